What follows belongs to an exercise in optimizing a design on an open flow for small area; a production flow would make more cautious choices.
Function was checked by simulation only, so behaviour that the tests miss may differ from the original.
The runs stand in the order in which they began. Some may have run side by side, so a run need not build on the results above it, and the first need not be the original design.
Some runs may be left out. An edit can pass the tests and still lose a function that they never use.
Power figures rest on the tool's default switching activity, not on a simulated workload.

**flow/run.sh**
```bash
#!/bin/bash
# synth_recipe.tcl (not shown) runs the flow's synth.tcl, then flattens the netlist and writes it again
# the make line also repeats each setting of config.mk as NAME=value (left out here)
make -C /OpenROAD-flow-scripts/flow DESIGN_CONFIG=/design/flow/config.mk WORK_HOME=/design/flow/orfs CLKGATE_MAP_FILE= SYNTH_SCRIPT=/design/flow/synth_recipe.tcl finish
```
**flow/config.mk**
```make
export PLATFORM = sky130hd
export DESIGN_NAME = processor
export DESIGN_NICKNAME = processor
export VERILOG_FILES = /design/flow/design.v
export SDC_FILE = /design/flow/constraint.sdc
export NUM_CORES = 4
export LEC_CHECK = 0
export CAP_MARGIN = 20
export CORE_MARGIN = 2
export CORE_UTILIZATION = 40
export SLEW_MARGIN = 20
```
**flow/constraint.sdc**
```tcl
create_clock -name core_clock -period 12.0 [get_ports {clk}]
set_input_delay 2.4000 -clock core_clock [delete_from_list [all_inputs] [get_ports {clk}]]
set_output_delay 2.4000 -clock core_clock [all_outputs]
set_load 0.01 [all_outputs]
```
**flow/design.v**
```verilog
module add4(
    input wire [31:0] pc_in,
    output wire [31:0] pc_out
);
        assign pc_out = pc_in + 4;
endmodule
module mux(
    input wire [31:0] i0,
    input wire [31:0] i1,
    input wire sel,
    output wire [31:0] y
);
    assign y = (sel == 1'b1) ? i1 : i0;
endmodule
module alu(
    input wire [31:0] operandA,
    input wire [31:0] operandB,
    input wire [3:0] aluControl,
    output reg [31:0] result
);
    always@(*)
        begin
            case(aluControl)
                4'b0000 : result = $signed(operandA) + $signed(operandB);  
                4'b0001 : result = $signed(operandA) - $signed(operandB);  
                4'b0010 : result = $signed(operandA) & $signed(operandB);  
                4'b0011 : result = $signed(operandA) | $signed(operandB);  
                4'b0100 : result = $signed(operandA) ^ $signed(operandB);  
                4'b0101 : result = operandA << operandB[4:0];  
                4'b0110 : result = operandA >> operandB[4:0];  
                4'b0111 : result = $signed(operandA) >>> operandB[4:0];  
                4'b1000 : result = operandA < operandB ? 1 : 0;  
                4'b1001 : result = $signed(operandA) < $signed(operandB) ? 1 : 0;  
                default : result = 0;
            endcase
        end
endmodule
module program_counter(
    input wire clk,
    input wire reset,
    input wire [31:0] pc_in,
    output wire [31:0] pc_out
);
    reg [31:0] pc_reg;
    assign pc_out = pc_reg;
    always @(posedge clk or posedge reset) begin
        if (reset == 1'b1) begin
            pc_reg <= 32'h0;
        end else begin
            pc_reg <= pc_in;
        end
    end
endmodule
module register_file(
    input wire clk,
    input wire reset,
    input wire read_enable,
    input wire [4:0] read_addr1,
    input wire [4:0] read_addr2,
    input wire write_enable,
    input wire [4:0] write_addr,
    input wire [31:0] write_data,
    output reg [31:0] data_out1,
    output reg [31:0] data_out2,
    output wire [31:0] x1,
    output wire [31:0] x2,
    output wire [31:0] x3,
    output wire [31:0] x4
);
    reg [31:0] data [0:31];
    assign x1 = data[1];
    assign x2 = data[2];
    assign x3 = data[3];
    assign x4 = data[4];
    integer i;
    always@(posedge clk or posedge reset) begin
        if(reset == 1'b1) begin
            for (i = 0; i < 32; i = i + 1) begin
                data[i] <= 32'b0;
            end
        end else begin
                if(write_enable == 1'b1 && write_addr != 5'd0) begin
                    data[write_addr] <= write_data;
                end
        end
    end
    always@(*) begin
        data_out1 = data[read_addr1];
        data_out2 = data[read_addr2];
    end
endmodule
module control(
    input wire [31:0] instruction,  
    input wire [31:0] address_from_pc,  
    output reg [31:0] address_to_pc_from_control,  
    output reg addr_sel_for_pc,  
    output reg write_enable_data_mem,  
    output reg read_enable_data_mem,  
    output reg [31:0] data_to_mem,  
    output reg [3:0] strobe_to_mem,  
    input wire [31:0] data_from_mem,  
    output reg [31:0] address_for_data_mem,  
    input wire [31:0] data_from_rs1,  
    input wire [31:0] data_from_rs2,  
    output reg write_enable_register_file,  
    output reg read_enable_register_file,  
    output reg [4:0] write_addr_register_file,  
    output reg [4:0] read_addr_rs1,  
    output reg [4:0] read_addr_rs2,  
    output reg [31:0] write_data_rd,  
    output reg [3:0] alu_op,
    output reg [31:0] data_for_alu,  
    output reg sel_for_alu,  
    input wire [31:0] data_from_alu  
);
    wire [6:0] opcode;  
    assign opcode = instruction[6:0];
    wire [2:0] funct3;
    assign funct3 = instruction[14:12];
    wire [6:0] funct7;
    assign funct7 = instruction[31:25];
    wire [4:0] rs1;
    assign rs1 = instruction[19:15];
    wire [4:0] rs2;
    assign rs2 = instruction[24:20];
    wire [4:0] rd;
    assign rd = instruction[11:7];
    reg [31:0] immediate;
    wire [31:0] mem_addr;
    assign mem_addr = data_from_rs1 + immediate;
    wire [7:0] load_byte;
    assign load_byte = data_from_mem >> {mem_addr[1:0], 3'b000};
    wire [15:0] load_half;
    assign load_half = mem_addr[1] ? data_from_mem[31:16] : data_from_mem[15:0];
    always@(*)
        begin
            case(opcode)
                7'b0010011: immediate <= {{20{instruction[31]}},instruction[31:20]};  
                7'b0010111: immediate <= {instruction[31:12],12'b0};  
                7'b1100011: immediate <= {{20{instruction[31]}},instruction[7],instruction[30:25],instruction[11:8],1'b0};  
                7'b1101111: immediate <= {{12{instruction[31]}}, instruction[19:12], instruction[20], instruction[30:21], 1'b0};  
                7'b1100111: immediate <= { {20{instruction[31]}},instruction[31:20]};  
                7'b0000011: immediate <= { {20{instruction[31]}},instruction[31:20]};  
                7'b0100011: immediate <= { {20{instruction[31]}}, instruction[31:25], instruction[11:7]};  
                7'b0110111: immediate <= {instruction[31:12], 12'b0};  
                default: immediate <= 32'b0;
            endcase
    end
     always@(*)
         begin
                      data_for_alu <= 32'b0;
                      read_addr_rs2 <= rs2;
                      read_addr_rs1 <= rs1;
                      write_addr_register_file <= rd;
                      write_enable_register_file <= 1'b0;
                      read_enable_register_file <= 1'b0;
                      write_data_rd <= 1'b0;
                      sel_for_alu <= 1'b0;  
                      alu_op <= 5'b0;  
                      address_to_pc_from_control <= 32'b0;
                      addr_sel_for_pc <= 1'b0;
                      write_enable_data_mem <= 1'b0;
                      read_enable_data_mem <= 1'b0;
                      address_for_data_mem <= 32'b0;
                      data_to_mem <= 32'b0;
                      strobe_to_mem <= 4'b0;
             case(opcode)
                 7'b0110011:  
                      begin
                      write_enable_register_file <= 1'b1;
                      read_enable_register_file <= 1'b1;
                      write_data_rd <= data_from_alu;
                      case(funct3)
                          3'b000: begin if(funct7 == 7'b0100000) alu_op <= 4'b0001; else alu_op <= 4'b0000; end  
                          3'b001: alu_op <= 4'b0101;  
                          3'b010: alu_op <= 4'b1001;  
                          3'b011: alu_op <= 4'b1000;  
                          3'b100: alu_op <= 4'b0100;  
                          3'b101: begin if(funct7 == 7'b0100000) alu_op <= 4'b0111; else alu_op <= 4'b0110; end  
                          3'b110: alu_op <= 4'b0011;  
                          3'b111: alu_op <= 4'b0010;  
                          default: alu_op <= 4'b0000;
                      endcase
                      end
                7'b0010011: begin  
                      write_enable_register_file <= 1'b1;
                      read_enable_register_file <= 1'b1;
                      write_data_rd <= data_from_alu;
                      addr_sel_for_pc <= 1'b0;
                      data_for_alu <= immediate;
                      sel_for_alu <= 1'b1;  
                    case(funct3)
                        3'b000: alu_op <= 4'b0000;  
                        3'b100: alu_op <= 4'b0100;  
                        3'b011: alu_op <= 4'b1000;  
                        3'b010: alu_op <= 4'b1001;  
                        3'b110: alu_op <= 4'b0011;  
                        3'b111: alu_op <= 4'b0010;  
                        3'b001: alu_op <= 4'b0101;  
                        3'b101: begin if(funct7 == 7'b0100000) alu_op <= 4'b0111; else alu_op <= 4'b0110; end  
                        default: alu_op <= 4'b0000;
                    endcase    
                end
                7'b0010111: begin  
                      write_enable_register_file <= 1'b1;
                      read_enable_register_file <= 1'b0;
                      write_data_rd <= immediate + address_from_pc;
                end
                7'b1100011: begin  
                      read_enable_register_file <= 1'b1;
                    case(funct3)
                        3'b000: begin 
                        if(data_from_rs1 == data_from_rs2) begin 
                        address_to_pc_from_control <= $signed(address_from_pc) + $signed(immediate);
                        addr_sel_for_pc <= 1'b1; 
                        end 
                        else begin 
                        address_to_pc_from_control <= 32'b0; 
                        addr_sel_for_pc <= 1'b0; 
                        end 
                        end  
                        3'b101: begin 
                        if($signed(data_from_rs1) >= $signed(data_from_rs2)) begin 
                        address_to_pc_from_control <= $signed(address_from_pc) + $signed(immediate);
                        addr_sel_for_pc <= 1'b1; 
                        end 
                        else begin 
                        address_to_pc_from_control <= 32'b0; 
                        addr_sel_for_pc <= 1'b0; 
                        end 
                        end  
                        3'b111: begin 
                        if(data_from_rs1 >= data_from_rs2) begin 
                        address_to_pc_from_control <= $signed(address_from_pc) + $signed(immediate);
                        addr_sel_for_pc <= 1'b1; 
                        end 
                        else begin 
                        address_to_pc_from_control <= 32'b0; 
                        addr_sel_for_pc <= 1'b0; 
                        end 
                        end  
                        3'b100: begin if($signed(data_from_rs1) < $signed(data_from_rs2)) begin 
                        address_to_pc_from_control <= $signed(address_from_pc) + $signed(immediate);
                        addr_sel_for_pc <= 1'b1; 
                        end 
                        else begin 
                        address_to_pc_from_control <= 32'b0; 
                        addr_sel_for_pc <= 1'b0; 
                        end 
                        end  
                        3'b110: begin if(data_from_rs1 < data_from_rs2) begin 
                        address_to_pc_from_control <= $signed(address_from_pc) + $signed(immediate);
                        addr_sel_for_pc <= 1'b1; 
                        end 
                        else begin 
                        address_to_pc_from_control <= 32'b0; 
                        addr_sel_for_pc <= 1'b0; 
                        end 
                        end  
                        3'b001: begin if(data_from_rs1 != data_from_rs2) begin 
                        address_to_pc_from_control <= $signed(address_from_pc) + $signed(immediate);
                        addr_sel_for_pc <= 1'b1; 
                        end 
                        else begin 
                        address_to_pc_from_control <= 32'b0; 
                        addr_sel_for_pc <= 1'b0; 
                        end 
                        end  
                        default: address_to_pc_from_control <= address_from_pc;
                    endcase
                end
                7'b1101111: begin  
                      write_enable_register_file <= 1'b1;
                      write_data_rd <= address_from_pc + 4;
                      address_to_pc_from_control <= $signed(address_from_pc) + $signed(immediate);
                      addr_sel_for_pc <= 1'b1;
                end
                7'b1100111: begin  
                      write_enable_register_file <= 1'b1;
                      read_enable_register_file <= 1'b1;
                      write_data_rd <= address_from_pc + 4;
                     address_to_pc_from_control <= (data_from_rs1 + immediate) & 32'hFFFFFFFE;
                      addr_sel_for_pc <= 1'b1;
                end
                7'b0000011: begin  
                      write_enable_register_file <= 1'b1;
                      read_enable_register_file <= 1'b1;
                      read_enable_data_mem <= 1'b1;
                      address_for_data_mem <= mem_addr;
                    case(funct3)
                    3'b000: begin
                    write_data_rd <= {{24{load_byte[7]}},load_byte};
                    end  
                    3'b100: begin
                        write_data_rd <= {24'b0,load_byte};  
                    end  
                    3'b001: begin
                        write_data_rd <= {{16{load_half[15]}},
                        load_half};  
                    end
                    3'b101: begin
                        write_data_rd <= {16'b0,load_half};  
                    end
                    3'b010: begin
                        write_data_rd <= data_from_mem;  
                    end
                    default:
                        write_data_rd <= 32'b0;
                    endcase
                end
                7'b0100011: begin  
                      read_enable_register_file <= 1'b1;
                      write_enable_data_mem <= 1'b1;
                      address_for_data_mem <= mem_addr;
                    case(funct3)
                        3'b000: begin
                            data_to_mem <= {4{data_from_rs2[7:0]}};  
                            strobe_to_mem <= 4'b0001 << mem_addr[1:0];
                        end
                        3'b001: begin
                            data_to_mem <= {2{data_from_rs2[15:0]}};  
                            strobe_to_mem <= mem_addr[1] ? 4'b1100 : 4'b0011;
                        end
                        3'b010: begin
                            data_to_mem <= data_from_rs2;  
                            strobe_to_mem <= 4'b1111;
                        end
                        default: begin
                            data_to_mem <= 32'b0;
                            write_enable_data_mem <= 1'b0;
                        end
                    endcase
                end
                7'b0110111: begin  
                      write_enable_register_file <= 1'b1;
                      write_data_rd <= immediate;
                end
                 default: begin
                      write_enable_register_file <= 1'b0;
                      read_enable_register_file <= 1'b0;
                      write_data_rd <= immediate + address_from_pc;
                      sel_for_alu <= 1'b0;  
                      alu_op <= 5'b0;  
                      address_to_pc_from_control <= 32'b0;
                      addr_sel_for_pc <= 1'b0;
                      write_enable_data_mem <= 1'b0;
                      read_enable_data_mem <= 1'b0;
                      address_for_data_mem <= 32'b0;
                      data_to_mem <= 32'b0;
                      strobe_to_mem <= 4'b0;
                 end
             endcase
        end
endmodule 
module processor(
    input wire clk,
    input wire reset,
    output [31:0] imem_addr,
    input wire [31:0] imem_data,
    output [31:0] dmem_addr,
    output [31:0] dmem_wdata,
    output [3:0] dmem_wstrb,
    output dmem_we,
    output dmem_re,
    input wire [31:0] dmem_rdata,
    output [31:0] x1,
    output [31:0] x2,
    output [31:0] x3,
    output [31:0] x4
);
    wire [31:0] address_to_pc_from_control;
    wire addr_sel_for_pc;
    wire [31:0] address_for_data_mem;
    wire [31:0] data_to_mem;
    wire [3:0] strobe_to_mem;
    wire [31:0] data_from_mem;
    wire read_enable_data_mem;
    wire write_enable_data_mem;
    wire [31:0] data_from_rs1;
    wire [31:0] data_from_rs2;
    wire [4:0] read_addr1;
    wire [4:0] read_addr2;
    wire [4:0] write_addr;
    wire read_enable_register_file;
    wire write_enable_register_file;
    wire [31:0] write_data;
    wire [31:0] pc_in;
    wire [31:0] pc_out_add;
    wire [31:0] operandB;
    wire [31:0] result;
    wire [3:0] alu_op;
    wire sel_for_alu;
    wire [31:0] data_for_alu;
    wire [31:0] address;
    wire [31:0] instruction;
    assign imem_addr = address;
    assign instruction = imem_data;
    assign dmem_addr = address_for_data_mem;
    assign dmem_wdata = data_to_mem;
    assign dmem_wstrb = strobe_to_mem;
    assign dmem_we = write_enable_data_mem;
    assign dmem_re = read_enable_data_mem;
    assign data_from_mem = dmem_rdata;
    add4 add4_0(
        .pc_in(address),
        .pc_out(pc_out_add)
    );
    mux mux0(
        .i0(pc_out_add),
        .i1(address_to_pc_from_control),
        .sel(addr_sel_for_pc),
        .y(pc_in)
    );
    mux mux1(
        .i0(data_from_rs2),
        .i1(data_for_alu),
        .sel(sel_for_alu),
        .y(operandB)
    );
    register_file register_file0(
        .clk(clk),
        .reset(reset),
        .read_enable(read_enable_register_file),
        .write_enable(write_enable_register_file),
        .read_addr1(read_addr1),
        .read_addr2(read_addr2),
        .write_addr(write_addr),
        .write_data(write_data),
        .data_out1(data_from_rs1),
        .data_out2(data_from_rs2),
        .x1(x1),
        .x2(x2),
        .x3(x3),
        .x4(x4)
    );
    program_counter program_counter0(
        .pc_in(pc_in),
        .pc_out(address),
        .clk(clk),
        .reset(reset)
    );
    alu alu0(
        .operandA(data_from_rs1),
        .operandB(operandB),
        .aluControl(alu_op),
        .result(result)
    );
    control control(
        .instruction(instruction),
        .address_from_pc(address),
        .address_to_pc_from_control(address_to_pc_from_control),
        .addr_sel_for_pc(addr_sel_for_pc),
        .write_enable_data_mem(write_enable_data_mem),
        .read_enable_data_mem(read_enable_data_mem),
        .data_to_mem(data_to_mem),
        .strobe_to_mem(strobe_to_mem),
        .data_from_mem(data_from_mem),
        .address_for_data_mem(address_for_data_mem),
        .data_from_rs1(data_from_rs1),
        .data_from_rs2(data_from_rs2),
        .write_enable_register_file(write_enable_register_file),
        .read_enable_register_file(read_enable_register_file),
        .write_addr_register_file(write_addr),
        .read_addr_rs1(read_addr1),
        .read_addr_rs2(read_addr2),
        .write_data_rd(write_data),
        .alu_op(alu_op),
        .data_for_alu(data_for_alu),
        .sel_for_alu(sel_for_alu),
        .data_from_alu(result)
    );
endmodule
```
==> metrics.csv, run 1 <==
metric,value,unit
leading cell types by count after synthesis,"1162 x nand2_1, 1056 x dfrtp_1, 721 x nand3_1",
global-route wire length before repair,613000,um
CP max-delay cell,a2111oi_0,
Critical Path End Type,output pin,
worst hold start,register_file0.data[0][4],
gr busiest metal,met2,
Post-layout nets,8576,
post-synth cell types,113,
sequential area share after synthesis,0.381,
most frequently used flop master after synthesis,dfrtp_1,
Mapped Area,69300,um^2
"Max FO, Critical Path",19,
Leakage,35.0,nW
Worst Setup SP,imem_data[15],
PD cells,141,nW/um^2
Wirelength per Cell,42.2,um
Mapped Cells,8225,
DR vias,77200,
Final ANT Viol Nets,0,
fin cells,10700,
yosys warns,5,
Worst EP required,9.60,ns
critical path type,in2out,
Clock Latency Late Sink,0.83,ns
1st-iter DRT viols,13100,
placed insts,10500,
Final TNS setup,0,ns
CTS tree,yes,
Pre-Repair DR Iteration Count,7,
Seq cells post-synth,1056,
final setup margin,0.256,ns
post-synth top area cell,dfrtp_1,
CP max stage delay,0.68,ns
Worst Path Arrival,9.34,ns
count of final setup violators,0,
"CTS clk-pin slew, worst paths",0.07,ns
most numerous cell in the Yosys netlist,nand2_1,
fill count,16900,
Post-synth ARST share,1.00,
area of the die,177000,um^2
pre-CTS setup slack,0.347,ns
"Remaining Overflow, GRT",0,
Max Buffers Root-to-Sink,3,
post-route clock skew,0.0727,ns
number of max-cap violations,0,
hpwl dp,320000,um
routed wire length,454000,um
Synth top area share,0.381,
port buffer count,295,
largest net degree at the start of global routing,158,
Avg Vias per Cell,7.18,
"Avg Cell Area, Syn",8.43,um^2
Synth-to-Final Area Change,16.7,%
met2 Use GR,0.710,
buffers plus inverters on the worst setup path,5,
Die Ht,420,um
met1 usage,0.618,
peak supply drop,132,uV
Pins Over Slew Limit,0,
routability cong.,1.06,
chip width,420,um
largest cells by area after synthesis,"dfrtp_1 38%, nand2_1 6.3%, a22oi_1 5.5%, nand3_1 5.2%, mux2_2 4.7%",
Tcrit/Tclk final,0.979,
maximum clock rate,85.2,MHz
Worst-Margin Slew,1.27,ns
min Tclk post-route,11.74,ns
worst hold path type,reg2reg,
row count,152,
worst r2r src,register_file0.data[1][0],
Post-synth EDFFs,0,
gr usage total,0.501,
cts hold-fix bufs,0,
Largest register FFs,1024,
design area,80900,um^2
DP Area,76500,um^2
Num CTS Buffers,120,
CP Launch Type,input pin,
I/O pin count,296,
vias in the first global route,70900,
CTS H-tree depth,3,
Core ar.,172000,um^2
top cell family by delay on the critical path,compound AO/OA/AOI/OAI gates,
Residual DRC,0,
RSZ-0062 raised after global routing,no,
worst relative slew slack,0.150,
Final Hold Fails,0,
final design utilization,0.471,
met3 Use GR,0.163,
share of layout cells above drive strength 1,0.144,
Starting Density,0.403,
outcome,"complete, no violations",
initial antenna violation count,28,
clock sink count,1056,
Clk Tree Root Cell,clkbuf_16,
-- worst paths after layout --
check                           cells after the start  slack, ns                     endpoint
worst min register to register                      0       0.41    register_file0.data[0][4]
worst max-delay path                               25       0.26                dmem_addr[30]
worst min-delay path                                0       0.41    register_file0.data[0][4]
worst max register to register                     16       4.22  register_file0.data[31][13]
min in group asynchronous                           2       2.14   register_file0.data[8][16]
max in group asynchronous                           4       7.57   register_file0.data[6][30]
-- cell type report --
class,instances,area [um^2],area share
well taps,2310,2890,0.0357
clock inverters,58,892,0.0110
flip-flops and latches,1056,26400,0.327
clock buffers,166,3410,0.0421
diodes,20,50.0,0.000619
repair buffers,729,6560,0.0811
inverters,153,581,0.00717
multi-input cells,6253,40100,0.496
-- through the flow --
| step | hold slack [ns] | total power, mW |
|---|---|---|
| floorplan | 0.444 | 5.62 |
| global placement | 0.390 | 7.19 |
| detailed placement | 0.390 | 7.20 |
| CTS | 0.405 | 11.2 |
| global route | 0.415 | 11.6 |
| finish | 0.407 | 11.4 |
-- power by group --
group          internal, mW  total, mW  switching [mW]
Sequential             3.82       4.24           0.417
Combinational         0.934       3.08            2.14
Clock                  2.39       4.09            1.70
-- per-layer routing --
| metal | vias to the layer above | part of all wire |
|---|---|---|
| met1 | 37900 | 0.36 |
| met4 | 10 | 0.11 |
| met3 | 1972 | 0.13 |
| li1 | 30500 | - |
| met2 | 6777 | 0.40 |
| met5 | - | 0.00017 |
-- worst register-to-register path, delay by kind of cell (launching register included) --
| family | cells | cell delay, ns |
|---|---|---|
| muxes | 2 | 0.93 |
| buffers and inverters | 1 | 0.32 |
| adders and majority gates | 2 | 1.10 |
| and+or+nand+nor | 4 | 1.31 |
| AOI/OAI and AO/OA | 7 | 3.46 |
| DFF | 1 | 0.58 |
-- placed cells by master, fill, tap and decap left out, types with 40 or more instances in the layout --
cell type	instances
and3_1	129
o211ai_1	127
mux2_2	292
a21o_1	78
clkdlybuf4s50_1	285
buf_4	402
xnor2_1	61
o31ai_1	47
o22ai_1	43
a221oi_1	64
a22o_1	49
o21ai_1	85
nand2b_1	47
inv_1	145
nor2_4	46
a21oi_1	355
ha_1	193
a22oi_1	505
clkbuf_16	121
nor4_1	72
nand3_1	708
nand4_1	187
dfrtp_1	1056
nand2_1	1144
o21ai_0	625
nor2_1	422
mux2i_1	128
nor3_1	84
xor2_1	40
-- cells by family (layout without fill, tap and decap cells) --
group / count (synthesis) / after routing / synth area share
XOR/XNOR: 101 / 101 / 0.0128
AO/OA/AOI/OAI: 2395 / 2395 / 0.229
multiplexers: 444 / 444 / 0.0732
adder cells (fa/ha/maj): 197 / 197 / 0.0360
flip-flops: 1056 / 1056 / 0.381
buffers and inverters: 916 / 1106 / 0.0570
AND/OR/NAND/NOR: 3116 / 3116 / 0.211
other: 0 / 20 / 0
-- timing repair --
item / 4_1_cts / 5_1_grt
resized for setup: 0 / 2
endpoints found under the setup margin: 0 / 1
setup buffers: 0 / 0
==> run 2: changes to the inputs <==
==> flow/design.v (replaced) <==
module add4(
    input wire [31:0] pc_in,
    output wire [31:0] pc_out
);
        assign pc_out = pc_in + 4;
endmodule
module mux(
    input wire [31:0] i0,
    input wire [31:0] i1,
    input wire sel,
    output wire [31:0] y
);
    assign y = (sel == 1'b1) ? i1 : i0;
endmodule
module alu(
    input wire [31:0] operandA,
    input wire [31:0] operandB,
    input wire sub,
    input wire arith,
    input wire [2:0] f3,
    output wire [31:0] sum,
    output wire eq,
    output wire ltu,
    output wire lt,
    output reg [31:0] result
);
    wire [32:0] s = {1'b0, operandA} + {1'b0, operandB ^ {32{sub}}} + {32'b0, sub};
    assign sum = s[31:0];
    assign eq = (s[31:0] == 32'b0);
    assign ltu = ~s[32];
    assign lt = (operandA[31] ^ operandB[31]) ? operandA[31] : ltu;
    wire left = (f3 == 3'b001);
    reg [31:0] ra, rr;
    integer i;
    always @(*) for (i = 0; i < 32; i = i + 1) ra[i] = operandA[31 - i];
    wire [31:0] shin = left ? ra : operandA;
    wire [31:0] shr = $signed({arith & ~left & operandA[31], shin}) >>> operandB[4:0];
    always @(*) for (i = 0; i < 32; i = i + 1) rr[i] = shr[31 - i];
    always @(*) begin
        case (f3)
            3'b000: result = sum;
            3'b001: result = rr;
            3'b010: result = {31'b0, lt};
            3'b011: result = {31'b0, ltu};
            3'b100: result = operandA ^ operandB;
            3'b101: result = shr;
            3'b110: result = operandA | operandB;
            default: result = operandA & operandB;
        endcase
    end
endmodule
module program_counter(
    input wire clk,
    input wire reset,
    input wire [31:1] pc_in,
    output wire [31:0] pc_out
);
    reg [31:1] pc_reg;
    assign pc_out = {pc_reg, 1'b0};
    always @(posedge clk or posedge reset) begin
        if (reset) pc_reg <= 31'h0;
        else pc_reg <= pc_in;
    end
endmodule
module register_file(
    input wire clk,
    input wire reset,
    input wire [4:0] read_addr1,
    input wire [4:0] read_addr2,
    input wire write_enable,
    input wire [4:0] write_addr,
    input wire [31:0] write_data,
    output wire [31:0] data_out1,
    output wire [31:0] data_out2,
    output wire [31:0] x1,
    output wire [31:0] x2,
    output wire [31:0] x3,
    output wire [31:0] x4
);
    reg [31:0] rlo [1:4];
    reg [31:0] rhi [5:31];
    reg [31:5] valid;
    assign x1 = rlo[1];
    assign x2 = rlo[2];
    assign x3 = rlo[3];
    assign x4 = rlo[4];
    integer i;
    always @(posedge clk or posedge reset) begin
        if (reset) begin
            for (i = 1; i <= 4; i = i + 1) rlo[i] <= 32'b0;
            valid <= 27'b0;
        end else if (write_enable) begin
            for (i = 1; i <= 4; i = i + 1)
                if (write_addr == i) rlo[i] <= write_data;
            for (i = 5; i <= 31; i = i + 1)
                if (write_addr == i) valid[i] <= 1'b1;
        end
    end
    always @(posedge clk) begin
        if (write_enable)
            for (i = 5; i <= 31; i = i + 1)
                if (write_addr == i) rhi[i] <= write_data;
    end
    reg [31:0] r1, r2;
    always @(*) begin
        r1 = 32'b0;
        r2 = 32'b0;
        for (i = 1; i <= 4; i = i + 1) begin
            r1 = r1 | (rlo[i] & {32{read_addr1 == i}});
            r2 = r2 | (rlo[i] & {32{read_addr2 == i}});
        end
        for (i = 5; i <= 31; i = i + 1) begin
            r1 = r1 | (rhi[i] & {32{read_addr1 == i && valid[i]}});
            r2 = r2 | (rhi[i] & {32{read_addr2 == i && valid[i]}});
        end
    end
    assign data_out1 = r1;
    assign data_out2 = r2;
endmodule
module control(
    input wire [31:0] instruction,
    input wire [31:0] address_from_pc,
    input wire [31:0] data_from_rs2,
    input wire [31:0] data_from_mem,
    input wire [1:0] mem_addr_lo,      
    input wire eq,
    input wire lt,
    input wire ltu,
    output wire [4:0] read_addr_rs1,   
    output wire [4:0] read_addr_rs2,
    output wire [4:0] write_addr_register_file,
    output wire write_enable_register_file,
    output wire sel_pc_a,              
    output wire [31:0] operand_b,      
    output wire alu_sub,
    output wire alu_arith,
    output wire [2:0] alu_f3,
    output wire jump,                  
    output wire branch_taken,
    output wire [31:0] branch_imm,
    output wire wb_link,               
    output wire wb_load,               
    output wire [31:0] load_data,
    output wire write_enable_data_mem,
    output wire read_enable_data_mem,
    output wire [31:0] data_to_mem,
    output wire [3:0] strobe_to_mem
);
    wire [31:0] ins = instruction;
    wire [2:0] f3 = ins[14:12];
    wire alt = (ins[31:25] == 7'b0100000);
    wire ok = (ins[1:0] == 2'b11);
    wire [4:0] op = ins[6:2];
    wire is_op    = ok && op == 5'b01100;
    wire is_opimm = ok && op == 5'b00100;
    wire is_lui   = ok && op == 5'b01101;
    wire is_auipc = ok && op == 5'b00101;
    wire is_jal   = ok && op == 5'b11011;
    wire is_jalr  = ok && op == 5'b11001;
    wire is_br    = ok && op == 5'b11000;
    wire is_load  = ok && op == 5'b00000;
    wire is_store = ok && op == 5'b01000;
    wire [31:0] immI = {{20{ins[31]}}, ins[31:20]};
    wire [31:0] immS = {{20{ins[31]}}, ins[31:25], ins[11:7]};
    wire [31:0] immB = {{20{ins[31]}}, ins[7], ins[30:25], ins[11:8], 1'b0};
    wire [31:0] immU = {ins[31:12], 12'b0};
    wire [31:0] immJ = {{12{ins[31]}}, ins[19:12], ins[20], ins[30:21], 1'b0};
    assign read_addr_rs1 = (is_lui | is_auipc | is_jal) ? 5'd0 : ins[19:15];
    assign read_addr_rs2 = ins[24:20];
    assign write_addr_register_file = ins[11:7];
    assign write_enable_register_file = is_op | is_opimm | is_lui | is_auipc | is_jal | is_jalr | is_load;
    assign sel_pc_a = is_auipc | is_jal;
    assign operand_b = (is_op | is_br) ? data_from_rs2 :
                       is_store ? immS :
                       (is_lui | is_auipc) ? immU :
                       is_jal ? immJ : immI;
    assign alu_sub = is_br | ((is_op | is_opimm) & (f3[2:1] == 2'b01)) | (is_op & f3 == 3'b000 & alt);
    assign alu_arith = alt;
    assign alu_f3 = (is_op | is_opimm) ? f3 : 3'b000;
    assign jump = is_jal | is_jalr;
    assign branch_taken = is_br & (f3[2] ? ((f3[1] ? ltu : lt) ^ f3[0]) : (~f3[1] & (eq ^ f3[0])));
    assign branch_imm = immB;
    assign wb_link = is_jal | is_jalr;
    assign wb_load = is_load;
    wire [7:0] lbyte = mem_addr_lo[1] ? (mem_addr_lo[0] ? data_from_mem[31:24] : data_from_mem[23:16])
                                      : (mem_addr_lo[0] ? data_from_mem[15:8] : data_from_mem[7:0]);
    wire [15:0] lhalf = mem_addr_lo[1] ? data_from_mem[31:16] : data_from_mem[15:0];
    reg [31:0] ld;
    always @(*) begin
        case (f3)
            3'b000: ld = {{24{lbyte[7]}}, lbyte};
            3'b100: ld = {24'b0, lbyte};
            3'b001: ld = {{16{lhalf[15]}}, lhalf};
            3'b101: ld = {16'b0, lhalf};
            3'b010: ld = data_from_mem;
            default: ld = 32'b0;
        endcase
    end
    assign load_data = ld;
    assign read_enable_data_mem = is_load;
    assign write_enable_data_mem = is_store & ~f3[2] & ~(f3[1] & f3[0]);
    assign strobe_to_mem = f3[1] ? 4'b1111 :
                           f3[0] ? (mem_addr_lo[1] ? 4'b1100 : 4'b0011) :
                           (4'b0001 << mem_addr_lo);
    assign data_to_mem[7:0]   = data_from_rs2[7:0];
    assign data_to_mem[15:8]  = (f3[1] | f3[0]) ? data_from_rs2[15:8] : data_from_rs2[7:0];
    assign data_to_mem[23:16] = f3[1] ? data_from_rs2[23:16] : data_from_rs2[7:0];
    assign data_to_mem[31:24] = f3[1] ? data_from_rs2[31:24] : f3[0] ? data_from_rs2[15:8] : data_from_rs2[7:0];
endmodule
module processor(
    input wire clk,
    input wire reset,
    output [31:0] imem_addr,
    input wire [31:0] imem_data,
    output [31:0] dmem_addr,
    output [31:0] dmem_wdata,
    output [3:0] dmem_wstrb,
    output dmem_we,
    output dmem_re,
    input wire [31:0] dmem_rdata,
    output [31:0] x1,
    output [31:0] x2,
    output [31:0] x3,
    output [31:0] x4
);
    wire [31:0] pc;
    wire [31:0] rs1_data, rs2_data;
    wire [4:0] ra1, ra2, wa;
    wire rf_we;
    wire [31:0] wb;
    wire sel_pc_a, alu_sub, alu_arith, jump, branch_taken, wb_link, wb_load;
    wire [2:0] alu_f3;
    wire [31:0] operand_a, operand_b, sum, result, branch_imm, load_data;
    wire eq, lt, ltu;
    assign imem_addr = pc;
    assign dmem_addr = sum;
    register_file register_file0(
        .clk(clk), .reset(reset),
        .read_addr1(ra1), .read_addr2(ra2),
        .write_enable(rf_we), .write_addr(wa), .write_data(wb),
        .data_out1(rs1_data), .data_out2(rs2_data),
        .x1(x1), .x2(x2), .x3(x3), .x4(x4)
    );
    control control0(
        .instruction(imem_data),
        .address_from_pc(pc),
        .data_from_rs2(rs2_data),
        .data_from_mem(dmem_rdata),
        .mem_addr_lo(sum[1:0]),
        .eq(eq), .lt(lt), .ltu(ltu),
        .read_addr_rs1(ra1), .read_addr_rs2(ra2),
        .write_addr_register_file(wa),
        .write_enable_register_file(rf_we),
        .sel_pc_a(sel_pc_a),
        .operand_b(operand_b),
        .alu_sub(alu_sub), .alu_arith(alu_arith), .alu_f3(alu_f3),
        .jump(jump), .branch_taken(branch_taken), .branch_imm(branch_imm),
        .wb_link(wb_link), .wb_load(wb_load), .load_data(load_data),
        .write_enable_data_mem(dmem_we),
        .read_enable_data_mem(dmem_re),
        .data_to_mem(dmem_wdata),
        .strobe_to_mem(dmem_wstrb)
    );
    assign operand_a = rs1_data | (pc & {32{sel_pc_a}});
    alu alu0(
        .operandA(operand_a), .operandB(operand_b),
        .sub(alu_sub), .arith(alu_arith), .f3(alu_f3),
        .sum(sum), .eq(eq), .ltu(ltu), .lt(lt),
        .result(result)
    );
    wire [31:1] pc_next_seq = pc[31:1] + (branch_taken ? branch_imm[31:1] : 31'd2);
    wire [31:1] pc_in = jump ? sum[31:1] : pc_next_seq;
    assign wb = wb_link ? {pc_next_seq, 1'b0} : wb_load ? load_data : result;
    program_counter program_counter0(
        .clk(clk), .reset(reset),
        .pc_in(pc_in), .pc_out(pc)
    );
endmodule
==> metrics.csv, run 2 <==
metric,value,unit,change
Max Buffers Root-to-Sink,3,,unchanged
Seq pwr share,0.414,,+0.043
initial antenna violation count,42,,+50%
Clock Latency Late Sink,0.80,ns,-0.03 ns
worst relative slew slack,0.0925,,-0.0573
Pre-Repair DR Iteration Count,12,,+5
Multi-input gate area,25500,um^2,-36%
CP max stage delay,0.53,ns,-0.15 ns
Post-synth EDFFs,864,,+864
Final Hold Slack,0.594,ns,+0.187 ns
"most common cell after layout, fill and taps aside",buf_4,,
port buffer count,294,,-0.34%
"Max FO, Critical Path",27,,+8
critical path type,in2reg,,
Die Ht,377,um,-10%
"Remaining Overflow, GRT",0,,unchanged
Final Hold Fails,0,,unchanged
Combinational Power Share,0.220,,-0.050
RSZ-0062 raised after global routing,yes,,
Avg Vias per Cell,7.61,,+5.9%
Seq cells post-synth,1050,,-0.57%
"Avg Cell Area, Syn",11.4,um^2,+35%
global-route wire length before repair,524000,um,-15%
fill count,11800,,-31%
Synth top area share,0.465,,+0.0842
Critical Path End Type,flip-flop,,
Post-layout nets,6363,,-26%
post-synth top area cell,edfxtp_1,,
Worst-Margin Slew,1.35,ns,+0.0809 ns
area of the die,142000,um^2,-19%
Int Pwr,7.32,mW,+2.3%
I/O pin count,296,,unchanged
"commonest cells after routing, fill and taps aside","1086 x buf_4, 864 x edfxtp_1, 450 x a22oi_1",,
Worst Path Arrival,13.39,ns,+4.05 ns
worst hold path type,reg2reg,,
Clk pwr share,0.366,,+0.007
Pins Over Slew Limit,0,,unchanged
Clk Tree Root Cell,clkbuf_16,,
peak supply drop,136,uV,+3.1%
largest net degree at the start of global routing,54,,-66%
post-route clock skew,0.0899,ns,+0.0172 ns
"CTS clk-pin slew, worst paths",0.06,ns,about the same
Mapped Cells,4884,,-41%
fin cells,8113,,-24%
number of max-cap violations,0,,unchanged
Starting Density,0.405,,+0.00125
DR vias,61700,,-20%
row count,136,,-11%
Leakage,29.8,nW,-15%
Wirelength per Cell,50.1,um,+18%
Num CTS Buffers,115,,-4.2%
maximum clock rate,77.8,MHz,-8.7%
most frequently used flop master after synthesis,edfxtp_1,,
share of layout cells above drive strength 1,0.308,,+0.164
Mapped Area,55800,um^2,-20%
hpwl dp,291000,um,-8.9%
min Tclk post-route,12.86,ns,+1.12 ns
Core ar.,138000,um^2,-20%
gr usage total,0.554,,+0.0528
Largest register FFs,864,,-16%
buffers plus inverters on the worst setup path,9,,+4
most numerous cell in the Yosys netlist,edfxtp_1,,
routed wire length,406000,um,-11%
chip width,377,um,-10%
placed insts,7742,,-26%
vias in the first global route,56300,,-21%
yosys warns,6,,+1
SO Faults,setup timing,,
outcome,"complete, but fails checks",,
Post-synth ARST share,0.177,,-0.823
pre-CTS setup slack,-3.12,ns,-3.47 ns
Residual DRC,0,,unchanged
leading cell types by count after synthesis,"864 x edfxtp_1, 457 x a22oi_1, 330 x nand2_1",,
top cell family by delay on the critical path,compound AO/OA/AOI/OAI gates,,
Switching Share,0.312,,-0.0611
count of final setup violators,529,,+529
post-synth cell types,93,,-18%
largest cells by area after synthesis,"edfxtp_1 47%, dfrtp_1 8.3%, a22oi_1 6.2%, ha_1 2.8%, a22o_1 2.6%",,
cts hold-fix bufs,0,,unchanged
sequential area share after synthesis,0.549,,+0.168
clock sink count,1050,,-0.57%
register area,30600,um^2,+16%
Worst EP required,12.53,ns,+2.93 ns
CP max-delay cell,a222oi_1,,
CP Launch Type,input pin,,
routability cong.,1.16,,+10%
final setup margin,-0.862,ns,-1.12 ns
NetSw,3.32,mW,-22%
CTS H-tree depth,3,,unchanged
total power,10.6,mW,-6.8%
Synth-to-Final Area Change,38.7,%,
Tcrit/Tclk final,1.07,,+0.0932
PD cells,138,nW/um^2,-2.4%
1st-iter DRT viols,14000,,+7.1%
Final ANT Viol Nets,0,,unchanged
CTS tree,yes,,
==> run 2: final timing paths <==
path,startpoint,to,slack (ns),cells past startpoint
min,register_file0.rlo[4][20],register_file0.rlo[4][20],0.59,2
max in group asynchronous,reset,register_file0.rlo[4][19],8.13,4
min reg2reg,register_file0.rlo[4][20],register_file0.rlo[4][20],0.59,2
max reg2reg,register_file0.valid[15],register_file0.rhi[16][31],0.65,49
max,imem_data[16],register_file0.rhi[16][31],-0.86,47
min in group asynchronous,reset,register_file0.rlo[3][0],2.10,2
==> run 2: power by group through the flow <==
stage                     sequential, mW  clock [mW]  combinational (mW)
final                               4.41        3.89                2.34
after global routing                4.39        4.00                2.39
after CTS                           4.37        3.87                2.13
after detailed placement            4.44           0                2.07
after global placement              4.45           0                2.06
after floorplan                     4.32           0               0.717
==> run 2: final cells by class <==
cell class,count,area share
timing repair inverter,2,0.000291
multi-input combinational,3329,0.329
timing repair buffer,1557,0.184
inverter,115,0.00647
clock buffer,152,0.0416
antenna,47,0.00152
sequential,1050,0.396
tap,1794,0.0290
clock inverter,67,0.0115
==> run 2: repair_timing <==
action | CTS | global route
resized for setup | 189 | 260
pin swaps | 72 | 128
cloned | 3 | 9
setup endpoints to repair | 828 | 745
setup buffers | 34 | 70
==> run 2: logic make-up after synthesis <==
group	synth area share
other	0.0000673
muxes	0.0381
buffers and inverters	0.0344
AOI/OAI and AO/OA	0.223
DFF	0.549
adders and majority gates	0.0288
xor gates and xnor gates	0.0127
and+or+nand+nor	0.114
==> run 2: stage by stage <==
step	TNS [ns]	area (um^2)	utilization
floorplan	-13.72	56200	-
global placement	-1800.71	70200	0.509
detailed placement	-1690.11	70200	0.509
CTS	-191.04	75400	0.547
global route	-213.90	77200	0.560
finish	-181.92	77300	0.561
==> run 2: routing by layer <==
metal | global-route usage | part of all wire | vias up
li1 | - | - | 22400
met1 | 0.629 | 0.33 | 30100
met2 | 0.758 | 0.39 | 6883
met3 | 0.306 | 0.17 | 2285
met4 | 0.452 | 0.11 | 40
met5 | 0.0106 | 0.0015 | -
==> run 2: worst min-delay path: cells and delay by family, from the launching register on <==
kind / cells / cell delay [ns]
flip-flops: 1 / 0.42
AND/OR/NAND/NOR: 1 / 0.07
AO/OA/AOI/OAI: 1 / 0.07
==> run 3: changes to the inputs <==
==> flow/design.v (replaced) <==
module add4(
    input wire [31:0] pc_in,
    output wire [31:0] pc_out
);
        assign pc_out = pc_in + 4;
endmodule
module mux(
    input wire [31:0] i0,
    input wire [31:0] i1,
    input wire sel,
    output wire [31:0] y
);
    assign y = (sel == 1'b1) ? i1 : i0;
endmodule
module alu_adder(
    input wire [31:0] a,
    input wire [31:0] b,
    input wire sub,
    output wire [31:0] s,
    output wire cout,
    output wire eq,
    output wire [31:0] p0,
    output wire [31:0] g0
);
    wire [31:0] bb = b ^ {32{sub}};
    assign p0 = a ^ bb;
    assign g0 = a & bb;
    reg [31:0] g, p;
    integer i, l;
    always @(*) begin
        g = g0; p = p0;
        g[0] = g0[0] | (p0[0] & sub);
        for (l = 1; l < 32; l = l * 2)
            for (i = 2*l-1; i < 32; i = i + 2*l) begin
                g[i] = g[i] | (p[i] & g[i-l]);
                p[i] = p[i] & p[i-l];
            end
        for (l = 8; l >= 1; l = l / 2)
            for (i = 3*l-1; i < 32; i = i + 2*l) begin
                g[i] = g[i] | (p[i] & g[i-l]);
                p[i] = p[i] & p[i-l];
            end
    end
    assign s = p0 ^ {g[30:0], sub};
    assign cout = g[31];
    assign eq = &p0;
endmodule
module alu(
    input wire [31:0] operandA,
    input wire [31:0] operandB,
    input wire sub,
    input wire s_sum,       
    input wire s_sll,
    input wire s_sr,        
    input wire s_sra,
    input wire s_and,       
    input wire s_xor,       
    input wire s_lt,
    input wire s_ltu,
    output wire [31:0] sum,
    output wire eq,
    output wire ltu,
    output wire lt,
    output wire [31:0] result
);
    wire cout;
    wire [31:0] p0, g0;
    alu_adder adder(.a(operandA), .b(operandB), .sub(sub), .s(sum), .cout(cout), .eq(eq), .p0(p0), .g0(g0));
    assign ltu = ~cout;
    assign lt = (operandA[31] ^ operandB[31]) ? operandA[31] : ltu;
    reg [31:0] ra, rr;
    integer i;
    always @(*) for (i = 0; i < 32; i = i + 1) ra[i] = operandA[31 - i];
    wire [31:0] shin = (operandA & {32{s_sr}}) | (ra & {32{s_sll}});
    wire [31:0] shr = $signed({s_sra & operandA[31], shin}) >>> operandB[4:0];
    always @(*) for (i = 0; i < 32; i = i + 1) rr[i] = shr[31 - i];
    assign result = (sum & {32{s_sum}}) | (rr & {32{s_sll}}) | (shr & {32{s_sr}}) |
                    (g0 & {32{s_and}}) | (p0 & {32{s_xor}}) |
                    {31'b0, (lt & s_lt) | (ltu & s_ltu)};
endmodule
module program_counter(
    input wire [31:1] pc,
    input wire [12:1] branch_imm,      
    input wire branch_taken,
    input wire jump,
    input wire [31:1] jump_target,
    output wire [31:1] pc_plus4,
    output wire [31:1] pc_next
);
    genvar i;
    wire [13:2] ci;
    wire [13:1] c;
    wire [12:1] bt_lo;
    assign ci[2] = 1'b1;
    assign c[1] = 1'b0;
    assign pc_plus4[1] = pc[1];
    generate
        for (i = 2; i <= 12; i = i + 1) begin : inc
            assign pc_plus4[i] = pc[i] ^ ci[i];
            assign ci[i+1] = ci[i] & pc[i];
        end
        for (i = 1; i <= 12; i = i + 1) begin : lo
            assign bt_lo[i] = pc[i] ^ branch_imm[i] ^ c[i];
            assign c[i+1] = (pc[i] & branch_imm[i]) | (c[i] & (pc[i] ^ branch_imm[i]));
        end
    endgenerate
    wire s = branch_imm[12];
    wire [32:13] all1, any1;
    wire [31:13] bt_hi;
    assign all1[13] = 1'b1;
    assign any1[13] = 1'b0;
    generate
        for (i = 13; i <= 31; i = i + 1) begin : hi
            assign all1[i+1] = all1[i] & pc[i];
            assign any1[i+1] = any1[i] | pc[i];
            assign pc_plus4[i] = pc[i] ^ (ci[13] & all1[i]);
            assign bt_hi[i] = pc[i] ^ (s ? (~c[13] & ~any1[i]) : (c[13] & all1[i]));
        end
    endgenerate
    assign pc_next = jump ? jump_target : branch_taken ? {bt_hi, bt_lo} : pc_plus4;
endmodule
module rf_aoi222(
    input wire a1, a2, b1, b2, c1, c2,
    output wire y
);
    assign y = ~((a1 & a2) | (b1 & b2) | (c1 & c2));
endmodule
module rf_read_bit #(parameter N = 31) (
    input wire [N-1:0] d,
    input wire [N-1:0] sel,
    output wire y
);
    localparam G = N / 3;
    wire [G:0] t;
    genvar k;
    generate
        for (k = 0; k < G; k = k + 1) begin : grp
            rf_aoi222 u(.a1(d[3*k]), .a2(sel[3*k]), .b1(d[3*k+1]), .b2(sel[3*k+1]),
                        .c1(d[3*k+2]), .c2(sel[3*k+2]), .y(t[k]));
        end
        if (N % 3 == 2) begin : rest2
            assign t[G] = ~((d[N-2] & sel[N-2]) | (d[N-1] & sel[N-1]));
        end else if (N % 3 == 1) begin : rest1
            assign t[G] = ~(d[N-1] & sel[N-1]);
        end else begin : rest0
            assign t[G] = 1'b1;
        end
    endgenerate
    assign y = ~&t;
endmodule
module rf_read #(parameter N = 32) (
    input wire [N*32-1:0] data,
    input wire [N-1:0] sel,
    output wire [31:0] y
);
    genvar b, e;
    generate
        for (b = 0; b < 32; b = b + 1) begin : bit_
            wire [N-1:0] col;
            for (e = 0; e < N; e = e + 1) begin : ent
                assign col[e] = data[32*e + b];
            end
            rf_read_bit #(.N(N)) u(.d(col), .sel(sel), .y(y[b]));
        end
    endgenerate
endmodule
module rf_wmux(
    input wire [31:0] q,
    input wire [31:0] wd,
    input wire we,
    input wire we_n,
    output wire [31:0] d
);
    assign d = (wd & {32{we}}) | (q & {32{we_n}});
endmodule
module rf_decode(
    input wire [4:0] wa,
    input wire wen,
    input wire [4:0] ra1,
    input wire kill1,                  
    input wire [4:0] ra2,
    input wire [31:5] valid,
    output reg [31:1] we,
    output reg [31:1] we_n,
    output reg [31:1] sel1,
    output reg [31:1] sel2
);
    integer i;
    always @(*) begin
        for (i = 1; i < 32; i = i + 1) begin
            we[i] = wen && wa == i;
            we_n[i] = !(wen && wa == i);
            sel1[i] = ra1 == i && !kill1;
            sel2[i] = ra2 == i;
            if (i >= 5) begin
                sel1[i] = sel1[i] && valid[i];
                sel2[i] = sel2[i] && valid[i];
            end
        end
    end
endmodule
module control(
    input wire [31:0] instruction,
    input wire [31:0] address_from_pc,
    input wire [31:0] data_from_rs2,
    input wire [31:0] data_from_mem,
    input wire [1:0] mem_addr_lo,      
    input wire eq,
    input wire lt,
    input wire ltu,
    output wire [4:0] read_addr_rs1,
    output wire kill_rs1,              
    output wire [4:0] read_addr_rs2,
    output wire [4:0] write_addr_register_file,
    output wire write_enable_register_file,
    output wire sel_pc_a,              
    output wire [31:0] operand_b,      
    output wire alu_sub,
    output wire s_sum,
    output wire s_sll,
    output wire s_sr,
    output wire s_sra,
    output wire s_and,
    output wire s_xor,
    output wire s_lt,
    output wire s_ltu,
    output wire jump,                  
    output wire branch_taken,
    output wire [31:0] branch_imm,
    output wire wb_link,               
    output wire wb_load,               
    output wire [31:0] load_data,
    output wire write_enable_data_mem,
    output wire read_enable_data_mem,
    output wire [31:0] data_to_mem,
    output wire [3:0] strobe_to_mem
);
    wire [31:0] ins = instruction;
    wire [2:0] f3 = ins[14:12];
    wire alt = (ins[31:25] == 7'b0100000);
    wire ok = (ins[1:0] == 2'b11);
    wire [4:0] op = ins[6:2];
    wire is_op    = ok && op == 5'b01100;
    wire is_opimm = ok && op == 5'b00100;
    wire is_lui   = ok && op == 5'b01101;
    wire is_auipc = ok && op == 5'b00101;
    wire is_jal   = ok && op == 5'b11011;
    wire is_jalr  = ok && op == 5'b11001;
    wire is_br    = ok && op == 5'b11000;
    wire is_load  = ok && op == 5'b00000;
    wire is_store = ok && op == 5'b01000;
    wire [31:0] immI = {{20{ins[31]}}, ins[31:20]};
    wire [31:0] immS = {{20{ins[31]}}, ins[31:25], ins[11:7]};
    wire [31:0] immB = {{20{ins[31]}}, ins[7], ins[30:25], ins[11:8], 1'b0};
    wire [31:0] immU = {ins[31:12], 12'b0};
    wire [31:0] immJ = {{12{ins[31]}}, ins[19:12], ins[20], ins[30:21], 1'b0};
    assign read_addr_rs1 = ins[19:15];
    assign kill_rs1 = is_lui | is_auipc | is_jal;
    assign read_addr_rs2 = ins[24:20];
    assign write_addr_register_file = ins[11:7];
    assign write_enable_register_file = is_op | is_opimm | is_lui | is_auipc | is_jal | is_jalr | is_load;
    assign sel_pc_a = is_auipc | is_jal;
    assign operand_b = (is_op | is_br) ? data_from_rs2 :
                       is_store ? immS :
                       (is_lui | is_auipc) ? immU :
                       is_jal ? immJ : immI;
    assign alu_sub = is_br | ((is_op | is_opimm) & (f3[2:1] == 2'b01)) | (is_op & f3 == 3'b000 & alt);
    wire is_alu = is_op | is_opimm;
    assign s_sum = ~is_alu | (f3 == 3'b000);
    assign s_sll = is_alu & (f3 == 3'b001);
    assign s_sr  = is_alu & (f3 == 3'b101);
    assign s_sra = is_alu & (f3 == 3'b101) & alt;
    assign s_and = is_alu & (f3[2:1] == 2'b11);
    assign s_xor = is_alu & (f3 == 3'b100 || f3 == 3'b110);
    assign s_lt  = is_alu & (f3 == 3'b010);
    assign s_ltu = is_alu & (f3 == 3'b011);
    assign jump = is_jal | is_jalr;
    assign branch_taken = is_br & (f3[2] ? ((f3[1] ? ltu : lt) ^ f3[0]) : (~f3[1] & (eq ^ f3[0])));
    assign branch_imm = immB;
    assign wb_link = is_jal | is_jalr;
    assign wb_load = is_load;
    wire [7:0] lbyte = mem_addr_lo[1] ? (mem_addr_lo[0] ? data_from_mem[31:24] : data_from_mem[23:16])
                                      : (mem_addr_lo[0] ? data_from_mem[15:8] : data_from_mem[7:0]);
    wire [15:0] lhalf = mem_addr_lo[1] ? data_from_mem[31:16] : data_from_mem[15:0];
    reg [31:0] ld;
    always @(*) begin
        case (f3)
            3'b000: ld = {{24{lbyte[7]}}, lbyte};
            3'b100: ld = {24'b0, lbyte};
            3'b001: ld = {{16{lhalf[15]}}, lhalf};
            3'b101: ld = {16'b0, lhalf};
            3'b010: ld = data_from_mem;
            default: ld = 32'b0;
        endcase
    end
    assign load_data = ld;
    assign read_enable_data_mem = is_load;
    assign write_enable_data_mem = is_store & ~f3[2] & ~(f3[1] & f3[0]);
    assign strobe_to_mem = f3[1] ? 4'b1111 :
                           f3[0] ? (mem_addr_lo[1] ? 4'b1100 : 4'b0011) :
                           (4'b0001 << mem_addr_lo);
    assign data_to_mem[7:0]   = data_from_rs2[7:0];
    assign data_to_mem[15:8]  = (f3[1] | f3[0]) ? data_from_rs2[15:8] : data_from_rs2[7:0];
    assign data_to_mem[23:16] = f3[1] ? data_from_rs2[23:16] : data_from_rs2[7:0];
    assign data_to_mem[31:24] = f3[1] ? data_from_rs2[31:24] : f3[0] ? data_from_rs2[15:8] : data_from_rs2[7:0];
endmodule
module processor(
    input wire clk,
    input wire reset,
    output [31:0] imem_addr,
    input wire [31:0] imem_data,
    output [31:0] dmem_addr,
    output [31:0] dmem_wdata,
    output [3:0] dmem_wstrb,
    output dmem_we,
    output dmem_re,
    input wire [31:0] dmem_rdata,
    output [31:0] x1,
    output [31:0] x2,
    output [31:0] x3,
    output [31:0] x4
);
    reg [31:1] pc;
    reg [31:0] regs [1:31];
    reg [31:5] valid;
    wire [31:1] pc_next;
    wire [31:1] we, we_n, sel1, sel2;
    wire [32*31-1:0] d_next;
    wire [32*31-1:0] q_all;
    wire [31:0] wb;
    wire rf_we;
    wire kill1;
    integer i;
    always @(posedge clk or posedge reset) begin
        if (reset) begin
            pc <= 31'b0;
            for (i = 1; i <= 4; i = i + 1) regs[i] <= 32'b0;
            valid <= 27'b0;
        end else begin
            pc <= pc_next;
            for (i = 1; i <= 4; i = i + 1) regs[i] <= d_next[32*(i-1) +: 32];
            valid <= valid | we[31:5];
        end
    end
    always @(posedge clk) begin
        for (i = 5; i <= 31; i = i + 1) regs[i] <= d_next[32*(i-1) +: 32];
    end
    genvar k;
    generate
        for (k = 1; k <= 31; k = k + 1) begin : rf
            assign q_all[32*(k-1) +: 32] = regs[k];
            rf_wmux wmux(.q(regs[k]), .wd(wb), .we(we[k]), .we_n(we_n[k]), .d(d_next[32*(k-1) +: 32]));
        end
    endgenerate
    assign x1 = regs[1];
    assign x2 = regs[2];
    assign x3 = regs[3];
    assign x4 = regs[4];
    wire [31:0] pc32 = {pc, 1'b0};
    wire [31:0] rs1_data, rs2_data;
    wire [4:0] ra1, ra2, wa;
    wire sel_pc_a, alu_sub, s_sum, s_sll, s_sr, s_sra, s_and, s_xor, s_lt, s_ltu, jump, branch_taken, wb_link, wb_load;
    wire [31:0] operand_b, sum, result, branch_imm, load_data;
    wire [31:1] pc_plus4;
    wire eq, lt, ltu;
    assign imem_addr = pc32;
    assign dmem_addr = sum;
    rf_decode dec(
        .wa(wa), .wen(rf_we), .ra1(ra1), .kill1(kill1), .ra2(ra2), .valid(valid),
        .we(we), .we_n(we_n), .sel1(sel1), .sel2(sel2)
    );
    rf_read #(.N(32)) read1(.data({pc32, q_all}), .sel({sel_pc_a, sel1}), .y(rs1_data));
    rf_read #(.N(31)) read2(.data(q_all), .sel(sel2), .y(rs2_data));
    control control0(
        .instruction(imem_data),
        .address_from_pc(pc32),
        .data_from_rs2(rs2_data),
        .data_from_mem(dmem_rdata),
        .mem_addr_lo(sum[1:0]),
        .eq(eq), .lt(lt), .ltu(ltu),
        .read_addr_rs1(ra1), .kill_rs1(kill1), .read_addr_rs2(ra2),
        .write_addr_register_file(wa),
        .write_enable_register_file(rf_we),
        .sel_pc_a(sel_pc_a),
        .operand_b(operand_b),
        .alu_sub(alu_sub), .s_sum(s_sum), .s_sll(s_sll), .s_sr(s_sr), .s_sra(s_sra),
        .s_and(s_and), .s_xor(s_xor), .s_lt(s_lt), .s_ltu(s_ltu),
        .jump(jump), .branch_taken(branch_taken), .branch_imm(branch_imm),
        .wb_link(wb_link), .wb_load(wb_load), .load_data(load_data),
        .write_enable_data_mem(dmem_we),
        .read_enable_data_mem(dmem_re),
        .data_to_mem(dmem_wdata),
        .strobe_to_mem(dmem_wstrb)
    );
    alu alu0(
        .operandA(rs1_data), .operandB(operand_b),
        .sub(alu_sub), .s_sum(s_sum), .s_sll(s_sll), .s_sr(s_sr), .s_sra(s_sra),
        .s_and(s_and), .s_xor(s_xor), .s_lt(s_lt), .s_ltu(s_ltu),
        .sum(sum), .eq(eq), .ltu(ltu), .lt(lt),
        .result(result)
    );
    program_counter pcu(
        .pc(pc), .branch_imm(branch_imm[12:1]), .branch_taken(branch_taken),
        .jump(jump), .jump_target(sum[31:1]),
        .pc_plus4(pc_plus4), .pc_next(pc_next)
    );
    assign wb = wb_link ? {pc_plus4, 1'b0} : wb_load ? load_data : result;
endmodule
--- a/flow/config.mk
+++ b/flow/config.mk
@@ -9,3 +9,4 @@
 export CORE_MARGIN = 2
 export CORE_UTILIZATION = 40
 export SLEW_MARGIN = 20
+export SYNTH_HIERARCHICAL = 1
==> metrics.csv, run 3 <==
metric,value,unit,change
CP max stage delay,1.17,ns,+0.64 ns
Worst Path Arrival,9.79,ns,-3.60 ns
routability cong.,1.07,,-7.7%
Die Ht,370,um,-2.0%
CP Launch Type,input pin,,
SO Faults,setup timing,,
total power,9.10,mW,-14%
1st-iter DRT viols,15400,,+9.9%
Pins Over Slew Limit,0,,unchanged
"CTS clk-pin slew, worst paths",0.07,ns,about the same
initial antenna violation count,23,,-45%
worst r2r src,valid[9],,
share of layout cells above drive strength 1,0.179,,-0.129
worst hold path type,reg2reg,,
Mapped Area,53500,um^2,-4.0%
DR vias,55300,,-10%
Final ANT Viol Nets,0,,unchanged
CTS H-tree depth,3,,unchanged
RSZ-0062 raised after global routing,no,,
Final TNS setup,-0.797,ns,+181.12 ns
number of max-cap violations,0,,unchanged
Starting Density,0.402,,-0.00234
Core ar.,133000,um^2,-3.4%
hpwl dp,208000,um,-28%
maximum clock rate,82.0,MHz,+5.5%
vias in the first global route,49300,,-13%
largest net degree at the start of global routing,67,,+24%
Worst EP required,9.60,ns,-2.93 ns
CP max-delay cell,a222oi_1,,
Pre-Repair DR Iteration Count,17,,+5
post-route clock skew,0.117,ns,+0.0266 ns
row count,134,,-1.5%
PD cells,144,nW/um^2,+4.3%
min Tclk post-route,12.19,ns,-0.668 ns
clock sink count,1050,,unchanged
I/O pin count,296,,unchanged
Residual DRC,0,,unchanged
Largest register FFs,992,,+15%
Max Buffers Root-to-Sink,3,,unchanged
"Remaining Overflow, GRT",0,,unchanged
chip width,370,um,-2.0%
outcome,"complete, but fails checks",,
Leakage,25.1,nW,-16%
critical path type,in2out,,
Critical Path End Type,output pin,,
Worst Setup SP,imem_data[19],,
"Max FO, Critical Path",32,,+19%
port buffer count,294,,unchanged
global-route wire length before repair,402000,um,-23%
Biggest register,regs,,
Final Hold Fails,0,,unchanged
"Avg Cell Area, Syn",10.9,um^2,-4.7%
CTS tree,yes,,
Clock Latency Late Sink,0.77,ns,-0.03 ns
peak supply drop,124,uV,-8.9%
Mapped Cells,4919,,+0.72%
gr usage total,0.408,,-0.146
Clk Tree Root Cell,clkbuf_16,,
worst reg-to-reg path cell count,26,,-47%
Wirelength per Cell,40.8,um,-18%
worst-path cell chain,"clkdlybuf4s50_1, and4bb_1, and3_1, buf_6, a222oi_1, nand4_1, or4_4, ha_2, nand2_1, o21ai_0, buf_4, a21oi_1, o21ai_1, a21oi_2, buf_4, fa_1, xnor2_2, clkdlybuf4s50_1",,
yosys warns,13,,+7
Num CTS Buffers,110,,-4.3%
"most common cell after layout, fill and taps aside",a22o_1,,
Post-layout nets,5457,,-14%
worst relative slew slack,0.107,,+0.0146
count of final setup violators,12,,-98%
Hold Path Depth,1,,-1
Avg Vias per Cell,7.69,,+1.1%
area of the die,137000,um^2,-3.9%
Worst-Margin Slew,1.34,ns,-0.0137 ns
final setup margin,-0.194,ns,+0.668 ns
routed wire length,293000,um,-28%
worst hold start,valid[9],,
Synth-to-Final Area Change,18.4,%,
final design utilization,0.476,,-0.0848
"commonest cells after routing, fill and taps aside","993 x a22o_1, 864 x dfxtp_1, 673 x a222oi_1",,
Tcrit/Tclk final,1.02,,-0.0557
-- run 3: cell count changes in the layout (fill, tap and decap cells not counted), sizes merged, moves of 80 or more --
cell	before	now
a22o	165	1055
dfxtp	0	864
edfxtp	864	0
buf	1257	477
a222oi	102	673
a22oi	457	31
a21oi	223	66
a221oi	151	13
nand3	155	36
nor2	236	130
ha	125	45
-- run 3: critical path, delay by kind of cell --
kind	cells	cell delay, ns
AO/OA/AOI/OAI	5	1.68
XOR/XNOR	1	0.22
buffers and inverters	5	2.24
AND/OR/NAND/NOR	5	2.37
adder cells (fa/ha/maj)	2	0.84
-- run 3: routing by layer --
layer | vias up | track usage | wire, um
met5 | - | 0.0210 | 730
li1 | 21700 | - | -
met4 | 36 | 0.213 | 19900
met2 | 5382 | 0.554 | 114000
met1 | 27300 | 0.540 | 109000
met3 | 930 | 0.177 | 49400
-- run 3: layout make-up --
| cell class | count | area [um^2] |
|---|---|---|
| clock buffer | 156 | 3240 |
| antenna | 6 | 15.0 |
| clock inverter | 52 | 788 |
| fill | 12200 | 69700 |
| timing repair buffer | 770 | 6930 |
| multi-input combinational | 3323 | 28000 |
| sequential | 1050 | 22000 |
| tap | 1768 | 2210 |
| inverter | 64 | 248 |
-- run 3: metrics by stage --
step / area, um^2 / hold slack (ns) / setup WS [ns] / instances
finish: 63400 / 0.480 / -0.194 / 7189
global route: 63400 / 0.500 / 0.0186 / 7183
CTS: 63200 / 0.480 / 0.00734 / 7177
detailed placement: 59200 / 0.460 / -0.239 / 6969
global placement: 59100 / 0.467 / -0.192 / 6964
floorplan: 53500 / 0.443 / 2.11 / 4920
-- run 3: worst paths after layout --
check                      slack, ns            end
setup / recovery               -0.19  dmem_addr[29]
hold / removal                  0.48       valid[9]
setup reg to reg                3.76   regs[29][31]
hold reg to reg                 0.48       valid[9]
max in group asynchronous       8.52          pc[7]
min in group asynchronous       2.10    regs[1][20]
-- run 3: what timing repair did --
item / CTS / global route
resized for setup: 4 / 11
setup buffers: 0 / 3
endpoints found under the setup margin: 2 / 14
pin swaps: 2 / 5
hold buffers: 0 / 0
-- run 3: power by group --
group          internal, mW  total, mW  leakage (nW)  switching [mW]
clock network          2.22       3.80          1.97            1.58
registers              3.71       4.06          9.52           0.354
logic                 0.502       1.23          13.6           0.731
==> run 4: changes to the inputs <==
==> flow/flow/run.sh (new file) <==
#!/bin/bash
set -e
cp standard.sh standard_sh_copy.log
export BUFFER_PORTS_ARGS="-buffer_cell sky130_fd_sc_hd__buf_1"
export CTS_ARGS="-sink_clustering_enable -repair_clock_nets -dont_use_dummy_load"
bash standard.sh > standard.log 2>&1
==> flow/standard.sh (new file) <==
#!/bin/bash
# synth_recipe.tcl (not shown) runs the flow's synth.tcl, then flattens the netlist and writes it again
# the make line also repeats each setting of config.mk as NAME=value (left out here)
make -C /OpenROAD-flow-scripts/flow DESIGN_CONFIG=/design/flow/config.mk WORK_HOME=/design/flow/orfs CLKGATE_MAP_FILE= SYNTH_SCRIPT=/design/flow/synth_recipe.tcl "${@:-finish}"
--- a/flow/config.mk
+++ b/flow/config.mk
@@ -8,5 +8,6 @@
 export CAP_MARGIN = 20
 export CORE_MARGIN = 2
 export CORE_UTILIZATION = 40
+export SETUP_SLACK_MARGIN = 0.2
 export SLEW_MARGIN = 20
 export SYNTH_HIERARCHICAL = 1
removed: flow/run.sh
==> metrics.csv, run 4 <==
metric,value,unit,change
outcome,"complete, no violations",,
CTS H-tree depth,3,,unchanged
"CTS clk-pin slew, worst paths",0.06,ns,about the same
1st-iter DRT viols,14900,,-3.4%
RSZ-0062 raised after global routing,no,,
Final Hold Fails,0,,unchanged
worst hold path type,reg2reg,,
Hold Path Depth,1,,unchanged
PD cells,138,nW/um^2,-3.7%
Mapped Cells,4919,,unchanged
Mapped Area,53500,um^2,unchanged
cts hold-fix bufs,0,,unchanged
worst-path cell chain,"buf_1, nor2b_1, nand4_1, nand2_2, nor4b_2, and3_1, buf_4, a222oi_1, nand4_1, or4_4, ha_1, a21oi_1, o21ai_1, a21o_1, a31oi_4, o21bai_2, buf_4, o41ai_2, fa_1, inv_1, buf_1",,
number of max-cap violations,0,,unchanged
routability cong.,1.06,,-1.4%
Num CTS Buffers,108,,-1.8%
"most common cell after layout, fill and taps aside",a22o_1,,
Core ar.,133000,um^2,unchanged
Int Pwr,5.66,mW,-12%
fill count,12600,,+4.0%
Residual DRC,0,,unchanged
Wirelength per Cell,41.9,um,+2.7%
Switching Share,0.302,,+0.00854
area of the die,137000,um^2,unchanged
register area,22000,um^2,unchanged
I/O pin count,296,,unchanged
Biggest register,regs,,
Post-CTS Resized,0,,-4
"Avg Cell Area, Syn",10.9,um^2,unchanged
flop-to-flop setup slack,3.75,ns,about the same
Critical Path End Type,output pin,,
Final TNS setup,0,ns,+0.797 ns
post-CTS setup buffers,0,,unchanged
Tcrit/Tclk final,0.973,,-0.0431
share of layout cells above drive strength 1,0.133,,-0.0459
Synth-to-Final Area Change,9.44,%,
Worst Path Arrival,9.28,ns,-0.51 ns
DR vias,54500,,-1.4%
Clk pwr share,0.364,,-0.054
Reg-to-Reg End,regs[11][31],,
Leakage,22.6,nW,-9.7%
chip width,370,um,unchanged
worst hold start,valid[5],,
global-route wire length before repair,393000,um,-2.2%
maximum clock rate,85.6,MHz,+4.4%
largest net degree at the start of global routing,89,,+33%
row count,134,,unchanged
Clk Tree Root Cell,clkbuf_16,,
Starting Density,0.402,,unchanged
Pins Over Slew Limit,0,,unchanged
Worst-Margin Slew,1.31,ns,-0.0282 ns
min Tclk post-route,11.68,ns,-0.518 ns
total power,8.10,mW,-11%
Post-layout nets,5250,,-3.8%
Seq pwr share,0.499,,+0.052
Multi-input gate area,28000,um^2,about the same
Largest register FFs,992,,unchanged
final design utilization,0.440,,-0.0360
gr usage total,0.400,,-0.00849
Final ANT Viol Nets,0,,unchanged
Pre-Repair DR Iteration Count,17,,unchanged
worst reg-to-reg path cell count,24,,-7.7%
worst relative slew slack,0.126,,+0.0188
count of final setup violators,0,,-12
"Max FO, Critical Path",20,,-38%
CP max stage delay,0.67,ns,-0.50 ns
CP max-delay cell,a222oi_1,,
clock sink count,1050,,unchanged
"commonest cells after routing, fill and taps aside","993 x a22o_1, 864 x dfxtp_1, 673 x a222oi_1",,
vias in the first global route,47900,,-2.7%
CP Launch Type,input pin,,
yosys warns,13,,unchanged
peak supply drop,127,uV,+2.3%
Worst EP required,9.60,ns,about the same
worst r2r src,valid[21],,
post-route clock skew,0.139,ns,+0.0227 ns
Worst Setup SP,imem_data[5],,
Avg Vias per Cell,7.92,,+3.0%
initial antenna violation count,25,,+8.7%
Max Buffers Root-to-Sink,3,,unchanged
Combinational Power Share,0.137,,about the same
"Remaining Overflow, GRT",0,,unchanged
routed wire length,288000,um,-1.7%
worst hold endpoint,valid[5],,
hpwl dp,205000,um,-1.7%
Die Ht,370,um,unchanged
CTS tree,yes,,
critical path type,in2out,,
Clock Latency Late Sink,0.78,ns,about the same
port buffer count,294,,unchanged
NetSw,2.44,mW,-8.4%
## run 4: metrics by stage
| step | instances | area (um^2) | worst slack [ns] | hold WS, ns |
|---|---|---|---|---|
| 3_5_place_dp | 6768 | 55800 | 0.545 | 0.470 |
| 5_1_grt | 6878 | 58600 | 0.247 | 0.498 |
| 3_3_place_gp | 6761 | 55600 | 0.607 | 0.474 |
| 6_report | 6883 | 58600 | 0.324 | 0.488 |
| 4_1_cts | 6876 | 58500 | 0.528 | 0.485 |
| 2_1_floorplan | 4920 | 53500 | 2.11 | 0.443 |
## run 4: final cells by class
type                       instances  share of cell area
tap                             1768              0.0378
clock buffer                     108              0.0461
antenna                            5            0.000214
timing repair buffer             565              0.0586
inverter                          64             0.00423
multi-input combinational       3323               0.478
sequential                      1050               0.375
## run 4: worst max-delay path: cells and delay by family
kind	cells	cell delay, ns
adders and majority gates	2	0.84
buffers and inverters	5	1.14
AOI/OAI and AO/OA	7	1.85
and+or+nand+nor	7	3.01
## run 4: power groups by stage
stage               clock, mW  combinational (mW)  sequential [mW]
floorplan                   0               0.645             3.95
CTS                      2.93                1.07             4.02
finish                   2.95                1.11             4.04
global placement            0                1.06             4.09
global route             3.07                1.16             4.05
detailed placement          0                1.07             4.09
## run 4: worst max path at each step
stage / end / slack (ns) / cells after the start
5_1_grt: dmem_addr[31] / 0.25 / 20
4_1_cts: dmem_addr[31] / 0.53 / 20
3_3_place_gp: dmem_addr[31] / 0.61 / 20
2_1_floorplan: regs[1][31] / 2.11 / 23
6_report: dmem_addr[26] / 0.32 / 21
3_5_place_dp: dmem_addr[31] / 0.55 / 20
## run 4: layer usage
| layer | wire, um | up-vias | global-route usage |
|---|---|---|---|
| met5 | 648 | - | 0.0140 |
| met4 | 21600 | 44 | 0.239 |
| met3 | 46200 | 961 | 0.145 |
| met2 | 113000 | 5391 | 0.548 |
| met1 | 107000 | 27000 | 0.531 |
| li1 | - | 21200 | - |
==> run 5: changes to the inputs <==
--- a/flow/design.v
+++ b/flow/design.v
@@ -254,31 +254,37 @@
     wire [31:0] immB = {{20{ins[31]}}, ins[7], ins[30:25], ins[11:8], 1'b0};
     wire [31:0] immU = {ins[31:12], 12'b0};
     wire [31:0] immJ = {{12{ins[31]}}, ins[19:12], ins[20], ins[30:21], 1'b0};
+    wire f_alu   = ~ins[2] & ins[4] & ~ins[6];           
+    wire f_op    = f_alu & ins[5];                       
+    wire f_br    = ~ins[2] & ~ins[4] & ins[6];           
+    wire f_rs2   = ~ins[2] & ins[5] & (ins[4] | ins[6]);  
+    wire f_immS  = ~ins[2] & ins[5];                     
+    wire f_immU  = ins[2] & ins[4];                      
+    wire f_immJ  = ins[2] & ins[3];                      
+    assign kill_rs1 = ins[2] & (ins[3] | ins[4]);        
+    assign sel_pc_a = ins[2] & (ins[3] | (ins[4] & ~ins[5]));  
     assign read_addr_rs1 = ins[19:15];
-    assign kill_rs1 = is_lui | is_auipc | is_jal;
     assign read_addr_rs2 = ins[24:20];
     assign write_addr_register_file = ins[11:7];
     assign write_enable_register_file = is_op | is_opimm | is_lui | is_auipc | is_jal | is_jalr | is_load;
-    assign sel_pc_a = is_auipc | is_jal;
-    assign operand_b = (is_op | is_br) ? data_from_rs2 :
-                       is_store ? immS :
-                       (is_lui | is_auipc) ? immU :
-                       is_jal ? immJ : immI;
-    assign alu_sub = is_br | ((is_op | is_opimm) & (f3[2:1] == 2'b01)) | (is_op & f3 == 3'b000 & alt);
-    wire is_alu = is_op | is_opimm;
-    assign s_sum = ~is_alu | (f3 == 3'b000);
-    assign s_sll = is_alu & (f3 == 3'b001);
-    assign s_sr  = is_alu & (f3 == 3'b101);
-    assign s_sra = is_alu & (f3 == 3'b101) & alt;
-    assign s_and = is_alu & (f3[2:1] == 2'b11);
-    assign s_xor = is_alu & (f3 == 3'b100 || f3 == 3'b110);
-    assign s_lt  = is_alu & (f3 == 3'b010);
-    assign s_ltu = is_alu & (f3 == 3'b011);
+    assign operand_b = f_rs2 ? data_from_rs2 :
+                       f_immS ? immS :
+                       f_immU ? immU :
+                       f_immJ ? immJ : immI;
+    assign alu_sub = f_br | (f_alu & (f3[2:1] == 2'b01)) | (f_op & f3 == 3'b000 & alt);
+    assign s_sum = ~f_alu | (f3 == 3'b000);
+    assign s_sll = f_alu & (f3 == 3'b001);
+    assign s_sr  = f_alu & (f3 == 3'b101);
+    assign s_sra = f_alu & (f3 == 3'b101) & alt;
+    assign s_and = f_alu & (f3[2:1] == 2'b11);
+    assign s_xor = f_alu & (f3 == 3'b100 || f3 == 3'b110);
+    assign s_lt  = f_alu & (f3 == 3'b010);
+    assign s_ltu = f_alu & (f3 == 3'b011);
     assign jump = is_jal | is_jalr;
     assign branch_taken = is_br & (f3[2] ? ((f3[1] ? ltu : lt) ^ f3[0]) : (~f3[1] & (eq ^ f3[0])));
     assign branch_imm = immB;
-    assign wb_link = is_jal | is_jalr;
-    assign wb_load = is_load;
+    assign wb_link = ins[2] & ins[6];                    
+    assign wb_load = ~ins[2] & ~ins[4] & ~ins[5];        
     wire [7:0] lbyte = mem_addr_lo[1] ? (mem_addr_lo[0] ? data_from_mem[31:24] : data_from_mem[23:16])
                                       : (mem_addr_lo[0] ? data_from_mem[15:8] : data_from_mem[7:0]);
     wire [15:0] lhalf = mem_addr_lo[1] ? data_from_mem[31:16] : data_from_mem[15:0];
==> flow/flow/run.sh (replaced) <==
#!/bin/bash
set -e
cp standard.sh standard_sh_copy.log
export BUFFER_PORTS_ARGS="-buffer_cell sky130_fd_sc_hd__buf_1"
export CTS_ARGS="-sink_clustering_enable -repair_clock_nets -dont_use_dummy_load -sink_clustering_size 30 -sink_clustering_max_diameter 60"
bash standard.sh > standard.log 2>&1
--- a/flow/config.mk
+++ b/flow/config.mk
@@ -9,5 +9,5 @@
 export CORE_MARGIN = 2
 export CORE_UTILIZATION = 40
 export SETUP_SLACK_MARGIN = 0.2
-export SLEW_MARGIN = 20
+export SLEW_MARGIN = 40
 export SYNTH_HIERARCHICAL = 1
==> metrics.csv, run 5 <==
metric,value,unit,change
outcome,"complete, no violations",,
routed wire length,286000,um,-0.98%
worst reg-to-reg path cell count,23,,-4.2%
post-CTS setup buffers,0,,unchanged
Leakage,22.5,nW,-0.64%
clock sink count,1050,,unchanged
1st-iter DRT viols,14300,,-3.8%
critical path type,in2out,,
DP Area,56100,um^2,+0.56%
"Remaining Overflow, GRT",0,,unchanged
Die Ht,370,um,+0.12%
port buffer count,294,,unchanged
"CTS clk-pin slew, worst paths",0.08,ns,+0.02 ns
placed insts,6792,,+0.35%
"commonest cells after routing, fill and taps aside","993 x a22o_1, 864 x dfxtp_1, 672 x a222oi_1",,
hpwl dp,202000,um,-1.5%
"Max FO, Critical Path",18,,-10%
share of layout cells above drive strength 1,0.136,,+0.00259
final design utilization,0.439,,-0.00129
Reg-to-Reg End,regs[19][25],,
RSZ-0062 raised after global routing,no,,
Largest register FFs,992,,unchanged
maximum clock rate,88.8,MHz,+3.6%
Clk pwr share,0.302,,-0.062
fill count,12600,,-0.20%
Mapped Cells,4943,,+0.49%
Final TNS setup,0,ns,unchanged
Critical Path End Type,output pin,,
largest net degree at the start of global routing,71,,-20%
Pins Over Slew Limit,0,,unchanged
DR vias,54500,,+0.037%
Wirelength per Cell,41.4,um,-1.2%
peak supply drop,89.8,uV,-29%
flop-to-flop setup slack,3.75,ns,about the same
Biggest register,regs,,
PD cells,150,nW/um^2,+8.3%
I/O pin count,296,,unchanged
Combinational Power Share,0.237,,+0.100
vias in the first global route,48000,,+0.033%
Int Pwr,5.65,mW,-0.17%
crit path to,dmem_addr[25],,
register area,22000,um^2,unchanged
Worst-Margin Slew,1.07,ns,-0.245 ns
Worst Setup SP,imem_data[3],,
Switching Share,0.355,,+0.0537
Clock Latency Late Sink,0.72,ns,-0.06 ns
Final ANT Viol Nets,0,,unchanged
worst hold path type,reg2reg,,
Final Hold Fails,0,,unchanged
initial antenna violation count,19,,-24%
count of final setup violators,0,,unchanged
Synth-to-Final Area Change,9.00,%,
area of the die,137000,um^2,+0.24%
worst relative slew slack,0.289,,+0.163
Max Buffers Root-to-Sink,3,,unchanged
post-route clock skew,0.0997,ns,-0.0395 ns
Core ar.,133000,um^2,+0.13%
design area,58500,um^2,-0.17%
Seq pwr share,0.461,,-0.038
Post-layout nets,5263,,+0.25%
chip width,370,um,+0.12%
Post-CTS Resized,0,,unchanged
Starting Density,0.403,,+0.000442
Pre-Repair DR Iteration Count,17,,unchanged
Worst EP required,9.60,ns,about the same
CTS tree,yes,,
"Avg Cell Area, Syn",10.9,um^2,-0.25%
"most common cell after layout, fill and taps aside",a22o_1,,
NetSw,3.11,mW,+27%
Num CTS Buffers,91,,-16%
Residual DRC,0,,unchanged
routability cong.,1.06,,+0.36%
Tcrit/Tclk final,0.939,,-0.0340
Clk Tree Root Cell,clkbuf_16,,
row count,134,,unchanged
global-route wire length before repair,390000,um,-0.79%
Avg Vias per Cell,7.91,,-0.17%
yosys warns,13,,unchanged
gr usage total,0.395,,-0.00499
Mapped Area,53700,um^2,+0.24%
worst r2r src,valid[21],,
Multi-input gate area,28200,um^2,+0.74%
number of max-cap violations,0,,unchanged
CP Launch Type,input pin,,
min Tclk post-route,11.27,ns,-0.409 ns
CTS H-tree depth,3,,unchanged
cts hold-fix bufs,0,,unchanged
fin cells,6897,,+0.20%
Worst Path Arrival,8.87,ns,-0.41 ns
run 5: how the worst min path moves through the flow:
| stage | start | slack, ns | cells after the start | endpoint |
|---|---|---|---|---|
| floorplan | valid[10] | 0.44 | 1 | valid[10] |
| global placement | valid[16] | 0.46 | 1 | valid[16] |
| detailed placement | valid[23] | 0.46 | 1 | valid[23] |
| CTS | valid[29] | 0.48 | 1 | valid[29] |
| global route | valid[19] | 0.50 | 1 | valid[19] |
| finish | valid[19] | 0.48 | 1 | valid[19] |
run 5: layout make-up:
class | instances | area share
multi-input combinational | 3351 | 0.483
sequential | 1050 | 0.375
timing repair buffer | 573 | 0.0611
clock buffer | 91 | 0.0389
tap | 1768 | 0.0378
inverter | 58 | 0.00385
antenna | 6 | 0.000257
run 5: per-stage QoR:
step	hold slack [ns]	setup slack, ns	power (mW)
after floorplan	0.443	2.92	5.03
after global placement	0.458	0.981	6.03
after detailed placement	0.459	1.05	6.08
after CTS	0.482	1.02	8.65
after global routing	0.501	0.831	8.94
final	0.483	0.733	8.76
run 5: routing by layer:
layer | global-route usage | wire [um]
met5 | 0.0234 | 529
met4 | 0.228 | 21300
met3 | 0.153 | 46000
met2 | 0.538 | 112000
met1 | 0.523 | 106000
run 5: critical path, cell delays in order:
cell      delay (ns)
buf_1           0.06
buf_4           0.12
o21a_1          0.52
buf_4           0.36
and4bb_1        0.29
and3_1          0.53
buf_4           0.39
a222oi_1        0.32
nand4_1         0.51
or4_4           0.71
ha_1            0.43
and4_1          0.33
nand4_1         0.21
o21bai_4        0.26
nand3_1         0.16
inv_1           0.09
fa_1            0.41
xnor2_1         0.50
buf_1           0.22
run 5: power by group through the flow:
stage | logic (mW) | clock network [mW] | registers, mW
2_1_floorplan | 1.08 | 0 | 3.95
3_3_place_gp | 1.94 | 0 | 4.09
3_5_place_dp | 1.98 | 0 | 4.10
4_1_cts | 1.99 | 2.63 | 4.02
5_1_grt | 2.12 | 2.76 | 4.05
6_report | 2.08 | 2.65 | 4.04
==> run 6: changes to the inputs <==
==> flow/flow/run.sh (replaced) <==
#!/bin/bash
set -e
cp standard.sh standard_sh_copy.log
export BUFFER_PORTS_ARGS="-buffer_cell sky130_fd_sc_hd__buf_1"
export CTS_ARGS="-sink_clustering_enable -repair_clock_nets -dont_use_dummy_load -buf_list sky130_fd_sc_hd__clkbuf_8 -sink_clustering_size 12 -sink_clustering_max_diameter 50"
bash standard.sh > standard.log 2>&1
==> metrics.csv, run 6 <==
metric,value,unit,change
CP max stage delay,0.77,ns,+0.06 ns
"Remaining Overflow, GRT",0,,unchanged
Core ar.,133000,um^2,unchanged
hpwl dp,202000,um,unchanged
count of final setup violators,0,,unchanged
Critical Path End Type,output pin,,
Pre-Repair DR Iteration Count,15,,-2
"CTS clk-pin slew, worst paths",0.07,ns,about the same
Final Hold Fails,0,,unchanged
Biggest register,regs,,
Clock Latency Late Sink,0.93,ns,+0.21 ns
Multi-input gate area,28200,um^2,about the same
fill count,12700,,+0.52%
Clk Tree Root Cell,clkbuf_8,,
routability cong.,1.06,,unchanged
Final TNS setup,0,ns,unchanged
1st-iter DRT viols,14400,,+0.62%
worst hold start,valid[17],,
vias in the first global route,48100,,+0.33%
DR vias,54600,,+0.022%
DRT met1 WL,107000,um,+0.89%
Pins Over Slew Limit,0,,unchanged
Starting Density,0.403,,unchanged
flop-to-flop setup slack,3.66,ns,-0.09 ns
Final ANT Viol Nets,0,,unchanged
initial antenna violation count,24,,+5
port buffer count,294,,unchanged
worst-path cell chain,"buf_1, and3b_1, and3_1, buf_4, a222oi_1, nand4_1, a2111o_1, a221o_1, xor2_1, ha_1, and4_4, nand4_1, o21bai_4, nand3_1, inv_1, fa_1, xnor2_1, buf_1",,
"Avg Cell Area, Syn",10.9,um^2,unchanged
Post-CTS Resized,0,,unchanged
RSZ-0062 raised after global routing,no,,
global-route wire length before repair,391000,um,+0.13%
top cell family by delay on the critical path,compound AO/OA/AOI/OAI gates,,
Reg-to-Reg End,regs[30][25],,
CP max-delay cell,a222oi_1,,
critical path type,in2out,,
PD cells,142,nW/um^2,-4.9%
Worst EP required,9.60,ns,about the same
pre-CTS setup slack,1.05,ns,unchanged
Worst-Margin Slew,1.02,ns,-0.0434 ns
worst hold path type,reg2reg,,
worst r2r src,valid[19],,
Hold Path Depth,1,,unchanged
met3 routed WL,46200,um,+0.37%
share of layout cells above drive strength 1,0.140,,+0.00397
row count,134,,unchanged
yosys warns,13,,unchanged
Met2 Wirelength,112000,um,+0.31%
Max Buffers Root-to-Sink,3,,unchanged
register area,22000,um^2,unchanged
Residual DRC,0,,unchanged
I/O pin count,296,,unchanged
Tcrit/Tclk final,0.945,,+0.00562
Worst Path Arrival,8.93,ns,+0.06 ns
chip width,370,um,unchanged
CP Launch Type,input pin,,
worst reg-to-reg path cell count,23,,unchanged
Largest register FFs,992,,unchanged
gr usage total,0.396,,+0.00115
"most common cell after layout, fill and taps aside",a22o_1,,
Post-layout nets,5289,,+0.49%
area of the die,137000,um^2,unchanged
worst relative slew slack,0.318,,+0.0289
min Tclk post-route,11.33,ns,+0.0675 ns
DP Area,56100,um^2,unchanged
post-CTS setup buffers,0,,unchanged
"Max FO, Critical Path",19,,+1
design area,57800,um^2,-1.1%
peak supply drop,88.5,uV,-1.4%
Mapped Cells,4943,,unchanged
"commonest cells after routing, fill and taps aside","993 x a22o_1, 864 x dfxtp_1, 672 x a222oi_1",,
number of stages on the worst setup path,18,,-1
Mapped Area,53700,um^2,unchanged
largest net degree at the start of global routing,71,,unchanged
Die Ht,370,um,unchanged
buffers plus inverters on the worst setup path,4,,-2
outcome,"complete, no violations",,
Wirelength per Cell,41.3,um,-0.31%
Num CTS Buffers,115,,+26%
routed wire length,286000,um,+0.16%
CTS H-tree depth,3,,unchanged
post-route clock skew,0.153,ns,+0.0534 ns
CTS tree,yes,,
number of max-cap violations,0,,unchanged
Leakage,22.2,nW,-1.3%
worst hold endpoint,valid[17],,
highest metal used,met5,,
cts hold-fix bufs,0,,unchanged
maximum clock rate,88.2,MHz,-0.60%
clock sink count,1050,,unchanged
Synth-to-Final Area Change,7.75,%,
total power,8.23,mW,-6.0%
Avg Vias per Cell,7.87,,-0.44%
final setup margin,0.665,ns,-0.0675 ns
-- run 6: worst max-delay path by stage --
stage,startpoint,end
after CTS,imem_data[24],dmem_addr[25]
after detailed placement,imem_data[24],dmem_addr[25]
after global routing,imem_data[24],dmem_addr[25]
after global placement,imem_data[20],dmem_addr[21]
after floorplan,imem_data[4],regs[1][31]
final,imem_data[24],dmem_addr[25]
-- run 6: worst reg2reg max path, stage by stage, from the launching register on --
cell and delay [ns]:
dfrtp_1 0.38, and3_1 0.44, buf_4 0.34, a222oi_1 0.78, nand4_1 0.50, a2111o_1 0.64
a221o_1 0.41, xor2_1 0.19, ha_1 0.35, and4_4 0.26, nand4_1 0.19, o21bai_4 0.27
nand3_1 0.17, inv_1 0.09, fa_1 0.41, xnor2_1 0.25, a222oi_1 0.41, inv_1 0.24
a211oi_1 0.31, nand3_1 0.40, mux2i_1 0.45, o21ai_4 0.06, buf_4 0.32, a22o_1 0.35
-- run 6: final cells by class --
class,count,share of cell area
sequential,1050,0.380
timing repair buffer,575,0.0620
antenna,12,0.000519
multi-input combinational,3351,0.488
clock buffer,115,0.0274
tap,1768,0.0383
inverter,58,0.00390
-- run 6: where the power goes --
| group | switching [mW] | total [mW] | internal, mW |
|---|---|---|---|
| Sequential | 0.335 | 4.04 | 3.70 |
| Clock | 1.27 | 2.12 | 0.843 |
| Combinational | 1.46 | 2.08 | 0.612 |
| Total | 3.07 | 8.23 | 5.16 |
-- run 6: stage by stage --
| stage | utilization | hold WS, ns | std cells |
|---|---|---|---|
| global route | 0.434 | 0.501 | 6921 |
| floorplan | - | 0.443 | 4944 |
| detailed placement | 0.421 | 0.459 | 6792 |
| CTS | 0.433 | 0.483 | 6907 |
| finish | 0.434 | 0.483 | 6929 |
| global placement | 0.416 | 0.458 | 6753 |
-- run 6: metal layers --
metal	global-route usage	vias to the layer above
li1	-	21300
met1	0.524	27100
met5	0	-
met2	0.541	5280
met3	0.156	873
met4	0.226	18
==> run 7: changes to the inputs <==
==> flow/flow/run.sh (replaced) <==
#!/bin/bash
set -e
cp standard.sh standard_sh_copy.log
export BUFFER_PORTS_ARGS="-buffer_cell sky130_fd_sc_hd__buf_1"
export CTS_ARGS="-sink_clustering_enable -repair_clock_nets -dont_use_dummy_load -buf_list sky130_fd_sc_hd__clkbuf_8 -sink_clustering_size 16 -sink_clustering_max_diameter 50"
bash standard.sh > standard.log 2>&1
--- a/flow/config.mk
+++ b/flow/config.mk
@@ -5,7 +5,7 @@
 export SDC_FILE = /design/flow/constraint.sdc
 export NUM_CORES = 4
 export LEC_CHECK = 0
-export CAP_MARGIN = 20
+export CAP_MARGIN = 10
 export CORE_MARGIN = 2
 export CORE_UTILIZATION = 40
 export SETUP_SLACK_MARGIN = 0.2
==> metrics.csv, run 7 <==
metric,value,unit,change
Final ANT Viol Nets,0,,unchanged
"Max FO, Critical Path",19,,unchanged
DR vias,54600,,+0.029%
post-route clock skew,0.180,ns,+0.0267 ns
worst relative slew slack,0.282,,-0.0362
DP Area,56100,um^2,unchanged
Starting Density,0.403,,unchanged
Pins Over Slew Limit,0,,unchanged
fill count,12700,,+0.20%
worst-path cell chain,"buf_1, and3b_1, and3_1, buf_4, a222oi_1, nand4_1, a2111o_1, a221o_1, xor2_1, ha_1, and4_4, nand4_1, o21bai_4, nand3_1, inv_1, fa_1, xnor2_1, buf_1",,
placed insts,6792,,unchanged
CTS tree,yes,,
Largest register FFs,992,,unchanged
worst r2r src,valid[19],,
row count,134,,unchanged
Worst Path Arrival,8.99,ns,+0.06 ns
number of max-cap violations,0,,unchanged
hpwl dp,202000,um,unchanged
flop-to-flop setup slack,3.64,ns,-0.02 ns
Critical Path End Type,output pin,,
port buffer count,294,,unchanged
Final TNS setup,0,ns,unchanged
CP max stage delay,0.80,ns,+0.03 ns
Wirelength per Cell,41.3,um,about the same
Final Hold Slack,0.477,ns,-0.00588 ns
worst hold path type,reg2reg,,
Synth-to-Final Area Change,7.59,%,
initial antenna violation count,23,,-4.2%
routed wire length,286000,um,-0.12%
Clock Latency Late Sink,0.90,ns,-0.03 ns
RSZ-0062 raised after global routing,no,,
Post-CTS Resized,0,,unchanged
Post-layout nets,5283,,-0.11%
final setup margin,0.611,ns,-0.0541 ns
global-route wire length before repair,390000,um,-0.22%
outcome,"complete, no violations",,
yosys warns,13,,unchanged
maximum clock rate,87.8,MHz,-0.48%
Pre-Repair DR Iteration Count,17,,+2
cts hold-fix bufs,0,,unchanged
min Tclk post-route,11.39,ns,+0.0541 ns
Max Buffers Root-to-Sink,3,,unchanged
fin cells,6923,,-0.087%
Tcrit/Tclk final,0.949,,+0.00451
post-CTS setup buffers,0,,unchanged
Worst EP required,9.60,ns,about the same
"CTS clk-pin slew, worst paths",0.07,ns,about the same
1st-iter DRT viols,14500,,+1.1%
"most common cell after layout, fill and taps aside",a22o_1,,
Mapped Area,53700,um^2,unchanged
critical path type,in2out,,
design area,57700,um^2,-0.14%
CP max-delay cell,a222oi_1,,
pre-CTS setup slack,1.05,ns,unchanged
count of final setup violators,0,,unchanged
chip width,370,um,unchanged
Die Ht,370,um,unchanged
I/O pin count,296,,unchanged
Avg Vias per Cell,7.88,,+0.12%
Mapped Cells,4943,,unchanged
routability cong.,1.06,,unchanged
"Remaining Overflow, GRT",0,,unchanged
"Avg Cell Area, Syn",10.9,um^2,unchanged
Leakage,22.2,nW,-0.17%
clock sink count,1050,,unchanged
Final Hold Fails,0,,unchanged
vias in the first global route,48000,,-0.21%
Worst-Margin Slew,1.08,ns,+0.0543 ns
gr usage total,0.395,,-0.00120
Clk Tree Root Cell,clkbuf_8,,
PD cells,141,nW/um^2,-0.86%
worst hold start,valid[19],,
CTS H-tree depth,3,,unchanged
Worst Setup SP,imem_data[24],,
largest net degree at the start of global routing,71,,unchanged
area of the die,137000,um^2,unchanged
"commonest cells after routing, fill and taps aside","993 x a22o_1, 864 x dfxtp_1, 672 x a222oi_1",,
Biggest register,regs,,
peak supply drop,78.2,uV,-12%
CP Launch Type,input pin,,
Core ar.,133000,um^2,unchanged
Residual DRC,0,,unchanged
Num CTS Buffers,107,,-7.0%
share of layout cells above drive strength 1,0.139,,-0.00100
## run 7: cell count changes in the layout (fill, tap and decap cells not counted)
cell | before | now
xnor2_2 | 0 | 1
nand2b_2 | 2 | 1
xnor2_1 | 23 | 22
buf_2 | 19 | 18
nand2b_1 | 15 | 16
clkbuf_2 | 4 | 5
buf_6 | 2 | 4
clkbuf_8 | 115 | 107
## run 7: final cells by class
class,instances,area [um^2],area share
Tap cell,1768,2210,0.0383
Timing Repair Buffer,577,3610,0.0625
Antenna cell,12,30.0,0.000520
Multi-Input combinational cell,3351,28200,0.489
Sequential cell,1050,22000,0.380
Clock buffer,107,1470,0.0255
Inverter,58,225,0.00390
## run 7: stage by stage
step	util	total power [mW]
2_1_floorplan	-	5.03
3_3_place_gp	0.416	6.03
3_5_place_dp	0.421	6.08
4_1_cts	0.432	8.03
5_1_grt	0.433	8.32
6_report	0.433	8.15
## run 7: worst max-delay path: cells and delay by family
kind                     cells  cell delay (ns)
AO/OA/AOI/OAI                4             2.11
AND/OR/NAND/NOR              6             2.02
buffers and inverters        4             1.01
adder cells (fa/ha/maj)      2             0.76
XOR/XNOR                     2             0.68
## run 7: worst paths after layout
check,to,cells after the start
worst min register to register,valid[19],1
max in group asynchronous,pc[11],3
worst max-delay path,dmem_addr[25],18
worst min-delay path,valid[19],1
worst max register to register,regs[27][25],23
min in group asynchronous,regs[2][23],2
## run 7: layer usage
| metal | up-vias | track usage | share of wire |
|---|---|---|---|
| li1 | 21300 | - | - |
| met1 | 27000 | 0.522 | 0.37 |
| met2 | 5277 | 0.538 | 0.39 |
| met3 | 1005 | 0.154 | 0.16 |
| met4 | 14 | 0.226 | 0.075 |
| met5 | - | 0.0252 | 0.0018 |
## run 7: power breakdown
group | switching [mW] | internal (mW) | total, mW | leakage, nW
sequential | 0.334 | 3.70 | 4.04 | 9.51
combinational | 1.47 | 0.613 | 2.08 | 11.9
clock | 1.25 | 0.787 | 2.03 | 0.769
==> run 8: changes to the inputs <==
==> flow/flow/run.sh (replaced) <==
#!/bin/bash
set -e
cp standard.sh standard_sh_copy.log
export BUFFER_PORTS_ARGS="-buffer_cell sky130_fd_sc_hd__buf_1"
export CTS_ARGS="-sink_clustering_enable -repair_clock_nets -dont_use_dummy_load -buf_list sky130_fd_sc_hd__clkbuf_8 -sink_clustering_size 12 -sink_clustering_max_diameter 50"
bash standard.sh > standard.log 2>&1
--- a/flow/config.mk
+++ b/flow/config.mk
@@ -9,5 +9,5 @@
 export CORE_MARGIN = 2
 export CORE_UTILIZATION = 40
 export SETUP_SLACK_MARGIN = 0.2
-export SLEW_MARGIN = 40
+export SLEW_MARGIN = 30
 export SYNTH_HIERARCHICAL = 1
==> metrics.csv, run 8 <==
metric,value,unit,change
Worst Path Arrival,9.03,ns,+0.04 ns
initial antenna violation count,23,,unchanged
Clk Tree Root Cell,clkbuf_8,,
Worst EP required,9.60,ns,about the same
row count,134,,unchanged
"CTS clk-pin slew, worst paths",0.08,ns,about the same
area of the die,137000,um^2,unchanged
I/O pin count,296,,unchanged
Worst Setup SP,imem_data[3],,
Residual DRC,0,,unchanged
1st-iter DRT viols,15000,,+3.0%
largest net degree at the start of global routing,71,,unchanged
outcome,"complete, no violations",,
CTS H-tree depth,3,,unchanged
min Tclk post-route,11.43,ns,+0.0366 ns
Reg-to-Reg End,regs[27][25],,
routability cong.,1.06,,unchanged
DP Area,55900,um^2,-0.44%
Post-layout nets,5260,,-0.44%
number of max-cap violations,0,,unchanged
design area,57600,um^2,-0.30%
worst r2r src,valid[21],,
Worst-Margin Slew,1.29,ns,+0.211 ns
Largest register FFs,992,,unchanged
Post-CTS Resized,0,,unchanged
Core ar.,133000,um^2,unchanged
hpwl dp,201000,um,-0.18%
peak supply drop,84.4,uV,+7.8%
count of final setup violators,0,,unchanged
"commonest cells after routing, fill and taps aside","993 x a22o_1, 864 x dfxtp_1, 672 x a222oi_1",,
clock sink count,1050,,unchanged
routed wire length,287000,um,+0.32%
chip width,370,um,unchanged
CP Launch Type,input pin,,
Starting Density,0.403,,unchanged
critical path type,in2out,,
Avg Vias per Cell,7.88,,about the same
Mapped Area,53700,um^2,unchanged
Tcrit/Tclk final,0.952,,+0.00305
DR vias,54300,,-0.40%
"Remaining Overflow, GRT",0,,unchanged
yosys warns,13,,unchanged
Final ANT Viol Nets,0,,unchanged
Biggest register,regs,,
worst reg-to-reg path cell count,23,,unchanged
Synth-to-Final Area Change,7.27,%,
Wirelength per Cell,41.5,um,+0.71%
post-CTS setup buffers,0,,unchanged
Leakage,22.1,nW,-0.47%
RSZ-0062 raised after global routing,no,,
Pre-Repair DR Iteration Count,17,,unchanged
Critical Path End Type,output pin,,
Final Hold Fails,0,,unchanged
vias in the first global route,48100,,+0.20%
"most common cell after layout, fill and taps aside",a22o_1,,
fill count,12700,,-0.19%
"Max FO, Critical Path",12,,-7
Clock Latency Late Sink,0.91,ns,about the same
Max Buffers Root-to-Sink,3,,unchanged
Pins Over Slew Limit,0,,unchanged
gr usage total,0.397,,+0.00194
post-route clock skew,0.143,ns,-0.0370 ns
share of layout cells above drive strength 1,0.133,,-0.00641
port buffer count,294,,unchanged
global-route wire length before repair,391000,um,+0.39%
worst hold path type,reg2reg,,
Die Ht,370,um,unchanged
PD cells,143,nW/um^2,+1.1%
worst relative slew slack,0.132,,-0.150
crit path to,dmem_addr[21],,
CTS tree,yes,,
Num CTS Buffers,113,,+5.6%
cts hold-fix bufs,0,,unchanged
Mapped Cells,4943,,unchanged
maximum clock rate,87.5,MHz,-0.32%
flop-to-flop setup slack,3.58,ns,-0.06 ns
Final TNS setup,0,ns,unchanged
"Avg Cell Area, Syn",10.9,um^2,unchanged
==> run 8: worst min-delay path by stage <==
stage / start / end / slack, ns / cells after the start
after floorplan: valid[10] / valid[10] / 0.44 / 1
after CTS: valid[19] / valid[19] / 0.48 / 1
after global placement: valid[16] / valid[16] / 0.46 / 1
after detailed placement: valid[31] / valid[31] / 0.46 / 1
final: valid[19] / valid[19] / 0.48 / 1
after global routing: valid[19] / valid[19] / 0.50 / 1
==> run 8: through the flow <==
stage	setup slack (ns)	util	hold WS, ns	instances	power [mW]
6_report	0.574	0.432	0.484	6896	8.21
5_1_grt	0.675	0.432	0.504	6891	8.39
4_1_cts	0.972	0.431	0.485	6882	8.11
3_5_place_dp	0.999	0.419	0.462	6769	6.08
3_3_place_gp	0.981	0.416	0.458	6753	6.03
2_1_floorplan	2.92	-	0.443	4944	5.03
==> run 8: area by class of cell <==
cell class	instances	area, um^2	area share
antenna	8	20.0	0.000348
clock buffer	113	1560	0.0270
inverter	58	225	0.00391
multi-input combinational	3351	28200	0.490
sequential	1050	22000	0.381
tap	1768	2210	0.0384
timing repair buffer	548	3420	0.0594
==> run 8: layer usage <==
metal  routed length, um  vias up  global-route usage
li1                    -    21200                   -
met1              107000    26900               0.524
met2              111000     5252               0.535
met3               46400      979               0.159
met4               22400       14               0.238
met5                 247        -             0.00524
==> run 8: power by group <==
group / leakage [nW] / switching [mW] / internal (mW)
Sequential: 9.51 / 0.334 / 3.70
Combinational: 11.8 / 1.47 / 0.612
Clock: 0.813 / 1.27 / 0.829
==> run 8: worst max-delay path, cell delays in order <==
cell	delay (ns)
buf_1	0.07
buf_4	0.13
o21a_1	0.54
buf_4	0.37
and4bb_1	0.29
and3_1	0.48
a222oi_1	0.85
nand4_1	0.58
or4_4	0.69
inv_1	0.12
fa_1	0.23
nand3b_1	0.16
a21oi_2	0.09
nor2_1	0.27
o21a_1	0.27
o21ai_1	0.13
fa_1	0.41
xor2_1	0.66
buf_1	0.23
==> run 9: changes to the inputs <==
==> flow/flow/run.sh (replaced) <==
#!/bin/bash
set -e
cp standard.sh standard_sh_copy.log
export BUFFER_PORTS_ARGS="-buffer_cell sky130_fd_sc_hd__buf_1"
export CTS_ARGS="-sink_clustering_enable -repair_clock_nets -dont_use_dummy_load -buf_list sky130_fd_sc_hd__clkbuf_8 -sink_clustering_size 16 -sink_clustering_max_diameter 50"
bash standard.sh > standard.log 2>&1
==> metrics.csv, run 9 <==
metric,value,unit,change
outcome,"complete, no violations",,
worst hold start,valid[16],,
Residual DRC,0,,unchanged
routability cong.,1.06,,unchanged
Biggest register,regs,,
Worst EP required,9.60,ns,about the same
1st-iter DRT viols,14700,,-2.1%
worst hold path type,reg2reg,,
row count,134,,unchanged
CTS H-tree depth,3,,unchanged
Clk pwr share,0.252,,-0.003
Critical Path End Type,output pin,,
"most common cell after layout, fill and taps aside",a22o_1,,
chip width,370,um,unchanged
total power,8.16,mW,-0.59%
cts hold-fix bufs,0,,unchanged
Mapped Area,53700,um^2,unchanged
Avg Vias per Cell,7.86,,-0.22%
worst reg-to-reg path cell count,23,,unchanged
design area,57500,um^2,-0.13%
RSZ-0062 raised after global routing,no,,
Pre-Repair DR Iteration Count,17,,unchanged
"Avg Cell Area, Syn",10.9,um^2,unchanged
clock sink count,1050,,unchanged
CP max-delay cell,a222oi_1,,
Core ar.,133000,um^2,unchanged
share of layout cells above drive strength 1,0.132,,-0.000848
Largest register FFs,992,,unchanged
largest net degree at the start of global routing,71,,unchanged
worst-path cell chain,"buf_1, buf_4, o21a_1, and4bb_1, and3_1, buf_4, a222oi_1, nand4_1, or4_4, ha_1, and4_1, nand4_1, o21bai_4, nand3_1, inv_1, fa_1, xnor2_1, buf_1",,
CP max stage delay,0.77,ns,-0.08 ns
worst r2r src,valid[21],,
global-route wire length before repair,390000,um,-0.20%
Final Hold Slack,0.492,ns,+0.00801 ns
Clock Latency Late Sink,0.89,ns,-0.02 ns
Post-CTS Resized,0,,unchanged
flop-to-flop setup slack,3.60,ns,+0.02 ns
initial antenna violation count,24,,+4.3%
port buffer count,294,,unchanged
post-route clock skew,0.101,ns,-0.0415 ns
post-CTS setup buffers,0,,unchanged
Hold Path Depth,1,,unchanged
Mapped Cells,4943,,unchanged
Post-layout nets,5255,,-0.095%
DR vias,54200,,-0.29%
min Tclk post-route,11.54,ns,+0.111 ns
I/O pin count,296,,unchanged
"CTS clk-pin slew, worst paths",0.08,ns,about the same
Synth-to-Final Area Change,7.13,%,
NetSw,3.05,mW,-0.43%
Final TNS setup,0,ns,unchanged
Int Pwr,5.11,mW,-0.68%
"commonest cells after routing, fill and taps aside","993 x a22o_1, 864 x dfxtp_1, 672 x a222oi_1",,
Final ANT Viol Nets,0,,unchanged
peak supply drop,75.6,uV,-10%
Clk Tree Root Cell,clkbuf_8,,
Die Ht,370,um,unchanged
"Remaining Overflow, GRT",0,,unchanged
Wirelength per Cell,41.5,um,-0.21%
DP Area,55900,um^2,unchanged
Num CTS Buffers,108,,-4.4%
Worst Setup SP,imem_data[3],,
Reg-to-Reg End,regs[24][25],,
Starting Density,0.403,,unchanged
CTS tree,yes,,
vias in the first global route,48000,,-0.26%
count of final setup violators,0,,unchanged
routed wire length,286000,um,-0.28%
yosys warns,13,,unchanged
Max Buffers Root-to-Sink,3,,unchanged
Combinational Power Share,0.254,,about the same
PD cells,142,nW/um^2,-0.46%
"Max FO, Critical Path",19,,+7
Seq pwr share,0.495,,+0.003
CP Launch Type,input pin,,
critical path type,in2out,,
area of the die,137000,um^2,unchanged
Final Hold Fails,0,,unchanged
Worst-Margin Slew,1.29,ns,-0.00310 ns
maximum clock rate,86.7,MHz,-0.96%
Tcrit/Tclk final,0.961,,+0.00921
fill count,12700,,-0.039%
gr usage total,0.396,,-0.000488
Switching Share,0.374,,+0.000589
Worst Path Arrival,9.14,ns,+0.11 ns
worst relative slew slack,0.134,,+0.00209
hpwl dp,201000,um,unchanged
worst hold endpoint,valid[16],,
Pins Over Slew Limit,0,,unchanged
Leakage,22.0,nW,-0.22%
number of max-cap violations,0,,unchanged
## run 9: critical path, delay by kind of cell
family                     cells  cell delay [ns]
AOI/OAI and AO/OA              3             1.58
adders and majority gates      2             0.81
and+or+nand+nor                7             2.97
buffers and inverters          5             0.85
xor gates and xnor gates       1             0.51
## run 9: power by group through the flow
stage	logic, mW	clock network, mW	registers (mW)
6_report	2.07	2.05	4.04
5_1_grt	2.12	2.16	4.05
4_1_cts	1.99	2.04	4.02
3_5_place_dp	1.98	0	4.10
3_3_place_gp	1.94	0	4.09
2_1_floorplan	1.08	0	3.95
## run 9: worst max path at each step
stage | endpoint | slack, ns
2_1_floorplan | regs[1][31] | 2.92
3_3_place_gp | dmem_addr[21] | 0.98
3_5_place_dp | dmem_addr[21] | 1.0
4_1_cts | dmem_addr[21] | 0.97
5_1_grt | dmem_addr[21] | 0.59
6_report | dmem_addr[25] | 0.46
## run 9: stage by stage
stage / setup WS, ns / std cells / util
finish: 0.464 / 6891 / 0.431
floorplan: 2.92 / 4944 / -
global route: 0.591 / 6888 / 0.431
CTS: 0.972 / 6877 / 0.430
global placement: 0.981 / 6753 / 0.416
detailed placement: 0.999 / 6769 / 0.419
## run 9: layer usage
| metal | wire length (um) | GRT usage |
|---|---|---|
| met1 | 106000 | 0.524 |
| met2 | 111000 | 0.536 |
| met3 | 46700 | 0.160 |
| met4 | 21900 | 0.235 |
| met5 | 172 | 0 |
## run 9: layout make-up
| cell class | count | area [um^2] | area share |
|---|---|---|---|
| Sequential cell | 1050 | 22000 | 0.382 |
| Tap cell | 1768 | 2210 | 0.0385 |
| Timing Repair Buffer | 548 | 3420 | 0.0594 |
| Inverter | 58 | 225 | 0.00392 |
| Antenna cell | 8 | 20.0 | 0.000348 |
| Multi-Input combinational cell | 3351 | 28200 | 0.490 |
| Clock buffer | 108 | 1490 | 0.0259 |
==> run 10: changes to the inputs <==
--- a/flow/config.mk
+++ b/flow/config.mk
@@ -9,5 +9,5 @@
 export CORE_MARGIN = 2
 export CORE_UTILIZATION = 40
 export SETUP_SLACK_MARGIN = 0.2
-export SLEW_MARGIN = 30
+export SLEW_MARGIN = 25
 export SYNTH_HIERARCHICAL = 1
==> metrics.csv, run 10 <==
metric,value,unit,change
worst reg-to-reg path cell count,23,,unchanged
"CTS clk-pin slew, worst paths",0.08,ns,about the same
Final ANT Viol Nets,0,,unchanged
outcome,"complete, no violations",,
worst hold start,valid[19],,
port buffer count,294,,unchanged
Pre-Repair DR Iteration Count,15,,-2
Max Buffers Root-to-Sink,3,,unchanged
CP Launch Type,input pin,,
Final Hold Slack,0.480,ns,-0.0111 ns
register area,22000,um^2,unchanged
area of the die,137000,um^2,unchanged
Synth-to-Final Area Change,6.79,%,
Mapped Cells,4943,,unchanged
Avg Vias per Cell,7.92,,+0.77%
Die Ht,370,um,unchanged
worst hold path type,reg2reg,,
worst relative slew slack,0.175,,+0.0408
Largest register FFs,992,,unchanged
vias in the first global route,48100,,+0.17%
"Remaining Overflow, GRT",0,,unchanged
Pins Over Slew Limit,0,,unchanged
I/O pin count,296,,unchanged
count of final setup violators,0,,unchanged
Post-layout nets,5247,,-0.15%
1st-iter DRT viols,14300,,-2.7%
Tcrit/Tclk final,0.954,,-0.00748
hpwl dp,201000,um,-0.37%
Starting Density,0.403,,unchanged
CTS tree,yes,,
Reg-to-Reg End,regs[19][25],,
CTS H-tree depth,3,,unchanged
critical path type,in2out,,
gr usage total,0.395,,-0.000875
Worst EP required,9.60,ns,about the same
yosys warns,13,,unchanged
"most common cell after layout, fill and taps aside",a22o_1,,
post-CTS setup buffers,0,,unchanged
Leakage,22.0,nW,-0.33%
"Avg Cell Area, Syn",10.9,um^2,unchanged
initial antenna violation count,22,,-8.3%
Clk Tree Root Cell,clkbuf_8,,
clock sink count,1050,,unchanged
cts hold-fix bufs,0,,unchanged
number of max-cap violations,0,,unchanged
Mapped Area,53700,um^2,unchanged
min Tclk post-route,11.45,ns,-0.0898 ns
Hold Path Depth,1,,unchanged
Clk pwr share,0.251,,about the same
Num CTS Buffers,108,,unchanged
Final TNS setup,0,ns,unchanged
Core ar.,133000,um^2,unchanged
fill count,12700,,+0.36%
PD cells,142,nW/um^2,+0.26%
Post-CTS Resized,0,,unchanged
chip width,370,um,unchanged
Worst-Margin Slew,1.24,ns,-0.0476 ns
"commonest cells after routing, fill and taps aside","993 x a22o_1, 864 x dfxtp_1, 672 x a222oi_1",,
worst r2r src,valid[21],,
"Max FO, Critical Path",12,,-7
Critical Path End Type,output pin,,
Clock Latency Late Sink,0.92,ns,+0.03 ns
DR vias,54500,,+0.65%
peak supply drop,82.8,uV,+9.4%
post-route clock skew,0.156,ns,+0.0547 ns
RSZ-0062 raised after global routing,no,,
Switching Share,0.374,,about the same
share of layout cells above drive strength 1,0.130,,-0.00195
Combinational Power Share,0.254,,about the same
flop-to-flop setup slack,3.62,ns,+0.02 ns
NetSw,3.05,mW,-0.12%
Worst Path Arrival,9.05,ns,-0.09 ns
global-route wire length before repair,390000,um,-0.20%
Int Pwr,5.11,mW,about the same
largest net degree at the start of global routing,71,,unchanged
Wirelength per Cell,41.5,um,about the same
Seq pwr share,0.495,,about the same
Residual DRC,0,,unchanged
Multi-input gate area,28200,um^2,about the same
Final Hold Fails,0,,unchanged
Biggest register,regs,,
maximum clock rate,87.4,MHz,+0.78%
routed wire length,285000,um,-0.10%
row count,134,,unchanged
worst hold endpoint,valid[19],,
routability cong.,1.06,,unchanged
==> run 10: routing by layer <==
layer / global-route usage / routed length (um) / vias to the layer above
met3: 0.159 / 46900 / 968
met4: 0.230 / 21900 / 22
li1: - / - / 21200
met2: 0.538 / 111000 / 5312
met5: 0.0143 / 384 / -
met1: 0.521 / 106000 / 27000
==> run 10: worst max path at each step <==
stage	slack, ns	endpoint	from	depth (start not counted)
floorplan	2.92	regs[1][31]	imem_data[4]	22
finish	0.55	dmem_addr[21]	imem_data[3]	19
global route	0.61	dmem_addr[21]	imem_data[24]	18
detailed placement	1.02	dmem_addr[21]	imem_data[24]	18
CTS	1.00	dmem_addr[21]	imem_data[24]	18
global placement	0.98	dmem_addr[21]	imem_data[20]	17
==> run 10: final cells by class <==
type | count | area share
Antenna cell | 8 | 0.000349
Clock buffer | 108 | 0.0259
Inverter | 58 | 0.00393
Multi-Input combinational cell | 3351 | 0.492
Sequential cell | 1050 | 0.383
Tap cell | 1768 | 0.0386
Timing Repair Buffer | 540 | 0.0565
==> run 10: worst max-delay path, cell delays in order <==
cell and delay [ns]:
buf_1 0.07, buf_4 0.13, o21a_1 0.52, buf_4 0.37, and4bb_1 0.29, and3_1 0.51, a222oi_1 0.88, nand4_1 0.52
or4_4 0.65, inv_1 0.11, fa_1 0.23, nand3b_1 0.15, a21oi_2 0.09, nor2_1 0.30, o21a_1 0.28, o21ai_1 0.14
fa_1 0.42, xor2_1 0.69, buf_1 0.24
==> run 10: stage by stage <==
stage,power (mW),utilization,setup slack [ns],area [um^2],cells
after detailed placement,6.07,0.418,1.02,55700,6762
final,8.16,0.430,0.554,57300,6883
after global placement,6.03,0.416,0.981,55500,6753
after CTS,8.04,0.429,1.00,57200,6870
after global routing,8.35,0.430,0.612,57300,6879
after floorplan,5.03,-,2.92,53700,4944
==> run 10: power by group through the flow <==
stage	clock [mW]	combinational, mW	sequential, mW
2_1_floorplan	0	1.08	3.95
3_3_place_gp	0	1.94	4.09
3_5_place_dp	0	1.97	4.10
4_1_cts	2.04	1.98	4.02
5_1_grt	2.17	2.12	4.05
6_report	2.05	2.07	4.04
==> run 11: changes to the inputs <==
--- a/flow/config.mk
+++ b/flow/config.mk
@@ -5,7 +5,7 @@
 export SDC_FILE = /design/flow/constraint.sdc
 export NUM_CORES = 4
 export LEC_CHECK = 0
-export CAP_MARGIN = 10
+export CAP_MARGIN = 0
 export CORE_MARGIN = 2
 export CORE_UTILIZATION = 40
 export SETUP_SLACK_MARGIN = 0.2
==> metrics.csv, run 11 <==
metric,value,unit,change
outcome,"complete, no violations",,
min Tclk post-route,11.45,ns,unchanged
worst hold path type,reg2reg,,
row count,134,,unchanged
Int Pwr,5.11,mW,unchanged
port buffer count,294,,unchanged
count of final setup violators,0,,unchanged
"most common cell after layout, fill and taps aside",a22o_1,,
area of the die,137000,um^2,unchanged
Tcrit/Tclk final,0.954,,unchanged
gr usage total,0.395,,unchanged
Combinational Power Share,0.254,,about the same
top cell family by delay on the critical path,simple AND/OR/NAND/NOR gates,,
Switching Share,0.374,,unchanged
Synth-to-Final Area Change,6.79,%,unchanged
I/O pin count,296,,unchanged
global-route wire length before repair,390000,um,unchanged
Seq pwr share,0.495,,about the same
"Max FO, Critical Path",12,,unchanged
Residual DRC,0,,unchanged
Clock Latency Late Sink,0.92,ns,about the same
worst relative slew slack,0.175,,unchanged
Critical Path End Type,output pin,,
critical path type,in2out,,
buffers plus inverters on the worst setup path,5,,unchanged
post-route clock skew,0.156,ns,unchanged
Post-CTS Resized,0,,unchanged
"Avg Cell Area, Syn",10.9,um^2,unchanged
CTS tree,yes,,
RSZ-0062 raised after global routing,no,,
vias in the first global route,48100,,unchanged
Post-layout nets,5247,,unchanged
Largest register FFs,992,,unchanged
Core ar.,133000,um^2,unchanged
NetSw,3.05,mW,unchanged
routability cong.,1.06,,unchanged
Pins Over Slew Limit,0,,unchanged
Die Ht,370,um,unchanged
Worst Path Arrival,9.05,ns,about the same
DR vias,54500,,unchanged
Pre-Repair DR Iteration Count,15,,unchanged
Mapped Area,53700,um^2,unchanged
CP max-delay cell,a222oi_1,,
post-CTS setup buffers,0,,unchanged
DP Area,55700,um^2,unchanged
final setup margin,0.554,ns,unchanged
Leakage,22.0,nW,unchanged
"Remaining Overflow, GRT",0,,unchanged
"commonest cells after routing, fill and taps aside","993 x a22o_1, 864 x dfxtp_1, 672 x a222oi_1",,
Final TNS setup,0,ns,unchanged
final design utilization,0.430,,unchanged
CP max stage delay,0.88,ns,about the same
Starting Density,0.403,,unchanged
clock sink count,1050,,unchanged
number of max-cap violations,0,,unchanged
design area,57300,um^2,unchanged
peak supply drop,82.8,uV,unchanged
Final ANT Viol Nets,0,,unchanged
1st-iter DRT viols,14300,,unchanged
Worst EP required,9.60,ns,about the same
Wirelength per Cell,41.5,um,unchanged
CTS H-tree depth,3,,unchanged
worst-path cell chain,"buf_1, buf_4, o21a_1, buf_4, and4bb_1, and3_1, a222oi_1, nand4_1, or4_4, inv_1, fa_1, nand3b_1, a21oi_2, nor2_1, o21a_1, o21ai_1, fa_1, xor2_1, buf_1",,
Biggest register,regs,,
Clk pwr share,0.251,,about the same
Mapped Cells,4943,,unchanged
share of layout cells above drive strength 1,0.130,,unchanged
pre-CTS setup slack,1.02,ns,unchanged
PD cells,142,nW/um^2,unchanged
maximum clock rate,87.4,MHz,unchanged
chip width,370,um,unchanged
Worst-Margin Slew,1.24,ns,unchanged
Avg Vias per Cell,7.92,,unchanged
Final Hold Fails,0,,unchanged
"CTS clk-pin slew, worst paths",0.08,ns,about the same
largest net degree at the start of global routing,71,,unchanged
CP Launch Type,input pin,,
hpwl dp,201000,um,unchanged
Clk Tree Root Cell,clkbuf_8,,
routed wire length,285000,um,unchanged
initial antenna violation count,22,,unchanged
Num CTS Buffers,108,,unchanged
yosys warns,13,,unchanged
total power,8.16,mW,unchanged
Max Buffers Root-to-Sink,3,,unchanged
cts hold-fix bufs,0,,unchanged
-- run 11: stage by stage --
step,hold WS (ns),instances
2_1_floorplan,0.443,4944
3_3_place_gp,0.458,6753
3_5_place_dp,0.462,6762
4_1_cts,0.484,6870
5_1_grt,0.496,6879
6_report,0.480,6883
-- run 11: layout make-up --
class	count	area, um^2
antenna	8	20.0
clock buffer	108	1490
fill	12700	76000
inverter	58	225
multi-input combinational	3351	28200
sequential	1050	22000
tap	1768	2210
timing repair buffer	540	3240
-- run 11: routing by layer --
layer  vias to the layer above  part of all wire  GRT usage
li1                      21200                 -          -
met1                     27000              0.37      0.521
met5                         -            0.0013     0.0143
met4                        22             0.077      0.230
met2                      5312              0.39      0.538
met3                       968              0.16      0.159
-- run 11: final timing paths --
kind,start,to,slack (ns),cells after the start
min reg2reg,valid[19],valid[19],0.48,1
min in group asynchronous,reset,regs[1][24],1.56,2
max,imem_data[3],dmem_addr[21],0.55,19
min,valid[19],valid[19],0.48,1
max reg2reg,valid[21],regs[19][25],3.62,23
max in group asynchronous,reset,pc[2],8.99,3
-- run 11: power groups by stage --
stage / clock network (mW) / logic [mW] / registers [mW]
final: 2.05 / 2.07 / 4.04
after global routing: 2.17 / 2.12 / 4.05
after CTS: 2.04 / 1.98 / 4.02
after detailed placement: 0 / 1.97 / 4.10
after global placement: 0 / 1.94 / 4.09
after floorplan: 0 / 1.08 / 3.95
==> run 12: changes to the inputs <==
--- a/flow/config.mk
+++ b/flow/config.mk
@@ -5,9 +5,9 @@
 export SDC_FILE = /design/flow/constraint.sdc
 export NUM_CORES = 4
 export LEC_CHECK = 0
-export CAP_MARGIN = 0
+export CAP_MARGIN = 10
 export CORE_MARGIN = 2
 export CORE_UTILIZATION = 40
 export SETUP_SLACK_MARGIN = 0.2
-export SLEW_MARGIN = 25
+export SLEW_MARGIN = 20
 export SYNTH_HIERARCHICAL = 1
==> metrics.csv, run 12 <==
metric,value,unit,change
"most common cell after layout, fill and taps aside",a22o_1,,
Synth-to-Final Area Change,6.53,%,
Num CTS Buffers,108,,unchanged
share of layout cells above drive strength 1,0.128,,-0.00181
design area,57200,um^2,-0.24%
Largest register FFs,992,,unchanged
Mapped Area,53700,um^2,unchanged
yosys warns,13,,unchanged
maximum clock rate,86.8,MHz,-0.64%
PD cells,142,nW/um^2,about the same
Final TNS setup,0,ns,unchanged
"Remaining Overflow, GRT",0,,unchanged
CTS H-tree depth,3,,unchanged
DR vias,54400,,-0.24%
post-CTS setup buffers,0,,unchanged
Core ar.,133000,um^2,unchanged
Tcrit/Tclk final,0.960,,+0.00613
peak supply drop,86.2,uV,+4.2%
placed insts,6757,,-0.074%
vias in the first global route,48000,,-0.15%
Critical Path End Type,output pin,,
Residual DRC,0,,unchanged
Final ANT Viol Nets,0,,unchanged
clock sink count,1050,,unchanged
area of the die,137000,um^2,unchanged
routed wire length,286000,um,+0.26%
critical path type,in2out,,
Multi-input gate area,28200,um^2,about the same
Pins Over Slew Limit,0,,unchanged
min Tclk post-route,11.52,ns,+0.0736 ns
final setup margin,0.480,ns,-0.0736 ns
Post-layout nets,5241,,-0.11%
Leakage,21.9,nW,-0.29%
register area,22000,um^2,unchanged
Clk Tree Root Cell,clkbuf_8,,
Starting Density,0.403,,unchanged
Worst EP required,9.60,ns,about the same
Biggest register,regs,,
final design utilization,0.429,,-0.00105
CP Launch Type,input pin,,
Worst-Margin Slew,1.41,ns,+0.174 ns
1st-iter DRT viols,14400,,+0.82%
row count,134,,unchanged
worst relative slew slack,0.0589,,-0.116
Pre-Repair DR Iteration Count,20,,+5
fin cells,6881,,-0.029%
Die Ht,370,um,unchanged
"commonest cells after routing, fill and taps aside","993 x a22o_1, 864 x dfxtp_1, 672 x a222oi_1",,
Wirelength per Cell,41.6,um,+0.28%
Clock Latency Late Sink,0.93,ns,about the same
routability cong.,1.06,,unchanged
hpwl dp,200000,um,-0.32%
"Avg Cell Area, Syn",10.9,um^2,unchanged
global-route wire length before repair,391000,um,+0.28%
"Max FO, Critical Path",12,,unchanged
fill count,12800,,+0.31%
Post-CTS Resized,0,,unchanged
Mapped Cells,4943,,unchanged
worst hold path type,reg2reg,,
cts hold-fix bufs,0,,unchanged
initial antenna violation count,24,,+9.1%
CTS tree,yes,,
Worst Path Arrival,9.12,ns,+0.07 ns
number of max-cap violations,0,,unchanged
gr usage total,0.397,,+0.00137
Max Buffers Root-to-Sink,3,,unchanged
Avg Vias per Cell,7.91,,-0.21%
I/O pin count,296,,unchanged
pre-CTS setup slack,1.03,ns,+0.00782 ns
chip width,370,um,unchanged
largest net degree at the start of global routing,71,,unchanged
post-route clock skew,0.165,ns,+0.00901 ns
Final Hold Slack,0.481,ns,+0.000656 ns
total power,8.14,mW,-0.18%
RSZ-0062 raised after global routing,no,,
DP Area,55500,um^2,-0.28%
"CTS clk-pin slew, worst paths",0.08,ns,about the same
count of final setup violators,0,,unchanged
outcome,"complete, no violations",,
port buffer count,294,,unchanged
flop-to-flop setup slack,3.50,ns,-0.12 ns
Final Hold Fails,0,,unchanged
[run 12: changes by cell type in the layout (fill, tap and decap cells not counted), moves of 2 or more]
cell	delta
and3_2	-2
buf_16	-6
buf_2	-2
and3_1	+2
diode_2	+4
[run 12: worst max-delay path, cell delays in order]
cell      delay (ns)
buf_1           0.07
buf_4           0.13
o21a_1          0.53
buf_4           0.36
nor4_1          0.11
and3_1          0.49
buf_4           0.34
a222oi_1        1.02
nand4_1         0.47
or4_4           0.70
ha_1            0.37
and4_4          0.27
nand4_1         0.19
o21bai_4        0.26
nand3_1         0.16
inv_1           0.09
fa_1            0.40
xnor2_1         0.50
buf_1           0.21
[run 12: worst paths after layout]
path,start,endpoint,cells after the start
hold / removal,valid[16],valid[16],1
setup / recovery,imem_data[3],dmem_addr[25],19
hold reg to reg,valid[16],valid[16],1
max in group asynchronous,reset,pc[11],3
setup reg to reg,valid[21],regs[29][25],23
min in group asynchronous,reset,regs[2][23],2
[run 12: cell type report]
class | count | share of cell area
Sequential cell | 1050 | 0.384
Antenna cell | 12 | 0.000525
Timing Repair Buffer | 534 | 0.0541
Multi-Input combinational cell | 3351 | 0.493
Tap cell | 1768 | 0.0387
Clock buffer | 108 | 0.0260
Inverter | 58 | 0.00394
[run 12: per-layer routing]
layer,global-route usage,share of wire,up-vias
met3,0.151,0.16,905
li1,-,-,21200
met5,0.00175,0.00025,-
met2,0.534,0.39,5301
met1,0.532,0.37,27000
met4,0.234,0.075,10
[run 12: where the power goes]
group	total, mW	leakage (nW)	internal, mW	switching [mW]
Combinational	2.06	11.6	0.597	1.46
Clock	2.05	0.777	0.793	1.26
Sequential	4.04	9.51	3.70	0.333
Total	8.14	21.9	5.09	3.05

==> re-timing with driven ports <==
The flow's constraints put no driver on any port. The routed layouts listed below were extracted and timed again, unchanged, in two steps.
Step 1 (the two cells are an assumption about what drives the block):
set clk [get_ports {clk}]
set_driving_cell -lib_cell sky130_fd_sc_hd__clkbuf_16 $clk
set_driving_cell -lib_cell sky130_fd_sc_hd__buf_2 [delete_from_list [all_inputs] $clk]
Step 2 moves the port delays by t, midway between the first and last clock arrival at a register: inputs arrive t later, outputs are due t later. That takes back most of the time a late clock gives input paths.
Three values: ideal, step 1, step 2; two values: the first two.
| run | t (ns) | setup WS [ns] | latest minus earliest clock arrival (ns) |
|---|---|---|---|
| run 1 | 0.887 | 0.256 / 0.218 / 0.218 | 0.072 / 0.073 |
| run 2 | 0.851 | -0.862 / -0.795 / -1.646 | 0.090 / 0.090 |
| run 3 | 0.787 | -0.194 / -0.223 / -0.223 | 0.117 / 0.117 |
| run 4 | 0.792 | 0.324 / 0.188 / 0.188 | 0.140 / 0.139 |
| run 5 | 0.751 | 0.733 / 0.602 / 0.602 | 0.100 / 0.100 |
| run 6 | 0.923 | 0.665 / 0.559 / 0.559 | 0.153 / 0.153 |
| run 7 | 0.885 | 0.611 / 0.504 / 0.504 | 0.179 / 0.179 |
| run 8 | 0.910 | 0.574 / 0.552 / 0.552 | 0.143 / 0.143 |
| run 9 | 0.920 | 0.464 / 0.442 / 0.442 | 0.102 / 0.101 |
| run 10 | 0.920 | 0.554 / 0.446 / 0.446 | 0.156 / 0.156 |
| run 11 | 0.920 | 0.554 / 0.446 / 0.446 | 0.156 / 0.156 |
| run 12 | 0.927 | 0.480 / 0.457 / 0.457 | 0.165 / 0.165 |
For run 2, which loses most, drivers alone change the setup slack by +0.067 ns; drivers and shift together by -0.784 ns.
